From an optimization exercise on the open Yosys and OpenROAD flow, aimed at a short achievable clock period and few clock cycles; shortcuts taken in it are not production practice.
Where RTL was checked, it was by simulation tests only, not by an equivalence proof against the original.
Runs are listed by start time; runs that overlapped did not see each other's results, and the first one shown may already differ from the original design.
The series may have gaps, and a smaller design here may also do less where the tests do not look.
No functional check of the RTL was part of run 1.
No activity file was given, so power comes from the tool's default toggle rates.

===== design.v =====
module flopr #(parameter WIDTH = 8)
            (input logic clk, reset,
              input logic [WIDTH-1:0] d,
              output logic [WIDTH-1:0] q);
  always_ff @(posedge clk, posedge reset)
    if (reset) q <= 0;
    else q <= d;
endmodule
module flopr2 #(parameter WIDTH = 8)
            (input logic clk, reset,
              input logic [WIDTH-1:0] d0, d1,
              output logic [WIDTH-1:0] q0, q1);
  always_ff @(posedge clk, posedge reset)
    if (reset)
    begin
      q0 <= 0; 
      q1 <= 0;
    end
    else 
    begin
      q0 <= d0;
      q1 <= d1;
    end
endmodule
module floprwithen #(parameter WIDTH = 8)
            (input logic clk, reset, en,
              input logic [WIDTH-1:0] d,
              output logic [WIDTH-1:0] q);
  always_ff @(posedge clk, posedge reset)
    if (reset) q <= 0;
    else if(en) q <= d;
endmodule
module mux2 #(parameter WIDTH = 8)
            (input logic [WIDTH-1:0] d0, d1,
              input logic s,
              output logic [WIDTH-1:0] y);
  assign y = s ? d1 : d0;
endmodule
module mux4 #(parameter WIDTH = 8)
            (input logic [WIDTH-1:0] d0, d1, d2, d3,
              input logic [1:0] s,
              output logic [WIDTH-1:0] y);
  assign y = s[1] ? (s[0] ? d3 : d2) : (s[0] ? d1 : d0);
endmodule
module signext(input logic [15:0] a,
                output logic [31:0] y);
  assign y = {{16{a[15]}}, a};
endmodule
module sl2(input logic [31:0] a,
            output logic [31:0] y);
  assign y = {a[29:0], 2'b00};
endmodule
module alu32(input logic [31:0] A, B,
              input logic [2:0] F,
              output logic [31:0] Y,
              output logic zero);
  always_comb
    case (F[2:0])
      3'b000: Y <= A & B;
      3'b001: Y <= A | B;
      3'b010: Y <= A + B;
      3'b011: Y <= 32'b0;
      3'b100: Y <= A & ~B;
      3'b101: Y <= A | ~B;
      3'b110: Y <= A - B;
      3'b111: Y <= (A < B);
      default: Y <= 32'b0;
    endcase
  assign zero = (Y == 0); 
endmodule
module regfile(input logic clk, 
                input logic we3, 
                input logic [4:0] ra1, ra2, wa3,
                input logic [31:0] wd3, 
                output logic [31:0] rd1, rd2);
  logic [31:0] rf[31:0];
  always_ff @(posedge clk)
    if (we3) rf[wa3] <= wd3;
  assign rd1 = (ra1 != 0) ? rf[ra1] : 0;
  assign rd2 = (ra2 != 0) ? rf[ra2] : 0;
endmodule
module aludec(input logic [5:0] funct,
              input logic [1:0] aluop,
              output logic [2:0] alucontrol);
  always_comb
    case(aluop)
      2'b00: alucontrol <= 3'b010;  
      2'b01: alucontrol <= 3'b110;  
      default: case(funct)  
        6'b100000: alucontrol <= 3'b010;  
        6'b100010: alucontrol <= 3'b110;  
        6'b100100: alucontrol <= 3'b000;  
        6'b100101: alucontrol <= 3'b001;  
        6'b101010: alucontrol <= 3'b111;  
        default: alucontrol <= 3'b010;  
        endcase
    endcase
endmodule
module maindec(input logic clk, reset,
                input logic [5:0] op,
                output logic memtoreg, memwrite,
                output logic branch, alusrca,
                output logic[1:0] alusrcb,
                output logic regdst, regwrite,
                output logic IorD,
                output logic irwrite, pcwrite,
                output logic [1:0] pcsrc, aluop);
  logic [14:0] controls;
  logic [3:0] state, nextstate;
  parameter S0 = 4'b0000;
  parameter S1 = 4'b0001;
  parameter S2 = 4'b0010;
  parameter S3 = 4'b0011;
  parameter S4 = 4'b0100;
  parameter S5 = 4'b0101;
  parameter S6 = 4'b0110;
  parameter S7 = 4'b0111;
  parameter S8 = 4'b1000;
  parameter S9 = 4'b1001;
  parameter S10 = 4'b1010;
  parameter S11 = 4'b1011;
  assign {memtoreg, memwrite, branch, alusrca, alusrcb, regdst, regwrite, IorD, irwrite, pcwrite, pcsrc, aluop} = controls;
  always_ff @(posedge clk, posedge reset)
    if(reset)
      state <= S0;
    else
      state <= nextstate;
  always_comb
    case(state)
      S0: nextstate <= S1;
      S1:
        case(op)
          6'b000000: nextstate <= S6; 
          6'b100011: nextstate <= S2;  
          6'b101011: nextstate <= S2;  
          6'b000100: nextstate <= S8;  
          6'b001000: nextstate <= S9; 
          6'b000010: nextstate <= S11;  
          default:  nextstate <= S0;  
        endcase 
      S2:
      begin
        case(op)
          6'b100011: nextstate <= S3;  
          6'b101011: nextstate <= S5;  
          default:   nextstate <= S0;
        endcase
      end
      S3: nextstate <= S4;  
      S4: nextstate <= S0;  
      S5: nextstate <= S0;  
      S6: nextstate <= S7;  
      S7: nextstate <= S0;  
      S8: nextstate <= S0;  
      S9: nextstate <= S10;  
      S10: nextstate <= S0;  
      S11: nextstate <= S0;  
      default: nextstate <= S0;
    endcase 
  always_comb
    begin
      case(state) 
	      S0: controls <= 15'b000_001_000_110_000;   
	      S1: controls <= 15'b000_011_000_000_000; 
	      S2: controls <= 15'b000_110_000_000_000;
	      S3: controls <= 15'b000_000_001_000_000;
	      S4: controls <= 15'b100_000_010_000_000;
	      S5: controls <= 15'b010_000_001_000_000;
	      S6: controls <= 15'b000_100_000_000_010;
	      S7: controls <= 15'b000_000_110_000_000;
	      S8: controls <= 15'b001_100_000_000_101;
	      S9: controls <= 15'b000_110_000_000_000;
	      S10: controls <= 15'b000_000_010_000_000;
	      S11: controls <= 15'b000_110_000_011_000;
	      default: controls <= 15'b000_001_000_110_000;
      endcase 
    end
endmodule
module controller(input logic clk, reset,
                  input logic [5:0] op, funct,  
                  input logic zero, 
                  output logic memtoreg, memwrite,
                  output logic alusrca,
                  output logic [1:0] alusrcb, pcsrc,
                  output logic regdst, regwrite,
                  output logic [2:0] alucontrol,
                  output logic IorD, irwrite,
                  output logic pcen);  
  logic [1:0] aluop;
  logic branch;  
  logic pcwrite;
  maindec md(clk, reset, op, memtoreg, memwrite, branch, alusrca, alusrcb, regdst, regwrite, IorD, irwrite, pcwrite, pcsrc, aluop);
  aludec ad(funct, aluop, alucontrol);
  logic pand;
  assign pand = branch && zero;
  assign pcen = pcwrite || pand;
endmodule
module datapath(input logic clk, reset,
                input logic memtoreg, 
                input logic [1:0] pcsrc,
                input logic alusrca,
                input logic [1:0] alusrcb,
                input logic regdst, regwrite,
                input logic [2:0] alucontrol,
                output logic zero,
                output logic [31:0] pc,
                input logic [31:0] readdata,
                output logic [31:0] adr, writedata,
                output logic [31:0] instr,
                input logic IorD,
                input logic irwrite,
                input logic pcen); 
  logic [31:0] pcnext;
  logic [31:0] signimm, signimmsh;
  logic [31:0] srca, srcb;
  logic [31:0] aluresult, aluout;
  logic [31:0] data;
  logic [31:0] jump;
  logic [4:0] a3;
  logic [31:0] rd1, rd2, a, b, wd3;
  floprwithen #(32) pcreg(clk, reset, pcen, pcnext, pc);
  sl2 sigjump({6'b0,instr[25:0]}, jump);
  mux4 #(32) pcmux(aluresult, aluout, {pc[31:28],jump[27:0]}, aluresult, pcsrc, pcnext);
  mux2 #(32) memmux(pc, aluout, IorD, adr);
  floprwithen #(32) ireg(clk, reset, irwrite, readdata, instr);
  flopr #(32) datareg(clk, reset, readdata, data); 
  mux2 #(5) a3mux(instr[20:16], instr[15:11], regdst, a3);
  mux2 #(32) wd3mux(aluout, data, memtoreg, wd3);
  regfile rf(clk, regwrite, instr[25:21], instr[20:16], a3, wd3, rd1, rd2);
  flopr2 #(32) aandbreg(clk, reset, rd1, rd2, a, writedata);    
  signext se(instr[15:0], signimm);
  mux2 #(32) srcamux(pc, a, alusrca, srca);
  sl2 signimml2(signimm, signimmsh);
  mux4 #(32) srcbmux(writedata, 32'b100, signimm, signimmsh, alusrcb, srcb);
  alu32 alu(srca, srcb, alucontrol, aluresult, zero);
  flopr #(32) resultreg(clk, reset, aluresult, aluout);
endmodule
module mips(input logic clk, reset,
            output logic memwrite,
            output logic [31:0] adr, writedata,  
            input logic [31:0] readdata);
  logic memtoreg, alusrca, regdst, regwrite, irwrite, pcen, IorD, zero;
  logic [1:0] alusrcb, pcsrc;
  logic [2:0] alucontrol;
  logic [31:0] instr;
  logic [31:0] pc;
  controller c(clk, reset, instr[31:26], instr[5:0], zero, memtoreg, memwrite,
    alusrca, alusrcb, pcsrc, regdst, regwrite, alucontrol, IorD, irwrite, pcen);
  datapath dp(clk, reset, memtoreg, pcsrc, alusrca, alusrcb, regdst, regwrite,
    alucontrol, zero, pc, readdata, adr, writedata, instr, IorD, irwrite, pcen);
endmodule

===== run.sh =====
#!/bin/bash
# synth_recipe.tcl (not shown) runs the flow's synth.tcl, then flattens the netlist and writes it again
# the make line also repeats each setting of config.mk as NAME=value (left out here)
make -C /OpenROAD-flow-scripts/flow DESIGN_CONFIG=/design/flow/config.mk WORK_HOME=/design/flow/orfs CLKGATE_MAP_FILE= SYNTH_SCRIPT=/design/flow/synth_recipe.tcl finish

===== config.mk =====
export PLATFORM = sky130hd
export DESIGN_NAME = mips
export DESIGN_NICKNAME = mips
export VERILOG_FILES = /design/flow/design.v
export SDC_FILE = /design/flow/constraint.sdc
export NUM_CORES = 4
export LEC_CHECK = 0
export CAP_MARGIN = 20
export CORE_MARGIN = 2
export CORE_UTILIZATION = 40
export SLEW_MARGIN = 20

===== constraint.sdc =====
create_clock -name core_clock -period 11.0 [get_ports {clk}]
set_input_delay 2.2000 -clock core_clock [delete_from_list [all_inputs] [get_ports {clk}]]
set_output_delay 2.2000 -clock core_clock [all_outputs]
set_load 0.01 [all_outputs]

==> impl_metrics.json, run 1 <==
{
  "whs_ps": 529,
  "avgViaCountPerCell": 6.44,
  "fillers": 13076,
  "syn_area_per_cell_um2": 16.9,
  "totalWireLength_um": 196000,
  "final_util_pct": 45.4,
  "syn-cell-area_um2": 61000,
  "cts_tree": "yes",
  "clk_latency_ps": 780,
  "overflow": 0,
  "drive_above_1_share_pct": 30.1,
  "synthCells": 3602,
  "cp.arrival_ps": 8470,
  "grt_util_all_layers_pct": 25.0,
  "start_util_pct": 40.2,
  "critPathRequiredTime_ps": 11640,
  "final_area_um2": 68800,
  "final_nets": 3768,
  "antenna_found_initial": 6,
  "synth_ff_type": "edfxtp_1",
  "cap_violations": 0,
  "synthArstFlopShare_pct": 16.1,
  "drc": 0,
  "synth_cell_type_count": 96,
  "hold_violations": 0,
  "status": "timing/DRC/antenna clean",
  "crit_path_end_kind": "register",
  "rsz0062_at_grt": "no",
  "routed-via-count": 37391,
  "cts_resized": 0,
  "worst_slew_pin_slew_ps": 1030,
  "synth_top_family_by_area": "multiplexers",
  "tns_ps": 0,
  "cts.sinks": 1220,
  "synth.area.mux_share_pct": 27.6,
  "yosys_register_bits": 1220,
  "die_x_um": 394,
  "hold_buffers": 0,
  "dieArea_um2": 156000,
  "numCtsBuffers": 131,
  "dpl_cell_area_um2": 64500,
  "synth_simple_gate_area_share_pct": 4.36,
  "yosysSeqAreaShare_pct": 58.5,
  "finalSetupViolations": 0,
  "clock.fmax_mhz": 128,
  "dp.final_hpwl_um": 114000,
  "post_cts_buffers": 0,
  "core_area_um2": 152000,
  "maxSlewViolCount": 0,
  "hp-class": "register to register",
  "io_pins": 99,
  "grt_max_degree": 103,
  "h-tree-depth": 4,
  "num_rows": 143,
  "port_buffers": 98,
  "first_pass_iters": 7,
  "start_kind": "register",
  "syn_nets": 3706,
  "area_growth_syn_to_layout_pct": 12.9,
  "grt_first_pass_wirelength_um": 277000,
  "synth_xor_area_share_pct": 0.345,
  "crit_type": "register to register",
  "yosys_warnings": 7,
  "synth_edf_count": 1024,
  "synth_fa_ha_area_share_pct": 1.53,
  "drt_iter0_drc": 4706,
  "cts-root-buf": "clkbuf_16",
  "finClkSkew_ps": 40.7,
  "clk_pin_slew_ps": 60,
  "period_share_pct": 71.2,
  "critPathMaxFanout": 25,
  "wl_per_cell_um": 33.7,
  "cts_max_path_buffers": 3,
  "die_height_um": 394,
  "final_antenna_net_count": 0,
  "synth_compound_area_share_pct": 5.32,
  "slew_headroom_pct": 30.8,
  "min_period_ps": 7840,
  "gp_congestion": 0.971,
  "grt_pass1_vias": 36908
}
-- critical path: stages (launching register included) --
cell      delay, ps
dfrtp_1         850
inv_1           360
a21oi_1         600
mux2_2          410
a22oi_1         240
inv_1            90
ha_1            460
nor2_1          120
a221oi_1        580
a21oi_1         330
or2_2           430
and3_1          200
o41ai_1         790
and4_1          410
and4_1          320
nand4_2         230
o211ai_4        430
buf_4           440
mux2_2          370
-- layer usage --
layer,routed length [um],track usage [%]
met4,7120,8.35
met1,78900,35.2
met3,18000,4.94
met5,21,0
met2,91700,39.2
-- Yosys cell counts, drive strengths merged, types with 33 or more instances --
cell type  count  area (um^2)
a21oi        126          634
buf           78          367
clkbuf       181          679
dfrtp        196         4900
edfxtp      1024        30700
ha            68          851
inv          104          390
mux2         120         1370
mux2i        107         1070
mux4         640        14400
nand2        129          484
nand3         33          165
nor2         204          771
nor3          38          195
o21ai        130          658
-- area by class of cell --
class                           count  area [um^2]  area share, %
Multi-Input combinational cell   2018        24200           35.2
Antenna cell                        1         2.50        0.00363
Inverter                          105          402          0.583
Clock inverter                     65          606          0.880
Sequential cell                  1220        35700           51.8
Tap cell                         2030         2540           3.69
Clock buffer                      176         3710           5.38
Timing Repair Buffer              188         1680           2.44
-- final timing paths --
path	endpoint	slack, ps	depth (start not counted)	startpoint
setup / recovery	dp.pcreg.q[24]$_DFFE_PP0P_	3160	18	c.md.state[3]$_DFF_PP0_
hold / removal	dp.pcreg.q[26]$_DFFE_PP0P_	530	1	dp.pcreg.q[26]$_DFFE_PP0P_
setup reg to reg	dp.pcreg.q[24]$_DFFE_PP0P_	3160	18	c.md.state[3]$_DFF_PP0_
hold reg to reg	dp.pcreg.q[26]$_DFFE_PP0P_	530	1	dp.pcreg.q[26]$_DFFE_PP0P_
max in group asynchronous	dp.pcreg.q[8]$_DFFE_PP0P_	7000	4	reset
min in group asynchronous	dp.aandbreg.q0[23]$_DFF_PP0_	1870	2	reset
-- logic make-up (layout without fill, tap and decap cells) --
group	after synthesis	count (layout)
mux	867	867
other cells	0	1
flops	1220	1220
compound gates	496	496
buf+inv	364	534
xor+xnor	24	24
simple gates	557	557
fa+ha+maj	74	74
-- flip-flops by register name (all words and copies together) (netlist names) --
register / flops
dp.pcreg.q: 32
dp.rf.rf: 1024
dp.resultreg.q: 32
dp.aandbreg.q1: 32
c.md.state: 4
dp.datareg.q: 32
dp.ireg.q: 32
dp.aandbreg.q0: 32
-- per-stage QoR --
| stage | std cells | setup slack (ps) |
|---|---|---|
| 2_1_floorplan | 3602 | 3460 |
| 4_1_cts | 5802 | 3330 |
| 3_3_place_gp | 5561 | 3480 |
| 6_report | 5803 | 3160 |
| 3_5_place_dp | 5561 | 3380 |
| 5_1_grt | 5803 | 2860 |
-- layout by cell type (no fill, tap or decap), drive strengths merged, types with 10 or more instances in the layout --
cell,n
clkinv,49
clkbuf,176
a22o,10
nand4,17
or3,23
inv,110
buf,90
nand3,33
a21o,19
ha,68
nor2b,15
mux2,120
a31oi,26
a211oi,12
mux4,640
clkdlybuf4s50,98
dfrtp,196
a221oi,13
o211ai,20
xnor2,19
nor3,38
or2,11
and3,17
a21oi,126
nor2,204
edfxtp,1024
o22ai,21
nand2,129
o31ai,12
nand2b,12
nor4,20
mux2i,107
o21ai,130
Power of run 1 is not shown: the default activity estimate is doubtful for this run.
==> inputs of run 2 (changes only) <==
--- a/design.v
+++ b/design.v
@@ -239,13 +239,130 @@
             output logic memwrite,
-            output logic [31:0] adr, writedata,  
+            output logic [31:0] adr, writedata,
             input logic [31:0] readdata);
-  logic memtoreg, alusrca, regdst, regwrite, irwrite, pcen, IorD, zero;
-  logic [1:0] alusrcb, pcsrc;
-  logic [2:0] alucontrol;
-  logic [31:0] instr;
   logic [31:0] pc;
-  controller c(clk, reset, instr[31:26], instr[5:0], zero, memtoreg, memwrite,
-    alusrca, alusrcb, pcsrc, regdst, regwrite, alucontrol, IorD, irwrite, pcen);
-  datapath dp(clk, reset, memtoreg, pcsrc, alusrca, alusrcb, regdst, regwrite,
-    alucontrol, zero, pc, readdata, adr, writedata, instr, IorD, irwrite, pcen);
+  logic        d_valid;
+  logic [31:0] d_instr, d_pc4;
+  logic        e_rw, e_lw, e_sw, e_beq, e_sub, e_and, e_or, e_slt, e_useimm;
+  logic        e_fam, e_faw, e_fbm, e_fbw;
+  logic [4:0]  e_rd;
+  logic [31:0] e_a, e_b, e_imm, e_bt;
+  logic        m_rw, m_lw, m_sw, m_mem;
+  logic [4:0]  m_rd;
+  logic [31:0] m_res, m_b;
+  logic        w_rw;
+  logic [4:0]  w_rd;
+  logic [31:0] w_val;
+  assign adr       = m_mem ? m_res : pc;
+  assign writedata = m_b;
+  assign memwrite  = m_sw;
+  logic [31:0] pc4;
+  logic        f_j;
+  assign pc4 = pc + 32'd4;
+  assign f_j = (readdata[31:26] == 6'b000010);
+  logic [5:0]  op, funct;
+  logic [4:0]  rs, rt, rdf, dest;
+  logic        is_r, is_addi, is_lw, is_sw, is_beq, uses_rt;
+  logic [31:0] simm, ra, rb;
+  logic        stall;
+  assign op    = d_instr[31:26];
+  assign rs    = d_instr[25:21];
+  assign rt    = d_instr[20:16];
+  assign rdf   = d_instr[15:11];
+  assign funct = d_instr[5:0];
+  assign is_r    = (op == 6'b000000);
+  assign is_addi = (op == 6'b001000);
+  assign is_lw   = (op == 6'b100011);
+  assign is_sw   = (op == 6'b101011);
+  assign is_beq  = (op == 6'b000100);
+  assign uses_rt = is_r | is_sw | is_beq;
+  assign dest    = is_r ? rdf : rt;
+  assign simm    = {{16{d_instr[15]}}, d_instr[15:0]};
+  logic [31:0] rf [1:31];
+  always_ff @(posedge clk)
+    if (w_rw) rf[w_rd] <= w_val;
+  assign ra = (rs == 5'd0) ? 32'd0 : (w_rw && w_rd == rs) ? w_val : rf[rs];
+  assign rb = (rt == 5'd0) ? 32'd0 : (w_rw && w_rd == rt) ? w_val : rf[rt];
+  assign stall = d_valid & e_lw & ((e_rd == rs) | (uses_rt & (e_rd == rt)));
+  logic [31:0] fa, fb, srcb, sum, res;
+  logic        cout, taken;
+  assign fa   = e_fam ? m_res : e_faw ? w_val : e_a;
+  assign fb   = e_fbm ? m_res : e_fbw ? w_val : e_b;
+  assign srcb = e_useimm ? e_imm : fb;
+  assign {cout, sum} = {1'b0, fa} + {1'b0, srcb ^ {32{e_sub}}} + {32'd0, e_sub};
+  always_comb
+    if (e_and)      res = fa & srcb;
+    else if (e_or)  res = fa | srcb;
+    else if (e_slt) res = {31'd0, ~cout};
+    else            res = sum;
+  assign taken = e_beq & (fa == fb);
+  logic id_rw;
+  assign id_rw = d_valid & (is_r | is_addi | is_lw) & (dest != 5'd0);
+  always_ff @(posedge clk, posedge reset)
+    if (reset) begin
+      pc      <= 32'd0;
+      d_valid <= 1'b0;
+      e_rw    <= 1'b0;
+      e_lw    <= 1'b0;
+      e_sw    <= 1'b0;
+      e_beq   <= 1'b0;
+      m_rw    <= 1'b0;
+      m_lw    <= 1'b0;
+      m_sw    <= 1'b0;
+      m_mem   <= 1'b0;
+      w_rw    <= 1'b0;
+    end else begin
+      if (taken) begin
+        pc      <= e_bt;
+        d_valid <= 1'b0;
+      end else if (stall) begin
+      end else if (m_mem) begin
+        d_valid <= 1'b0;
+      end else begin
+        pc      <= f_j ? {pc4[31:28], readdata[25:0], 2'b00} : pc4;
+        d_valid <= ~f_j;
+      end
+      if (taken | stall) begin
+        e_rw  <= 1'b0;
+        e_lw  <= 1'b0;
+        e_sw  <= 1'b0;
+        e_beq <= 1'b0;
+      end else begin
+        e_rw  <= id_rw;
+        e_lw  <= id_rw & is_lw;
+        e_sw  <= d_valid & is_sw;
+        e_beq <= d_valid & is_beq;
+      end
+      m_rw  <= e_rw;
+      m_lw  <= e_lw;
+      m_sw  <= e_sw;
+      m_mem <= e_lw | e_sw;
+      w_rw  <= m_rw;
+    end
+  always_ff @(posedge clk) begin
+    if (!taken && !stall && !m_mem) begin
+      d_instr <= readdata;
+      d_pc4   <= pc4;
+    end
+    if (!stall) begin
+      e_rd     <= dest;
+      e_sub    <= is_r ? (funct[1] | funct[3]) : is_beq;
+      e_and    <= is_r & funct[2] & ~funct[0];
+      e_or     <= is_r & funct[2] & funct[0];
+      e_slt    <= is_r & ~funct[2] & funct[3];
+      e_useimm <= ~is_r;
+      e_a      <= ra;
+      e_b      <= rb;
+      e_imm    <= simm;
+      e_bt     <= d_pc4 + {simm[29:0], 2'b00};
+      e_fam    <= e_rw & (e_rd == rs);
+      e_faw    <= m_rw & (m_rd == rs);
+      e_fbm    <= e_rw & (e_rd == rt);
+      e_fbw    <= m_rw & (m_rd == rt);
+    end
+    m_rd  <= e_rd;
+    m_res <= res;
+    m_b   <= fb;
+    w_rd  <= m_rd;
+    w_val <= m_lw ? readdata : m_res;
+  end
 endmodule
==> run 2 against run 1 <==
Still clean; flip-flop and latch count is 110 higher; non-clock buffer count increased by 9; hold slack worse by 120 ps; final cell count up 13%; first-iteration DRC count increased by 8.8%; die area rose by 6.0%; sequential share of layout area is 1.3 points higher; clock skew up 1.7 ps.
==> impl_metrics.json, run 2 <==
{
  "antenna_found_initial": 4,
  "hp-class": "register to register",
  "h-tree-depth": 4,
  "yosysTopAreaCell": "edfxtp_1",
  "hold_violations": 0,
  "final_antenna_net_count": 0,
  "report.power.total_uw": 14100,
  "num_rows": 147,
  "min_period_ps": 5170,
  "yosysSeqAreaShare_pct": 59.8,
  "synthCells": 4235,
  "final_area_um2": 72800,
  "synth_top_area_share_pct": 54.9,
  "final_nets": 4375,
  "synthArstFlopShare_pct": 3.16,
  "cp.arrival_ps": 2970,
  "area_growth_syn_to_layout_pct": 12.5,
  "numCtsBuffers": 140,
  "port_buffers": 98,
  "p_switching_uw": 4050,
  "maxSlewViolCount": 0,
  "syn_nets": 4337,
  "cts_resized": 0,
  "tns_ps": 0,
  "syn-cell-area_um2": 64700,
  "synth_commonest_cells": "edfxtp_1, mux4_2, a21oi_1",
  "largest_reg_flops": 992,
  "finalSetupViolations": 0,
  "worst_slew_pin_slew_ps": 1240,
  "critPathRequiredTime_ps": 8800,
  "post_cts_buffers": 0,
  "grt_pass1_vias": 40246,
  "avgViaCountPerCell": 6.19,
  "clock.fmax_mhz": 193,
  "finClkSkew_ps": 42.4,
  "grt_max_degree": 112,
  "status": "timing/DRC/antenna clean",
  "slew_headroom_pct": 17.7,
  "drt_iter0_drc": 5120,
  "hold_depth": 0,
  "rsz0062_at_grt": "no",
  "die_height_um": 406,
  "crit_type": "register to output pin",
  "routed-via-count": 40474,
  "start_kind": "register",
  "timing.rr.start": "w_val[10]$_DFF_P_",
  "synthTopCellsByArea": "edfxtp_1, mux4_2, mux2i_1",
  "dpl_cell_area_um2": 68200,
  "first_pass_iters": 6,
  "clk_latency_ps": 800,
  "crit_path_end_kind": "output pin",
  "combPwrFrac_pct": 15.2,
  "dieArea_um2": 165000,
  "yosys_warnings": 1,
  "worst_slack_ps": 5830,
  "dp.final_hpwl_um": 120000,
  "setup.worst_path.end": "adr[2]",
  "io_pins": 99,
  "cap_violations": 0,
  "mostFrequentLayoutCell": "edfxtp_1",
  "final_cell_mix": "edfxtp_1, mux4_2, a21oi_1, mux2i_1, nor2_1",
  "grt_first_pass_wirelength_um": 289000,
  "pre_cts_ws_ps": 6240,
  "gp_congestion": 0.964,
  "critPathMaxFanout": 20,
  "core_area_um2": 161000,
  "syn_area_per_cell_um2": 15.3,
  "yosys_register_bits": 1330,
  "power_density_nw_per_um2": 194,
  "p_leak_uw": 0.0243,
  "die_x_um": 406,
  "drive_above_1_share_pct": 22.4,
  "reg2regPathDepth": 9,
  "grt_util_all_layers_pct": 24.6,
  "synth_ff_type": "edfxtp_1",
  "drc": 0,
  "cts-root-buf": "clkbuf_16",
  "totalWireLength_um": 204000,
  "wl_per_cell_um": 31.2,
  "crit_start": "m_mem$_DFF_PP0_",
  "period_share_pct": 47.0,
  "overflow": 0,
  "insertedDiodeCount": 0,
  "start_util_pct": 40.3,
  "cts.sinks": 1330,
  "irDropWorstVdd_mv": 0.171,
  "r2r_setup_slack_ps": 6180,
  "cts_tree": "yes",
  "pwr-share-clk_pct": 33.8,
  "synth_cell_type_count": 78,
  "r2r-end": "d_pc4[5]$_DFFE_PP_",
  "clk_pin_slew_ps": 60,
  "synth_most_common_cell": "edfxtp_1",
  "p_int_uw": 10100,
  "p_sw_share_pct": 28.7,
  "whs_ps": 404,
  "hold_buffers": 0,
  "power_frac_seq_pct": 51.0,
  "cts_max_path_buffers": 3,
  "synth_edf_count": 1182
}
-- run 2: cell types whose count changed after synthesis, moves of 37 or more --
cell,previous run,this run
buf_2,22,59
dfrtp_1,196,42
a221oi_1,12,67
xor2_1,5,64
o21ai_0,124,163
a21oi_1,125,358
xnor2_1,19,111
dfxtp_1,0,106
mux2i_1,107,256
nor2_1,202,257
edfxtp_1,1024,1182
mux4_2,640,440
nor3_1,37,82
-- run 2: layout make-up --
class                      count  area, um^2
tap                         2160        2700
multi-input combinational   2533       24700
inverter                      71         267
sequential                  1330       38700
fill                       13928       87800
clock inverter                72         807
timing repair buffer         197        1840
clock buffer                 172        3730
-- run 2: cell families after synthesis --
| group | share of synthesized area, % |
|---|---|
| multiplexers | 21.8 |
| XOR/XNOR | 2.37 |
| buffers and inverters | 2.49 |
| adder cells (fa/ha/maj) | 1.34 |
| flip-flops | 59.8 |
| AO/OA/AOI/OAI | 7.41 |
| AND/OR/NAND/NOR | 4.81 |
-- run 2: worst max-delay path, cell delays in order, from the launching register on --
cell             delay [ps]
dfrtp_1                 820
buf_4                   440
nand2_1                  80
o21ai_0                 200
clkdlybuf4s50_1         630
-- run 2: how the worst min path moves through the flow --
| stage | startpoint | endpoint |
|---|---|---|
| 2_1_floorplan | e_sw$_DFF_PP0_ | m_sw$_DFF_PP0_ |
| 3_3_place_gp | m_rw$_DFF_PP0_ | w_rw$_DFF_PP0_ |
| 3_5_place_dp | m_rw$_DFF_PP0_ | w_rw$_DFF_PP0_ |
| 4_1_cts | m_rw$_DFF_PP0_ | w_rw$_DFF_PP0_ |
| 5_1_grt | m_rw$_DFF_PP0_ | w_rw$_DFF_PP0_ |
| 6_report | m_rw$_DFF_PP0_ | w_rw$_DFF_PP0_ |
-- run 2: per-layer routing --
metal	global-route usage [%]	up-vias	part of all wire, %
li1	-	16988	-
met1	33.1	21022	40
met2	39.1	2038	47
met3	4.19	424	8.0
met4	11.1	2	4.7
met5	0.119	-	0.013
-- run 2: through the flow --
stage	std cells	util, %
5_1_grt	6535	45.3
2_1_floorplan	4235	-
3_3_place_gp	6290	42.5
4_1_cts	6535	45.3
3_5_place_dp	6291	42.5
6_report	6535	45.3
-- run 2: power groups by stage --
stage	Clock [uW]	Sequential (uW)	Combinational [uW]
final	4770	7200	2140
after detailed placement	0	7300	2110
after CTS	4830	7200	2130
after floorplan	0	6910	1380
after global routing	5020	7260	2300
after global placement	0	7270	2110
Testbench counts for the RTL of run 2, summed over its fixed seeds: cycles 73,811.
==> inputs of run 3 (changes only) <==
--- a/design.v
+++ b/design.v
@@ -241,26 +241,135 @@
             input logic [31:0] readdata);
-  logic [31:0] pc;
-  logic        d_valid;
-  logic [31:0] d_instr, d_pc4;
-  logic        e_rw, e_lw, e_sw, e_beq, e_sub, e_and, e_or, e_slt, e_useimm;
-  logic        e_fam, e_faw, e_fbm, e_fbw;
+  logic [31:0] pc;         
+  logic [31:0] adr_q;      
+  logic        p_mode;     
+  logic [13:2] pf;         
+  logic [13:2] hw;         
+  logic        p_fill;     
+  logic [31:0] p_ins, p_pc;
+  logic        d_valid, d_v1, d_fill;
+  logic [31:0] d_instr, d_ins1, d_pc, d_pc4;
+  logic        e_rw, e_lw, e_sw, e_beq, e_sub, e_and, e_or, e_slt;
   logic [4:0]  e_rd;
   logic [31:0] e_a, e_b, e_imm, e_bt;
-  logic        m_rw, m_lw, m_sw, m_mem;
-  logic [4:0]  m_rd;
-  logic [31:0] m_res, m_b;
-  logic        w_rw;
-  logic [4:0]  w_rd;
-  logic [31:0] w_val;
-  assign adr       = m_mem ? m_res : pc;
+  logic        e_rw1, e_sub1, e_and1, e_or1, e_slt1, e_lw1, e_sw1;
+  logic [4:0]  e_rd1;
+  logic [31:0] e_a1, e_b1, e_imm1;
+  logic [2:0]  e_sa, e_sb, e_sa1, e_sb1;
+  logic        e_imm0, e_useimm1;
+  logic [2:0]  e_sst, e_sst1;             
+  logic        m_rw, m_lw, m_sw, m_mem, m_rw1, m_lw1;
+  logic        m_taken;                 
+  logic [31:0] m_bt;
+  logic [CN-1:0] m_bt_oh;
+  logic [4:0]  m_rd, m_rd1;
+  logic [31:0] m_res, m_b, m_res1;
+  assign adr       = adr_q;
   assign writedata = m_b;
   assign memwrite  = m_sw;
-  logic [31:0] pc4;
-  logic        f_j;
-  assign pc4 = pc + 32'd4;
-  assign f_j = (readdata[31:26] == 6'b000010);
-  logic [5:0]  op, funct;
-  logic [4:0]  rs, rt, rdf, dest;
-  logic        is_r, is_addi, is_lw, is_sw, is_beq, uses_rt;
-  logic [31:0] simm, ra, rb;
+  localparam int CB = 6;           
+  localparam int CN = 1 << CB;
+  logic [31:0] c_data [0:CN-1];
+  logic [13-CB-2:0] c_tag  [0:CN-1];
+  logic [CN-1:0] c_valid;
+  logic [CN-1:0] c_redir;            
+  logic [13:2] c_tgt  [0:CN-1];
+  logic [CN-1:0] c_skip;             
+  logic [13-CB-2:0] c_stag [0:CN-1]; 
+  logic [13:2] c_stgt [0:CN-1];
+  logic [CN-1:0] c_pair;             
+  logic [13-CB-2:0] c_ptag [0:CN-1]; 
+  logic        c_hit, f_ok, f_redir, f_j, f_skip, f_pair;
+  logic [31:0] pc4, pc8, f_ins, f_tgt, npc;
+  logic [CN-1:0]    oh, oh1, npc_oh, e_bt_oh;
+  logic [31:0]      r_data, n_data;
+  logic [13:2]      r_tgt, r_stgt, n_stgt;
+  logic             r_hit, r_redir, r_skip, r_pair, n_hit, n_skip;
+  assign oh1 = {oh[CN-2:0], oh[CN-1]};
+  always_comb begin
+    r_tgt = '0; r_stgt = '0; n_stgt = '0;
+    r_hit = 1'b0; r_redir = 1'b0; r_skip = 1'b0; r_pair = 1'b0; n_hit = 1'b0; n_skip = 1'b0;
+    for (int i = 0; i < CN; i++) begin
+      r_tgt   = r_tgt   | ({12{oh[i]}} & c_tgt[i]);
+      r_stgt  = r_stgt  | ({12{oh[i]}} & c_stgt[i]);
+      r_hit   = r_hit   | (oh[i] & c_valid[i] & (c_tag[i] == pc[13:CB+2]));
+      r_redir = r_redir | (oh[i] & c_redir[i]);
+      r_skip  = r_skip  | (oh[i] & c_skip[i] & (c_stag[i] == pc[13:CB+2]));
+      r_pair  = r_pair  | (oh[i] & c_pair[i] & (c_ptag[i] == pc[13:CB+2]));
+      n_hit   = n_hit   | (oh1[i] & c_valid[i] & (c_tag[i] == pc[13:CB+2]));
+      n_skip  = n_skip  | (oh1[i] & c_skip[i] & (c_stag[i] == pc[13:CB+2]));
+      n_stgt  = n_stgt  | ({12{oh1[i]}} & c_stgt[i]);
+    end
+  end
+  logic [CB-1:0] cidx1;
+  assign cidx1  = pc[CB+1:2] + 1'b1;
+  assign r_data = c_data[pc[CB+1:2]];
+  assign n_data = c_data[cidx1];
+  assign c_hit = r_hit & (pc[31:14] == 18'd0);
+  assign f_ok  = ~m_mem & ~p_mode | c_hit;
+  assign f_ins = (m_mem | p_mode) ? r_data : readdata;
+  assign pc4   = pc + 32'd4;
+  assign pc8   = pc + 32'd8;
+  assign f_j   = (readdata[31:26] == 6'b000010);
+  assign f_redir = c_hit ? r_redir : f_j;
+  assign f_tgt   = c_hit ? {18'd0, r_tgt, 2'b00} : {pc4[31:28], readdata[25:0], 2'b00};
+  assign f_skip  = c_hit & r_skip;
+  assign f_pair = c_hit & n_hit & ~oh[CN-1] & r_pair;
+  function automatic logic [CN-1:0] dec(input logic [CB-1:0] a);
+    dec = '0;
+    dec[a] = 1'b1;
+  endfunction
+  localparam int PFWIN = 32;      
+  logic        pf_want, pref_next;
+  logic [13:2] pf_d;
+  assign pf_d      = pf - hw;
+  assign pf_want   = (pf_d != 12'd0) & (pf_d <= 12'(PFWIN)) & (pf != pc4[13:2]);
+  logic        fl_en, fl_j, fl_rng;
+  logic [31:0] fl_ins, fl_pc;
+  logic [13:2] fl_tgt;
+  logic        fl_redir;
+  logic        q_en, q_redir, q_pen;
+  logic [31:0] q_ins;
+  logic [13:2] q_pc, q_prev, q_tgt;
+  logic        a_en;
+  logic [31:0] a_ins, a_pc, a_bt;
+  logic [31:0] d_bt;
+  always_ff @(posedge clk) begin
+    a_ins <= p_fill ? p_ins : d_instr;
+    a_pc  <= p_fill ? p_pc : d_pc;
+    a_bt  <= p_fill ? p_pc + 32'd4 + {{14{p_ins[15]}}, p_ins[15:0], 2'b00} : d_bt;
+  end
+  assign fl_en   = a_en;
+  assign fl_ins  = a_ins;
+  assign fl_pc   = a_pc;
+  assign fl_j    = (fl_ins[31:26] == 6'b000010);
+  assign fl_tgt  = fl_j ? fl_ins[11:0] : a_bt[13:2];
+  assign fl_rng  = fl_j ? (fl_ins[25:12] == 14'd0) : (a_bt[31:14] == 18'd0);
+  assign fl_redir = (fl_j | ((fl_ins[31:26] == 6'b000100) &
+                             ((fl_ins[25:21] == fl_ins[20:16]) | (fl_ins[15:0] == 16'd0))))
+                    & fl_rng;
+  logic        lf_valid, lf_pairs, lf_alu;
+  logic        pp_en;                  
+  logic [13:2] pp_pc;
+  logic [13:2] lf_pc;
+  logic [31:0] lf_ins;
+  logic [4:0]  lf_dst, q_dst;
+  logic        q_alu, q_r, q_mem, q_sw;
+  assign lf_alu = (lf_ins[31:26] == 6'b000000) | (lf_ins[31:26] == 6'b001000);
+  assign lf_dst = (lf_ins[31:26] == 6'b000000) ? lf_ins[15:11] :
+                  ((lf_ins[31:26] == 6'b001000) | (lf_ins[31:26] == 6'b100011)) ? lf_ins[20:16] :
+                  5'd0;
+  assign q_r    = (q_ins[31:26] == 6'b000000);
+  assign q_alu  = q_r | (q_ins[31:26] == 6'b001000);
+  assign q_sw   = (q_ins[31:26] == 6'b101011);
+  assign q_mem  = q_sw | (q_ins[31:26] == 6'b100011);
+  assign q_dst  = q_r ? q_ins[15:11] : q_sw ? 5'd0 : q_ins[20:16];
+  assign lf_pairs = lf_valid & (q_pc == lf_pc + 12'd1) & (lf_pc[CB+1:2] != {CB{1'b1}}) &
+                    (q_alu | (q_mem & lf_alu)) &
+                    ((lf_dst == 5'd0) |
+                     ((lf_dst != q_ins[25:21]) & (~(q_r | q_sw) | (lf_dst != q_ins[20:16])) &
+                      (lf_dst != q_dst)));
+  logic [5:0]  op, funct, funct1;
+  logic [4:0]  rs, rt, rdf, dest, rs1, rt1, dest1;
+  logic        is_r, is_addi, is_lw, is_sw, is_beq, uses_rt, is_r1, is_lw1, is_sw1, uses_rt1;
+  logic [31:0] simm, simm1, ra, rb, ra1, rb1;
   logic        stall;
@@ -279,17 +388,85 @@
   assign simm    = {{16{d_instr[15]}}, d_instr[15:0]};
+  assign d_bt    = d_pc4 + {simm[29:0], 2'b00};
+  assign rs1    = d_ins1[25:21];
+  assign rt1    = d_ins1[20:16];
+  assign funct1 = d_ins1[5:0];
+  assign is_r1  = (d_ins1[31:26] == 6'b000000);
+  assign is_lw1 = (d_ins1[31:26] == 6'b100011);
+  assign is_sw1 = (d_ins1[31:26] == 6'b101011);
+  assign uses_rt1 = is_r1 | is_sw1;
+  assign dest1  = is_r1 ? d_ins1[15:11] : rt1;
+  assign simm1  = {{16{d_ins1[15]}}, d_ins1[15:0]};
   logic [31:0] rf [1:31];
-  always_ff @(posedge clk)
-    if (w_rw) rf[w_rd] <= w_val;
-  assign ra = (rs == 5'd0) ? 32'd0 : (w_rw && w_rd == rs) ? w_val : rf[rs];
-  assign rb = (rt == 5'd0) ? 32'd0 : (w_rw && w_rd == rt) ? w_val : rf[rt];
-  assign stall = d_valid & e_lw & ((e_rd == rs) | (uses_rt & (e_rd == rt)));
+  logic [31:0] m_val, m_val1;
+  assign m_val  = m_lw  ? readdata : m_res;
+  assign m_val1 = m_lw1 ? readdata : m_res1;
+  always_ff @(posedge clk) begin
+    if (m_rw)  rf[m_rd]  <= m_val;
+    if (m_rw1) rf[m_rd1] <= m_val1;
+  end
+  function automatic logic [31:0] rdreg(input logic [4:0] r);
+    rdreg = (r == 5'd0) ? 32'd0 :
+            (m_rw1 && m_rd1 == r) ? m_val1 :
+            (m_rw && m_rd == r) ? m_val : rf[r];
+  endfunction
+  assign ra  = rdreg(rs);
+  assign rb  = rdreg(rt);
+  assign ra1 = rdreg(rs1);
+  assign rb1 = rdreg(rt1);
+  function automatic logic [2:0] fwd(input logic [4:0] r);
+    logic m0, m1;
+    m0 = e_rw  & (e_rd  == r);
+    m1 = e_rw1 & (e_rd1 == r);
+    fwd = {~m0 & ~m1, m1, m0};
+  endfunction
+  logic [2:0] sa, sb, sa1, sb1;
+  assign sa  = fwd(rs);
+  assign sb  = fwd(rt);
+  assign sa1 = fwd(rs1);
+  assign sb1 = fwd(rt1);
+  function automatic logic needs(input logic [4:0] r);
+    needs = (d_valid & ((r == rs) | (uses_rt & (r == rt)))) |
+            (d_v1 & ((r == rs1) | (uses_rt1 & (r == rt1))));
+  endfunction
+  logic base_busy;
+  assign base_busy = (d_valid & (is_lw | is_sw) & ((e_rw & (e_rd == rs)) | (e_rw1 & (e_rd1 == rs)))) |
+                     (d_v1 & (is_lw1 | is_sw1) & ((e_rw & (e_rd == rs1)) | (e_rw1 & (e_rd1 == rs1))));
+  assign stall = (e_lw & needs(e_rd)) | (e_lw1 & needs(e_rd1)) | base_busy;
+  function automatic logic [31:0] pick(input logic [2:0] s, input logic [31:0] own);
+    pick = ({32{s[0]}} & m_res) | ({32{s[1]}} & m_res1) | ({32{s[2]}} & own);
+  endfunction
+  function automatic logic [31:0] pickb(input logic [2:0] s, input logic [31:0] own,
+                                        input logic sub);
+    pickb = ({32{s[0]}} & (m_res ^ {32{sub}})) | ({32{s[1]}} & (m_res1 ^ {32{sub}})) |
+            ({32{s[2]}} & own);
+  endfunction
+  function automatic logic [32:0] ksadd(input logic [31:0] a, input logic [31:0] b,
+                                        input logic cin);
+    logic [32:0] g, p, g2, p2;
+    g = {a & b, cin};
+    p = {a ^ b, 1'b0};
+    for (int d = 1; d < 33; d = d * 2) begin
+      g2 = g;
+      p2 = p;
+      for (int i = d; i < 33; i++) begin
+        g2[i] = g[i] | (p[i] & g[i-d]);
+        p2[i] = p[i] & p[i-d];
+      end
+      g = g2;
+      p = p2;
+    end
+    ksadd = {g[32], (a ^ b) ^ g[31:0]};
+  endfunction
   logic [31:0] fa, fb, srcb, sum, res;
+  logic [32:0] add0;
   logic        cout, taken;
-  assign fa   = e_fam ? m_res : e_faw ? w_val : e_a;
-  assign fb   = e_fbm ? m_res : e_fbw ? w_val : e_b;
-  assign srcb = e_useimm ? e_imm : fb;
-  assign {cout, sum} = {1'b0, fa} + {1'b0, srcb ^ {32{e_sub}}} + {32'd0, e_sub};
+  assign fa   = pick(e_sa, e_a);
+  assign fb   = pick(e_sb, e_b);
+  assign srcb = pickb(e_imm0 ? 3'b100 : e_sb, e_imm0 ? e_imm : (e_b ^ {32{e_sub}}), e_sub);
+  assign add0 = ksadd(fa, srcb, e_sub);
+  assign sum  = add0[31:0];
+  assign cout = add0[32];
   always_comb
-    if (e_and)      res = fa & srcb;
-    else if (e_or)  res = fa | srcb;
+    if (e_and)      res = fa & fb;
+    else if (e_or)  res = fa | fb;
     else if (e_slt) res = {31'd0, ~cout};
@@ -297,4 +474,55 @@
   assign taken = e_beq & (fa == fb);
-  logic id_rw;
-  assign id_rw = d_valid & (is_r | is_addi | is_lw) & (dest != 5'd0);
+  logic [31:0] agu0, agu1;
+  assign agu0 = ksadd(e_a, e_imm, 1'b0);
+  assign agu1 = ksadd(e_a1, e_imm1, 1'b0);
+  logic [31:0] fa1, fb1, srcb1, res1;
+  logic [32:0] add1;
+  assign fa1   = pick(e_sa1, e_a1);
+  assign fb1   = pick(e_sb1, e_b1);
+  assign srcb1 = pickb(e_useimm1 ? 3'b100 : e_sb1, e_useimm1 ? e_imm1 : (e_b1 ^ {32{e_sub1}}),
+                       e_sub1);
+  assign add1  = ksadd(fa1, srcb1, e_sub1);
+  always_comb
+    if (e_and1)      res1 = fa1 & fb1;
+    else if (e_or1)  res1 = fa1 | fb1;
+    else if (e_slt1) res1 = {31'd0, ~add1[32]};
+    else             res1 = add1[31:0];
+  logic id_rw, id_rw1;
+  assign id_rw   = d_valid & (is_r | is_addi | is_lw) & (dest != 5'd0);
+  assign id_rw1  = d_v1 & ~is_sw1 & (dest1 != 5'd0);
+  logic [31:0]   npc_c, npc_m;
+  logic [CN-1:0] npc_c_oh, npc_m_oh;
+  logic          pair_ok;
+  assign pair_ok = r_pair & n_hit & ~oh[CN-1];
+  always_comb
+    if (r_redir) begin
+      npc_c = {18'd0, r_tgt, 2'b00};   npc_c_oh = dec(r_tgt[CB+1:2]);
+    end else if (r_skip) begin
+      npc_c = {18'd0, r_stgt, 2'b00};  npc_c_oh = dec(r_stgt[CB+1:2]);
+    end else if (pair_ok & n_skip) begin
+      npc_c = {18'd0, n_stgt, 2'b00};  npc_c_oh = dec(n_stgt[CB+1:2]);
+    end else if (pair_ok) begin
+      npc_c = pc8;  npc_c_oh = {oh[CN-3:0], oh[CN-1:CN-2]};
+    end else begin
+      npc_c = pc4;  npc_c_oh = oh1;
+    end
+  always_comb
+    if (m_mem | p_mode) begin           
+      npc_m = pc;   npc_m_oh = oh;
+    end else if (f_j) begin
+      npc_m = {pc4[31:28], readdata[25:0], 2'b00};  npc_m_oh = dec(readdata[CB-1:0]);
+    end else begin
+      npc_m = pc4;  npc_m_oh = oh1;
+    end
+  always_comb
+    if (m_taken) begin
+      npc = m_bt;   npc_oh = m_bt_oh;
+    end else if (stall) begin
+      npc = pc;     npc_oh = oh;
+    end else if (c_hit) begin
+      npc = npc_c;  npc_oh = npc_c_oh;
+    end else begin
+      npc = npc_m;  npc_oh = npc_m_oh;
+    end
+  assign pref_next = ~(e_lw | e_sw | e_lw1 | e_sw1) & ~m_taken & c_hit & pf_want;
   always_ff @(posedge clk, posedge reset)
@@ -302,3 +530,10 @@
       pc      <= 32'd0;
+      oh      <= CN'(1);
+      p_mode  <= 1'b0;
+      p_fill  <= 1'b0;
+      pf      <= 12'd0;
+      hw      <= 12'd0;
       d_valid <= 1'b0;
+      d_v1    <= 1'b0;
+      d_fill  <= 1'b0;
       e_rw    <= 1'b0;
@@ -307,19 +542,38 @@
       e_beq   <= 1'b0;
+      e_rw1   <= 1'b0;
+      e_lw1   <= 1'b0;
+      e_sw1   <= 1'b0;
       m_rw    <= 1'b0;
       m_lw    <= 1'b0;
-      m_sw    <= 1'b0;
       m_mem   <= 1'b0;
-      w_rw    <= 1'b0;
+      m_rw1   <= 1'b0;
+      m_taken <= 1'b0;
+      c_valid <= '0;
+      c_skip  <= '0;
+      c_pair  <= '0;
+      lf_valid <= 1'b0;
+      pp_en   <= 1'b0;
+      a_en    <= 1'b0;
+      q_en    <= 1'b0;
+      q_pen   <= 1'b0;
     end else begin
-      if (taken) begin
-        pc      <= e_bt;
+      pc     <= npc;
+      oh     <= npc_oh;
+      p_mode <= pref_next;
+      p_fill <= p_mode;
+      if (pc[13:2] > hw || pc[13:2] + 12'(CN) < hw) hw <= pc[13:2];
+      if (~pf_want)       pf <= hw + 12'd1;
+      else if (pref_next) pf <= pf + 12'd1;
+      if (m_taken) begin
         d_valid <= 1'b0;
+        d_v1    <= 1'b0;
+        d_fill  <= 1'b0;
       end else if (stall) begin
-      end else if (m_mem) begin
-        d_valid <= 1'b0;
+        d_fill  <= 1'b0;
       end else begin
-        pc      <= f_j ? {pc4[31:28], readdata[25:0], 2'b00} : pc4;
-        d_valid <= ~f_j;
+        d_valid <= f_ok & ~f_redir;
+        d_v1    <= f_ok & ~f_redir & ~f_skip & f_pair;
+        d_fill  <= ~m_mem & ~p_mode & ~c_hit;
       end
-      if (taken | stall) begin
+      if (m_taken | stall) begin
         e_rw  <= 1'b0;
@@ -328,2 +582,5 @@
         e_beq <= 1'b0;
+        e_rw1 <= 1'b0;
+        e_lw1 <= 1'b0;
+        e_sw1 <= 1'b0;
       end else begin
@@ -333,12 +590,64 @@
         e_beq <= d_valid & is_beq;
+        e_rw1 <= id_rw1;
+        e_lw1 <= id_rw1 & is_lw1;
+        e_sw1 <= d_v1 & is_sw1;
       end
-      m_rw  <= e_rw;
-      m_lw  <= e_lw;
-      m_sw  <= e_sw;
-      m_mem <= e_lw | e_sw;
-      w_rw  <= m_rw;
+      m_rw    <= e_rw & ~m_taken;
+      m_lw    <= e_lw & ~m_taken;
+      m_mem   <= (e_lw | e_sw | e_lw1 | e_sw1) & ~m_taken;
+      m_rw1   <= e_rw1 & ~taken & ~m_taken;
+      m_taken <= taken & ~m_taken;
+      a_en    <= p_fill ? (p_pc[31:14] == 18'd0) : (d_fill & (d_pc[31:14] == 18'd0));
+      q_en    <= fl_en;
+      q_pen   <= fl_en & fl_redir & (fl_pc[13:2] != 12'd0);
+      if (q_en)
+        c_valid[q_pc[CB+1:2]] <= 1'b1;
+      if (q_pen)
+        c_skip[q_prev[CB+1:2]] <= 1'b1;
+      if (q_en)
+        lf_valid <= 1'b1;
+      pp_en <= q_en & lf_pairs;
+      if (pp_en)
+        c_pair[pp_pc[CB+1:2]] <= 1'b1;
     end
   always_ff @(posedge clk) begin
-    if (!taken && !stall && !m_mem) begin
-      d_instr <= readdata;
+    adr_q <= ((e_lw | e_sw) & ~m_taken & ~reset) ? agu0 :
+             ((e_lw1 | e_sw1) & ~m_taken & ~reset) ? agu1 :
+             reset ? 32'd0 : pref_next ? {18'd0, pf, 2'b00} : npc;
+    m_sw  <= (e_sw | e_sw1) & ~m_taken & ~reset;
+  end
+  always_ff @(posedge clk) begin
+    q_ins   <= fl_ins;
+    q_pc    <= fl_pc[13:2];
+    q_prev  <= fl_pc[13:2] - 12'd1;
+    q_tgt   <= fl_tgt;
+    q_redir <= fl_redir;
+    if (q_en) begin
+      c_data[q_pc[CB+1:2]]  <= q_ins;
+      c_tag[q_pc[CB+1:2]]   <= q_pc[13:CB+2];
+      c_redir[q_pc[CB+1:2]] <= q_redir;
+      c_tgt[q_pc[CB+1:2]]   <= q_tgt;
+    end
+    if (q_pen) begin
+      c_stag[q_prev[CB+1:2]] <= q_prev[13:CB+2];
+      c_stgt[q_prev[CB+1:2]] <= q_tgt;
+    end
+    if (q_en) begin
+      lf_pc  <= q_pc;
+      lf_ins <= q_ins;
+    end
+    pp_pc <= lf_pc;
+    if (pp_en)
+      c_ptag[pp_pc[CB+1:2]] <= pp_pc[13:CB+2];
+  end
+  always_ff @(posedge clk)
+    if (p_mode) begin
+      p_ins <= readdata;
+      p_pc  <= adr_q;
+    end
+  always_ff @(posedge clk) begin
+    if (!stall) begin
+      d_instr <= f_ins;
+      d_ins1  <= n_data;
+      d_pc    <= pc;
       d_pc4   <= pc4;
@@ -346,22 +655,37 @@
     if (!stall) begin
-      e_rd     <= dest;
-      e_sub    <= is_r ? (funct[1] | funct[3]) : is_beq;
-      e_and    <= is_r & funct[2] & ~funct[0];
-      e_or     <= is_r & funct[2] & funct[0];
-      e_slt    <= is_r & ~funct[2] & funct[3];
-      e_useimm <= ~is_r;
-      e_a      <= ra;
-      e_b      <= rb;
-      e_imm    <= simm;
-      e_bt     <= d_pc4 + {simm[29:0], 2'b00};
-      e_fam    <= e_rw & (e_rd == rs);
-      e_faw    <= m_rw & (m_rd == rs);
-      e_fbm    <= e_rw & (e_rd == rt);
-      e_fbw    <= m_rw & (m_rd == rt);
-    end
-    m_rd  <= e_rd;
-    m_res <= res;
-    m_b   <= fb;
-    w_rd  <= m_rd;
-    w_val <= m_lw ? readdata : m_res;
+      e_rd      <= dest;
+      e_sub     <= is_r ? (funct[1] | funct[3]) : is_beq;
+      e_and     <= is_r & funct[2] & ~funct[0];
+      e_or      <= is_r & funct[2] & funct[0];
+      e_slt     <= is_r & ~funct[2] & funct[3];
+      e_imm0    <= ~is_r;
+      e_a       <= ra;
+      e_b       <= rb;
+      e_imm     <= simm;
+      e_bt      <= d_bt;
+      e_bt_oh   <= dec(d_bt[CB+1:2]);
+      e_sa      <= sa;
+      e_sb      <= sb;
+      e_sst     <= sb & {3{is_sw}};
+      e_rd1     <= dest1;
+      e_sub1    <= is_r1 & (funct1[1] | funct1[3]);
+      e_and1    <= is_r1 & funct1[2] & ~funct1[0];
+      e_or1     <= is_r1 & funct1[2] & funct1[0];
+      e_slt1    <= is_r1 & ~funct1[2] & funct1[3];
+      e_useimm1 <= ~is_r1;
+      e_a1      <= ra1;
+      e_b1      <= rb1;
+      e_imm1    <= simm1;
+      e_sa1     <= sa1;
+      e_sb1     <= sb1;
+      e_sst1    <= sb1 & {3{is_sw1}};
+    end
+    m_rd   <= e_rd;
+    m_bt   <= e_bt;
+    m_bt_oh <= e_bt_oh;
+    m_res  <= res;
+    m_b    <= e_sw1 ? pick(e_sst1, e_b1) : pick(e_sst, e_b);
+    m_lw1  <= e_lw1;
+    m_rd1  <= e_rd1;
+    m_res1 <= res1;
   end
==> flow/run.sh (new file) <==
#!/bin/bash
set -euo pipefail
bash standard.sh SETUP_SLACK_MARGIN=7.2 FASTROUTE_TCL="$PWD/flow/fastroute.tcl" finish > standard_flow.log 2>&1
==> flow/fastroute.tcl (new file) <==
# Global routing capacity: met1 and met2 are derated more than the upper
# layers, so that global routing moves wiring up and detailed routing has room
# for pin access on met1.
set_global_routing_layer_adjustment met1 0.45
set_global_routing_layer_adjustment met2 0.35
set_global_routing_layer_adjustment met3-met5 0.2
set_routing_layers -clock met3-met5
set_routing_layers -signal met1-met5
==> standard.sh (new file) <==
#!/bin/bash
# synth_recipe.tcl (not shown) runs the flow's synth.tcl, then flattens the netlist and writes it again
# the make line also repeats each setting of config.mk as NAME=value (left out here)
make -C /OpenROAD-flow-scripts/flow DESIGN_CONFIG=/design/flow/config.mk WORK_HOME=/design/flow/orfs CLKGATE_MAP_FILE= SYNTH_SCRIPT=/design/flow/synth_recipe.tcl "${@:-finish}"
--- a/config.mk
+++ b/config.mk
@@ -7,5 +7,9 @@
 export LEC_CHECK = 0
+export ABC_CLOCK_PERIOD_IN_PS = 3000
 export CAP_MARGIN = 20
+export CELL_PAD_IN_SITES_DETAIL_PLACEMENT = 1
+export CELL_PAD_IN_SITES_GLOBAL_PLACEMENT = 1
 export CORE_MARGIN = 2
 export CORE_UTILIZATION = 40
+export PLACE_DENSITY = 0.55
 export SLEW_MARGIN = 20
removed: run.sh
==> run 3 against run 2 <==
Now fails the layout checks on max-capacitance violations, max-slew violations; area after synthesis grew to 5.4 times the previous value; critical path depth up 15; synthesized cell count grew to 5.7 times the previous value; critical path type is now register to register; largest cell class unchanged.
==> impl_metrics.json, run 3 <==
{
  "status": "failed layout checks",
  "violations": "max-capacitance violations, max-slew violations",
  "synthCells": 24173,
  "min_period_ps": 4960,
  "cts_tree": "yes",
  "critPathBufInv": 7,
  "report.power.total_uw": 123000,
  "synth_most_common_cell": "edfxtp_1",
  "antenna_found_initial": 292,
  "yosys_warnings": 1,
  "io_pins": 99,
  "finClkSkew_ps": 82.6,
  "mostFrequentLayoutCell": "edfxtp_1",
  "synth_top_area_share_pct": 54.4,
  "slew_headroom_pct": -8.07,
  "tns_ps": 0,
  "syn_nets": 24540,
  "start_kind": "register",
  "p_leak_uw": 0.140,
  "critPathRequiredTime_ps": 12110,
  "synth_ff_type": "edfxtp_1",
  "die_height_um": 936,
  "rsz0062_at_grt": "yes",
  "overflow": 0,
  "final_antenna_net_count": 0,
  "synth_edf_count": 6302,
  "hold_violations": 0,
  "cts.sinks": 7027,
  "critPathMaxFanout": 8,
  "drt_iter0_drc": 26264,
  "hp-class": "register to register",
  "grt_first_pass_wirelength_um": 2450000,
  "crit_type": "register to register",
  "p_int_uw": 70400,
  "synth_cell_type_count": 118,
  "clk_pin_slew_ps": 70,
  "largest_reg_flops": 2048,
  "wl_per_cell_um": 49.4,
  "clock.fmax_mhz": 201,
  "synth_commonest_cells": "edfxtp_1, mux4_2, nor2_1",
  "combPwrFrac_pct": 48.4,
  "core_area_um2": 867000,
  "syn-cell-area_um2": 348000,
  "grt_pass1_vias": 269992,
  "yosys_register_bits": 7027,
  "drc": 0,
  "dp.final_hpwl_um": 1110000,
  "crit_path_end_kind": "register",
  "yosysTopAreaCell": "edfxtp_1",
  "numCtsBuffers": 790,
  "h-tree-depth": 6,
  "cap_violations": 1,
  "yosysSeqAreaShare_pct": 59.1,
  "first_pass_iters": 10,
  "cp_slowest_cell": "dfrtp_4",
  "hold_buffers": 0,
  "cp.arrival_ps": 6070,
  "p_sw_share_pct": 42.8,
  "gp_congestion": 1.02,
  "grt_util_all_layers_pct": 49.3,
  "cts-root-buf": "clkbuf_16",
  "path_common_cell": "buf_12",
  "maxSlewViolCount": 14,
  "cp_slowest_stage_delay_ps": 660,
  "start_util_pct": 40.1,
  "worst_slew_pin_slew_ps": 1620,
  "die_x_um": 936,
  "cp_top_family": "compound AO/OA/AOI/OAI gates",
  "totalWireLength_um": 1870000,
  "power_density_nw_per_um2": 296,
  "syn_area_per_cell_um2": 14.4,
  "period_share_pct": 45.1,
  "dieArea_um2": 877000,
  "crit_chain": "buf_12, buf_16, buf_4, xor2_2, nor3_2, nand4_1, nand4_1, a2111o_1, or4b_4, o21ai_4, buf_12, buf_16, buf_8, nor2_8, buf_12, a222oi_1, o31ai_1, a221oi_1, o31ai_1",
  "grt_max_degree": 145,
  "synthArstFlopShare_pct": 4.75,
  "power_frac_seq_pct": 29.6,
  "clk_latency_ps": 1240,
  "avgViaCountPerCell": 6.95,
  "port_buffers": 98,
  "final_cell_mix": "edfxtp_1, mux4_2, nor2_1, a21oi_1, buf_4",
  "dpl_cell_area_um2": 366000,
  "area_growth_syn_to_layout_pct": 19.9,
  "routed-via-count": 262792,
  "synthTopCellsByArea": "edfxtp_1, mux4_2, dfrtp_1",
  "cts_max_path_buffers": 4,
  "drive_above_1_share_pct": 27.6,
  "irDropWorstVdd_mv": 0.227,
  "final_nets": 25522,
  "pwr-share-clk_pct": 21.9,
  "num_rows": 342,
  "finalSetupViolations": 0,
  "p_switching_uw": 52800,
  "final_area_um2": 417000
}
run 3: logic make-up (layout without fill, tap and decap cells):
family	Yosys count	after routing	synth area share (%)
flops	7027	7027	59.1
fa+ha+maj	333	333	1.21
compound gates	5457	5461	11.0
simple gates	4353	4368	5.88
buf+inv	2413	4061	2.92
mux	3047	3047	16.0
other cells	0	431	0
xor+xnor	1543	1543	3.90
run 3: power groups by stage:
stage / clock network (uW) / registers (uW) / logic [uW]
4_1_cts: 27100 / 36200 / 55200
2_1_floorplan: 0 / 34400 / 28300
6_report: 27000 / 36500 / 59700
5_1_grt: 28000 / 36400 / 61100
3_3_place_gp: 0 / 37200 / 47300
3_5_place_dp: 0 / 37200 / 47600
run 3: path summary, 6_finish.rpt:
kind | from | endpoint | slack, ps | cells past startpoint
setup / recovery | pc[10]$_DFF_PP0_ | oh[35]$_DFFE_PP0P_ | 6040 | 19
min in group asynchronous | reset | pc[5]$_DFF_PP0_ | 1690 | 4
max in group asynchronous | reset | c_pair[9]$_DFFE_PP0P_ | 7600 | 6
hold reg to reg | e_bt[11]$_DFFE_PN_ | m_bt[11]$_DFF_P_ | 320 | 0
setup reg to reg | pc[10]$_DFF_PP0_ | oh[35]$_DFFE_PP0P_ | 6040 | 19
hold / removal | e_bt[11]$_DFFE_PN_ | m_bt[11]$_DFF_P_ | 320 | 0
run 3: area by class of cell:
| type | count | area [um^2] |
|---|---|---|
| Timing Repair Buffer | 2256 | 27800 |
| Inverter | 328 | 1310 |
| Tap cell | 11524 | 14400 |
| Clock buffer | 1041 | 21600 |
| Clock inverter | 436 | 4160 |
| Antenna cell | 431 | 1080 |
| Multi-Input combinational cell | 14752 | 140000 |
| Sequential cell | 7027 | 206000 |
| Fill cell | 83649 | 450000 |
run 3: what timing repair did:
item                                     CTS  global route
gates cloned                             175            63
resized for setup                       1767           597
hold endpoints to repair                   0             0
endpoints found under the setup margin  2087           914
setup buffers                            591           280
pin swaps                                359           345
run 3: through the flow:
step / cells / setup WS (ps) / utilization [%] / hold slack [ps]
floorplan: 24173 / 2390 / - / 323
global placement: 34752 / 3860 / 42.2 / 324
detailed placement: 34765 / 3860 / 42.2 / 328
CTS: 37008 / 6320 / 47.1 / 307
global route: 37548 / 6050 / 48.0 / 320
finish: 37795 / 6040 / 48.1 / 322
run 3: layer usage:
layer / GRT usage, % / vias up / wire (um)
li1: - / 99921 / -
met1: 63.0 / 134663 / 630000
met2: 63.7 / 20231 / 709000
met3: 32.8 / 7669 / 325000
met4: 38.0 / 308 / 193000
met5: 9.30 / - / 10600
Testbench counts for the RTL of run 3, summed over its fixed seeds: cycles 40,246.
==> inputs of run 4 (changes only) <==
==> flow/fastroute.tcl (replaced) <==
# Global routing: signals on met2-met5 (met1 is left to pin access),
# clock on met3-met5.
set_global_routing_layer_adjustment met2-met5 0.2
set_routing_layers -clock met3-met5
set_routing_layers -signal met2-met5
--- a/config.mk
+++ b/config.mk
@@ -13,2 +13,3 @@
 export CORE_UTILIZATION = 40
+export MIN_ROUTING_LAYER = met2
 export PLACE_DENSITY = 0.55
==> run 4 against run 3 <==
The flow now stops in global routing; synthesized cell count unchanged; area after synthesis unchanged.
==> impl_metrics.json, run 4 <==
{
  "synthTopCellsByArea": "edfxtp_1, mux4_2, dfrtp_1",
  "io_pins": 99,
  "synthArstFlopShare_pct": 4.75,
  "numCtsBuffers": 795,
  "yosysSeqAreaShare_pct": 59.1,
  "synth_ff_type": "edfxtp_1",
  "overflow": 196,
  "h-tree-depth": 6,
  "synth_edf_count": 6302,
  "grt_first_pass_wirelength_um": 2980000,
  "pre_cts_ws_ps": 3790,
  "tool.error": "[ERROR GRT-0116] Global routing finished with congestion. Check the congestion regions in the DRC Viewer.",
  "cts-root-buf": "clkbuf_16",
  "grt_pass1_vias": 403376,
  "grt_util_all_layers_pct": 73.9,
  "synth_most_common_cell": "edfxtp_1",
  "yosys_warnings": 1,
  "stop_stage": "global routing",
  "syn_area_per_cell_um2": 14.4,
  "synthCells": 24173,
  "synth_cell_type_count": 118,
  "cts.sinks": 7027,
  "status": "aborted with a tool error",
  "gp_congestion": 1.10,
  "dp.final_hpwl_um": 1210000,
  "die_x_um": 936,
  "die_height_um": 936,
  "grt_max_degree": 115,
  "num_rows": 342,
  "synth_top_area_share_pct": 54.4,
  "port_buffers": 98,
  "yosys_register_bits": 7027,
  "yosysTopAreaCell": "edfxtp_1",
  "syn-cell-area_um2": 348000,
  "start_util_pct": 40.1,
  "synth_commonest_cells": "edfxtp_1, mux4_2, nor2_1",
  "syn_nets": 24540,
  "cts_max_path_buffers": 4
}
-- run 4: stage by stage --
step           cell area, um^2  cells  utilization, %
4_1_cts                 412000  37183            47.5
3_5_place_dp            367000  34885            42.3
3_3_place_gp            367000  34881            42.3
2_1_floorplan           348000  24173               -
-- run 4: worst min path at each step --
stage / start / endpoint / slack [ps]
detailed placement: e_bt_oh[18]$_DFFE_PN_ / m_bt_oh[18]$_DFF_P_ / 330
global placement: e_bt_oh[62]$_DFFE_PN_ / m_bt_oh[62]$_DFF_P_ / 320
CTS: e_bt[7]$_DFFE_PN_ / m_bt[7]$_DFF_P_ / 280
floorplan: e_bt[0]$_DFFE_PN_ / m_bt[0]$_DFF_P_ / 320
-- run 4: timing repair --
| action | 4_1_cts |
|---|---|
| setup endpoints to repair | 2275 |
| resized for setup | 2081 |
| pin swaps | 391 |
| buffers inserted | 611 |
| hold endpoints to repair | 0 |
| hold buffers | 0 |
| cloned | 186 |
-- run 4: per-layer routing --
layer	global-route usage (%)	overflow
met1	-	-
met3	84.2	146
met5	60.6	28
met4	51.4	18
met2	78.0	4
-- run 4: cells by family after synthesis --
logic type / after synthesis / share of synthesized area, %
AOI/OAI and AO/OA: 5457 / 11.0
xor gates and xnor gates: 1543 / 3.90
adders and majority gates: 333 / 1.21
buffers and inverters: 2413 / 2.92
DFF: 7027 / 59.1
muxes: 3047 / 16.0
and+or+nand+nor: 4353 / 5.88
==> inputs of run 5 (changes only) <==
--- a/design.v
+++ b/design.v
@@ -529,4 +529,2 @@
     if (reset) begin
-      pc      <= 32'd0;
-      oh      <= CN'(1);
       p_mode  <= 1'b0;
@@ -559,4 +557,2 @@
     end else begin
-      pc     <= npc;
-      oh     <= npc_oh;
       p_mode <= pref_next;
@@ -613,2 +609,4 @@
   always_ff @(posedge clk) begin
+    pc    <= reset ? 32'd0 : npc;
+    oh    <= reset ? CN'(1) : npc_oh;
     adr_q <= ((e_lw | e_sw) & ~m_taken & ~reset) ? agu0 :
==> flow/run.sh (replaced) <==
#!/bin/bash
set -euo pipefail
bash standard.sh SETUP_SLACK_MARGIN=7.2 SKIP_GATE_CLONING=1 FASTROUTE_TCL="$PWD/flow/fastroute.tcl" finish > standard_flow.log 2>&1
==> flow/fastroute.tcl (replaced) <==
# Global routing capacity: met1 and met2 are derated more than the upper
# layers, so that global routing moves wiring up and detailed routing has room
# for pin access on met1.
set_global_routing_layer_adjustment met1 0.45
set_global_routing_layer_adjustment met2 0.35
set_global_routing_layer_adjustment met3-met5 0.2
set_routing_layers -clock met3-met5
set_routing_layers -signal met1-met5
--- a/config.mk
+++ b/config.mk
@@ -8,3 +8,3 @@
 export ABC_CLOCK_PERIOD_IN_PS = 3000
-export CAP_MARGIN = 20
+export CAP_MARGIN = 30
 export CELL_PAD_IN_SITES_DETAIL_PLACEMENT = 1
@@ -13,4 +13,3 @@
 export CORE_UTILIZATION = 40
-export MIN_ROUTING_LAYER = met2
 export PLACE_DENSITY = 0.55
-export SLEW_MARGIN = 20
+export SLEW_MARGIN = 30
==> run 5 against run 4 <==
The run again fails in global routing; synthesized cell count rose by 1.6%; area after synthesis rose by 0.20%.
==> impl_metrics.json, run 5 <==
{
  "yosys_warnings": 1,
  "synth_commonest_cells": "edfxtp_1, nor2_1, mux4_2",
  "synth_ff_type": "edfxtp_1",
  "tool.error": "[ERROR GRT-0229] Vertical edge usage exceeds the maximum allowed. (128, 28) usage=65535 limit=2200",
  "cts.sinks": 7027,
  "grt_max_degree": 123,
  "num_rows": 342,
  "yosys_register_bits": 7027,
  "synthCells": 24571,
  "gp_congestion": 1.01,
  "synth_simple_gate_area_share_pct": 6.31,
  "cts-root-buf": "clkbuf_16",
  "h-tree-depth": 6,
  "stop_stage": "global routing",
  "port_buffers": 98,
  "die_height_um": 937,
  "synth_top_family_by_area": "multiplexers",
  "syn-cell-area_um2": 348000,
  "synthTopCellsByArea": "edfxtp_1, mux4_2, dfxtp_1",
  "synthArstFlopShare_pct": 3.39,
  "synth_edf_count": 6302,
  "syn_area_per_cell_um2": 14.2,
  "yosysTopAreaCell": "edfxtp_1",
  "start_util_pct": 40.1,
  "cts_max_path_buffers": 4,
  "synth_cell_type_count": 112,
  "synth_xor_area_share_pct": 3.85,
  "synth_compound_area_share_pct": 11.1,
  "dp.final_hpwl_um": 1140000,
  "status": "aborted with a tool error",
  "yosysSeqAreaShare_pct": 58.8,
  "numCtsBuffers": 788,
  "synth_fa_ha_area_share_pct": 1.21,
  "synth_top_area_share_pct": 54.3,
  "synth.area.mux_share_pct": 15.8,
  "syn_nets": 24938,
  "die_x_um": 937,
  "io_pins": 99,
  "synth_most_common_cell": "edfxtp_1"
}
-- run 5: changes by cell type after synthesis, moves of 81 or more --
cell / delta
nor2_1: +81
nand3_1: +98
a22oi_1: -101
dfrtp_1: -95
nand2_1: +91
dfxtp_1: +96
-- run 5: worst min-delay path by stage --
stage | cells past startpoint | to | slack, ps
2_1_floorplan | 0 | m_bt[0]$_DFF_P_ | 320
3_3_place_gp | 0 | m_bt_oh[9]$_DFF_P_ | 320
3_5_place_dp | 0 | m_bt[23]$_DFF_P_ | 330
4_1_cts | 0 | m_bt[5]$_DFF_P_ | 320
-- run 5: logic make-up after synthesis --
group | after synthesis
flops | 7027
compound gates | 5549
simple gates | 4700
mux | 3003
buf+inv | 2427
xor+xnor | 1532
fa+ha+maj | 333
-- run 5: through the flow --
| step | hold WS, ps | area (um^2) | worst slack, ps | cells |
|---|---|---|---|---|
| 2_1_floorplan | 323 | 349000 | 7040 | 24571 |
| 3_3_place_gp | 324 | 367000 | 4190 | 35147 |
| 3_5_place_dp | 328 | 368000 | 4390 | 35173 |
| 4_1_cts | 317 | 412000 | 6720 | 37544 |
-- run 5: repair_timing --
item | 4_1_cts
endpoints found under the setup margin | 1954
gates resized for setup | 2031
cloned | 0
pin swaps | 447
setup buffers | 900
hold endpoints to repair | 0
hold buffers | 0
Testbench counts for the RTL of run 5, summed over its fixed seeds: cycles 40,246.
==> inputs of run 6 (changes only) <==
==> flow/run.sh (replaced) <==
#!/bin/bash
# The standard layout (standard synthesis, floorplan, placement, CTS,
# routing) with changes to how it is made, not to what it lays out: timing
# repair does not clone gates, and global routing derates met1/met2 more
# (flow/fastroute.tcl). The clock period and constraints are unchanged.
set -euo pipefail
bash standard.sh SKIP_GATE_CLONING=1 FASTROUTE_TCL="$PWD/flow/fastroute.tcl" finish > standard_flow.log 2>&1
--- a/config.mk
+++ b/config.mk
@@ -14,2 +14,3 @@
 export PLACE_DENSITY = 0.55
+export SETUP_SLACK_MARGIN = 5
 export SLEW_MARGIN = 30
==> run 6 against run 5 <==
The layout now fails its checks (antenna violations); area after synthesis stayed put; synthesized cell count stayed put.
==> impl_metrics.json, run 6 <==
{
  "final_antenna_net_count": 2,
  "drive_above_1_share_pct": 21.5,
  "cts.sinks": 7027,
  "hold_violations": 0,
  "final_nets": 24867,
  "grt_util_all_layers_pct": 48.0,
  "start_util_pct": 40.1,
  "clock.fmax_mhz": 165,
  "grt_first_pass_wirelength_um": 2390000,
  "clk_pin_slew_ps": 60,
  "yosys_register_bits": 7027,
  "synth_commonest_cells": "edfxtp_1, nor2_1, mux4_2",
  "period_share_pct": 55.1,
  "power_density_nw_per_um2": 255,
  "die_x_um": 937,
  "grt_pass1_vias": 264101,
  "report.power.total_uw": 101000,
  "whs_ps": 326,
  "yosysTopAreaCell": "edfxtp_1",
  "p_leak_uw": 0.131,
  "start_kind": "register",
  "dieArea_um2": 878000,
  "port_buffers": 98,
  "wl_per_cell_um": 48.5,
  "crit_path_end_kind": "register",
  "routed-via-count": 255279,
  "cts-root-buf": "clkbuf_16",
  "io_pins": 99,
  "tns_ps": 0,
  "num_rows": 342,
  "critPathRequiredTime_ps": 12130,
  "violations": "antenna violations",
  "cts_max_path_buffers": 4,
  "status": "failed layout checks",
  "r2r_setup_slack_ps": 4930,
  "avgViaCountPerCell": 6.89,
  "crit_start": "pc[10]$_SDFF_PP0_",
  "clk_latency_ps": 1240,
  "critPathMaxFanout": 57,
  "finClkSkew_ps": 78.8,
  "cp.arrival_ps": 7190,
  "gp_congestion": 1.00,
  "cap_violations": 0,
  "hp-class": "register to register",
  "finalSetupViolations": 0,
  "r2r-end": "adr_q[1]$_DFF_P_",
  "irDropWorstVdd_mv": 0.223,
  "area_growth_syn_to_layout_pct": 13.8,
  "cts_tree": "yes",
  "syn_area_per_cell_um2": 14.2,
  "final_cell_mix": "edfxtp_1, mux4_2, nor2_1, a21oi_1, buf_4",
  "worst_slew_pin_slew_ps": 1170,
  "synthArstFlopShare_pct": 3.39,
  "totalWireLength_um": 1800000,
  "hold_buffers": 0,
  "synth_ff_type": "edfxtp_1",
  "reg2regPathDepth": 14,
  "syn_nets": 24938,
  "die_height_um": 937,
  "h-tree-depth": 6,
  "first_pass_iters": 9,
  "synth_top_area_share_pct": 54.3,
  "overflow": 0,
  "core_area_um2": 868000,
  "yosysSeqAreaShare_pct": 58.8,
  "fillers": 84763,
  "maxSlewViolCount": 0,
  "mostFrequentLayoutCell": "edfxtp_1",
  "antenna_found_initial": 309,
  "crit_type": "register to register",
  "rsz0062_at_grt": "yes",
  "setup.worst_path.end": "adr_q[1]$_DFF_P_",
  "synth_most_common_cell": "edfxtp_1",
  "yosys_warnings": 1,
  "dp.final_hpwl_um": 1150000,
  "numCtsBuffers": 794,
  "synthTopCellsByArea": "edfxtp_1, mux4_2, dfxtp_1",
  "slew_headroom_pct": 21.9,
  "syn-cell-area_um2": 348000,
  "synthCells": 24571,
  "largest_reg_flops": 2048,
  "min_period_ps": 6070,
  "grt_max_degree": 129,
  "timing.rr.start": "pc[10]$_SDFF_PP0_",
  "drc": 0,
  "synth_edf_count": 6302,
  "drt_iter0_drc": 24223,
  "synth_cell_type_count": 112
}
[run 6: cell counts after synthesis]
No cell type changed its count.
[run 6: metrics by stage]
stage          util [%]  cell area [um^2]  setup slack [ps]  cells
3_5_place_dp       42.4            368000              4430  35200
2_1_floorplan         -            348000              5220  24571
5_1_grt            45.6            396000              4980  36838
3_3_place_gp       42.3            367000              4010  35167
6_report           45.7            396000              4930  37054
4_1_cts            45.5            395000              4900  36680
[run 6: final cells by class]
class                      count  area (um^2)  share of cell area [%]
sequential                  7027       205000                    51.8
multi-input combinational  15117       137000                    34.6
clock buffer                1039        21600                    5.44
tap                        11524        14400                    3.64
timing repair buffer        1263        11400                    2.87
clock inverter               440         4560                    1.15
inverter                     297         1140                   0.288
antenna                      347          868                   0.219
[run 6: kinds of logic (layout without fill, tap and decap cells)]
family                   after synthesis  in the layout  synth area share [%]
flip-flops                          7027           7027                  58.8
AO/OA/AOI/OAI                       5549           5549                  11.1
AND/OR/NAND/NOR                     4700           4700                  6.31
multiplexers                        3003           3003                  15.8
buffers and inverters               2427           3039                  2.88
XOR/XNOR                            1532           1532                  3.85
adder cells (fa/ha/maj)              333            333                  1.21
other                                  0            347                     0
[run 6: worst max-delay path: stages (launching register included)]
cell and delay, ps:
dfxtp_4 580, buf_16 270, buf_12 430, xnor2_1 140, and2_1 180, and4_1 170, a21oi_1 450, nand4_1 180
or4_1 800, o21ai_4 790, buf_6 550, nor2_1 330, o221ai_1 360, a31oi_1 180, a221oi_1 300
[run 6: worst min path at each step]
stage,startpoint,to,slack (ps),cells past startpoint
6_report,e_bt[24]$_DFFE_PN_,m_bt[24]$_DFF_P_,330,0
2_1_floorplan,e_bt[0]$_DFFE_PN_,m_bt[0]$_DFF_P_,320,0
3_5_place_dp,e_bt[6]$_DFFE_PN_,m_bt[6]$_DFF_P_,330,0
3_3_place_gp,e_bt[30]$_DFFE_PN_,m_bt[30]$_DFF_P_,320,0
5_1_grt,e_bt[24]$_DFFE_PN_,m_bt[24]$_DFF_P_,340,0
4_1_cts,e_bt[24]$_DFFE_PN_,m_bt[24]$_DFF_P_,320,0
[run 6: routing by layer]
layer / track usage, % / vias up / share of wire (%)
met5: 5.46 / - / 0.35
met4: 37.0 / 257 / 9.7
met3: 30.2 / 6437 / 16
met2: 63.1 / 17974 / 39
met1: 62.4 / 131690 / 35
li1: - / 98921 / -
[run 6: what timing repair did]
item | 4_1_cts | 5_1_grt
endpoints found under the setup margin | 103 | 62
setup buffers | 1 | 0
gates resized for setup | 17 | 20
[run 6: power by group]
| group | total [uW] | switching (uW) | internal (uW) |
|---|---|---|---|
| combinational | 37800 | 25300 | 12400 |
| clock | 27400 | 11900 | 15500 |
| sequential | 35800 | 3020 | 32800 |
| total | 101000 | 40200 | 60700 |
==> inputs of run 7 (changes only) <==
==> flow/run.sh (replaced) <==
#!/bin/bash
set -euo pipefail
bash standard.sh SETUP_SLACK_MARGIN=7.2 SKIP_GATE_CLONING=1 FASTROUTE_TCL="$PWD/flow/fastroute.tcl" finish > standard_flow.log 2>&1
--- a/config.mk
+++ b/config.mk
@@ -8,3 +8,3 @@
 export ABC_CLOCK_PERIOD_IN_PS = 3000
-export CAP_MARGIN = 30
+export CAP_MARGIN = 25
 export CELL_PAD_IN_SITES_DETAIL_PLACEMENT = 1
@@ -14,3 +14,2 @@
 export PLACE_DENSITY = 0.55
-export SETUP_SLACK_MARGIN = 5
-export SLEW_MARGIN = 30
+export SLEW_MARGIN = 25
==> run 7 against run 6 <==
Fails layout checks on max-capacitance violations; synthesized cell count stayed put; sequential power is essentially flat; first-iteration DRC count up 5.2%; area after synthesis stayed put; register-to-register slack gained 1500 ps; clock-buffer cell count is 34 lower; design area up 5.3%; critical path depth grew 5; non-clock buffer count increased by 1047; maximum frequency rose by 33%.
==> impl_metrics.json, run 7 <==
{
  "status": "failed layout checks",
  "violations": "max-capacitance violations",
  "rsz0062_at_grt": "yes",
  "final_nets": 25910,
  "hp-class": "register to register",
  "worst_slack_ps": 6450,
  "r2r_setup_slack_ps": 6450,
  "synth_commonest_cells": "edfxtp_1, nor2_1, mux4_2",
  "antenna_found_initial": 288,
  "cap_violations": 1,
  "p_leak_uw": 0.140,
  "yosysTopAreaCell": "edfxtp_1",
  "reg2regPathDepth": 19,
  "avgViaCountPerCell": 6.93,
  "grt_pass1_vias": 273295,
  "numCtsBuffers": 790,
  "clk_pin_slew_ps": 70,
  "gp_congestion": 1.01,
  "final_cell_mix": "edfxtp_1, mux4_2, nor2_1, a21oi_1, buf_4",
  "slew_headroom_pct": -2.22,
  "worst_slew_pin_slew_ps": 1520,
  "syn_nets": 24938,
  "synth_most_common_cell": "edfxtp_1",
  "clk_latency_ps": 1230,
  "largest_reg_flops": 2048,
  "hold_violations": 0,
  "overflow": 0,
  "synth_cell_type_count": 112,
  "irDropWorstVdd_mv": 0.207,
  "port_buffers": 98,
  "h-tree-depth": 6,
  "start_kind": "register",
  "critPathMaxFanout": 11,
  "drive_above_1_share_pct": 27.8,
  "cts_max_path_buffers": 4,
  "syn-cell-area_um2": 348000,
  "routed-via-count": 263907,
  "r2r-end": "oh[35]$_SDFFE_PP0P_",
  "finalSetupViolations": 0,
  "cp.arrival_ps": 5690,
  "synthCells": 24571,
  "final_antenna_net_count": 0,
  "drc": 0,
  "yosys_warnings": 1,
  "timing.rr.start": "pc[8]$_SDFF_PP0_",
  "tns_ps": 0,
  "synth_edf_count": 6302,
  "yosysSeqAreaShare_pct": 58.8,
  "finClkSkew_ps": 71.5,
  "die_x_um": 937,
  "hold_start": "e_bt[18]$_DFFE_PN_",
  "cts.sinks": 7027,
  "cts-root-buf": "clkbuf_16",
  "synthArstFlopShare_pct": 3.39,
  "synthTopCellsByArea": "edfxtp_1, mux4_2, dfxtp_1",
  "grt_max_degree": 123,
  "final_util_pct": 48.1,
  "grt_first_pass_wirelength_um": 2490000,
  "core_area_um2": 868000,
  "pre_cts_ws_ps": 4370,
  "mostFrequentLayoutCell": "edfxtp_1",
  "clock.fmax_mhz": 220,
  "wl_per_cell_um": 49.7,
  "synth_ff_type": "edfxtp_1",
  "power_density_nw_per_um2": 254,
  "first_pass_iters": 12,
  "dp.final_hpwl_um": 1140000,
  "yosys_register_bits": 7027,
  "hold_end": "m_bt[18]$_DFF_P_",
  "critPathRequiredTime_ps": 12140,
  "crit_type": "register to register",
  "grt_util_all_layers_pct": 50.3,
  "dieArea_um2": 878000,
  "io_pins": 99,
  "totalWireLength_um": 1890000,
  "min_period_ps": 4550,
  "crit_path_end_kind": "register",
  "maxSlewViolCount": 6,
  "area_growth_syn_to_layout_pct": 19.8,
  "drt_iter0_drc": 25491,
  "synth_top_area_share_pct": 54.3,
  "start_util_pct": 40.1,
  "cts_tree": "yes",
  "hold_depth": 0,
  "num_rows": 342,
  "period_share_pct": 41.3,
  "syn_area_per_cell_um2": 14.2,
  "die_height_um": 937
}
## run 7: cell counts after synthesis
Identical to the previous run, type by type.
## run 7: repair_timing
| item | CTS | global route |
|---|---|---|
| pin swaps | 484 | 305 |
| resized for setup | 2020 | 515 |
| hold buffers | 0 | 0 |
| endpoints found under the setup margin | 2034 | 972 |
| setup buffers | 876 | 235 |
## run 7: cell families (layout without fill, tap and decap cells)
family	count (synthesis)	in the layout	synth area share, %
other	0	339	0
buffers and inverters	2427	4082	2.88
xor gates and xnor gates	1532	1532	3.85
DFF	7027	7027	58.8
AOI/OAI and AO/OA	5549	5549	11.1
muxes	3003	3003	15.8
and+or+nand+nor	4700	4700	6.31
adders and majority gates	333	333	1.21
## run 7: cell type report
cell class	instances	area (um^2)
multi-input combinational	15117	142000
clock buffer	1005	21300
timing repair buffer	2310	26900
fill	83599	451000
sequential	7027	206000
clock inverter	470	4890
antenna	339	848
tap	11524	14400
inverter	297	1190
## run 7: routing by layer
metal	track usage [%]	share of wire [%]
met3	34.6	18
met1	63.9	34
met4	39.0	10
met5	8.30	0.58
met2	64.2	38
## run 7: report_power, final
group          total, uW  switching [uW]  internal [uW]
registers          35700            2960          32800
logic              42800           27700          15100
clock network      27300           11900          15400
## run 7: how the worst max path moves through the flow
| stage | startpoint | to | slack, ps |
|---|---|---|---|
| after floorplan | q_en$_DFF_PP0_ | c_data[15][0]$_DFFE_PP_ | 7040 |
| after global placement | pc[11]$_SDFF_PP0_ | adr_q[17]$_DFF_P_ | 4190 |
| after detailed placement | pc[11]$_SDFF_PP0_ | adr_q[1]$_DFF_P_ | 4370 |
| after CTS | pc[8]$_SDFF_PP0_ | adr_q[7]$_DFF_P_ | 6590 |
| after global routing | pc[8]$_SDFF_PP0_ | oh[20]$_SDFFE_PP0P_ | 6450 |
| final | pc[8]$_SDFF_PP0_ | oh[35]$_SDFFE_PP0P_ | 6450 |
## run 7: per-stage QoR
stage | std cells | total power (uW) | hold slack [ps] | instance area [um^2]
after floorplan | 24571 | 54900 | 323 | 349000
after global placement | 35147 | 71500 | 324 | 367000
after detailed placement | 35154 | 71900 | 328 | 367000
after CTS | 37505 | 103000 | 327 | 411000
after global routing | 37906 | 108000 | 330 | 417000
final | 38089 | 106000 | 319 | 417000
## run 7: critical path, stage by stage, from the launching register on
cell and delay (ps):
dfxtp_4 350, buf_12 170, buf_12 160, buf_16 150, buf_16 170, buf_4 170, xor2_1 170, nor4_1 660
a22oi_1 310, and3_1 290, nand4_4 170, buf_6 120, buf_4 140, o21ai_1 80, buf_6 160, nand3b_1 260
buf_4 240, o221a_2 260, a211oi_1 270, o21a_1 150
==> inputs of run 8 (changes only) <==
==> design.v (replaced) <==
module flopr #(parameter WIDTH = 8)
            (input logic clk, reset,
              input logic [WIDTH-1:0] d,
              output logic [WIDTH-1:0] q);
  always_ff @(posedge clk, posedge reset)
    if (reset) q <= 0;
    else q <= d;
endmodule
module flopr2 #(parameter WIDTH = 8)
            (input logic clk, reset,
              input logic [WIDTH-1:0] d0, d1,
              output logic [WIDTH-1:0] q0, q1);
  always_ff @(posedge clk, posedge reset)
    if (reset)
    begin
      q0 <= 0; 
      q1 <= 0;
    end
    else 
    begin
      q0 <= d0;
      q1 <= d1;
    end
endmodule
module floprwithen #(parameter WIDTH = 8)
            (input logic clk, reset, en,
              input logic [WIDTH-1:0] d,
              output logic [WIDTH-1:0] q);
  always_ff @(posedge clk, posedge reset)
    if (reset) q <= 0;
    else if(en) q <= d;
endmodule
module mux2 #(parameter WIDTH = 8)
            (input logic [WIDTH-1:0] d0, d1,
              input logic s,
              output logic [WIDTH-1:0] y);
  assign y = s ? d1 : d0;
endmodule
module mux4 #(parameter WIDTH = 8)
            (input logic [WIDTH-1:0] d0, d1, d2, d3,
              input logic [1:0] s,
              output logic [WIDTH-1:0] y);
  assign y = s[1] ? (s[0] ? d3 : d2) : (s[0] ? d1 : d0);
endmodule
module signext(input logic [15:0] a,
                output logic [31:0] y);
  assign y = {{16{a[15]}}, a};
endmodule
module sl2(input logic [31:0] a,
            output logic [31:0] y);
  assign y = {a[29:0], 2'b00};
endmodule
module alu32(input logic [31:0] A, B,
              input logic [2:0] F,
              output logic [31:0] Y,
              output logic zero);
  always_comb
    case (F[2:0])
      3'b000: Y <= A & B;
      3'b001: Y <= A | B;
      3'b010: Y <= A + B;
      3'b011: Y <= 32'b0;
      3'b100: Y <= A & ~B;
      3'b101: Y <= A | ~B;
      3'b110: Y <= A - B;
      3'b111: Y <= (A < B);
      default: Y <= 32'b0;
    endcase
  assign zero = (Y == 0); 
endmodule
module regfile(input logic clk, 
                input logic we3, 
                input logic [4:0] ra1, ra2, wa3,
                input logic [31:0] wd3, 
                output logic [31:0] rd1, rd2);
  logic [31:0] rf[31:0];
  always_ff @(posedge clk)
    if (we3) rf[wa3] <= wd3;
  assign rd1 = (ra1 != 0) ? rf[ra1] : 0;
  assign rd2 = (ra2 != 0) ? rf[ra2] : 0;
endmodule
module aludec(input logic [5:0] funct,
              input logic [1:0] aluop,
              output logic [2:0] alucontrol);
  always_comb
    case(aluop)
      2'b00: alucontrol <= 3'b010;  
      2'b01: alucontrol <= 3'b110;  
      default: case(funct)  
        6'b100000: alucontrol <= 3'b010;  
        6'b100010: alucontrol <= 3'b110;  
        6'b100100: alucontrol <= 3'b000;  
        6'b100101: alucontrol <= 3'b001;  
        6'b101010: alucontrol <= 3'b111;  
        default: alucontrol <= 3'b010;  
        endcase
    endcase
endmodule
module maindec(input logic clk, reset,
                input logic [5:0] op,
                output logic memtoreg, memwrite,
                output logic branch, alusrca,
                output logic[1:0] alusrcb,
                output logic regdst, regwrite,
                output logic IorD,
                output logic irwrite, pcwrite,
                output logic [1:0] pcsrc, aluop);
  logic [14:0] controls;
  logic [3:0] state, nextstate;
  parameter S0 = 4'b0000;
  parameter S1 = 4'b0001;
  parameter S2 = 4'b0010;
  parameter S3 = 4'b0011;
  parameter S4 = 4'b0100;
  parameter S5 = 4'b0101;
  parameter S6 = 4'b0110;
  parameter S7 = 4'b0111;
  parameter S8 = 4'b1000;
  parameter S9 = 4'b1001;
  parameter S10 = 4'b1010;
  parameter S11 = 4'b1011;
  assign {memtoreg, memwrite, branch, alusrca, alusrcb, regdst, regwrite, IorD, irwrite, pcwrite, pcsrc, aluop} = controls;
  always_ff @(posedge clk, posedge reset)
    if(reset)
      state <= S0;
    else
      state <= nextstate;
  always_comb
    case(state)
      S0: nextstate <= S1;
      S1:
        case(op)
          6'b000000: nextstate <= S6; 
          6'b100011: nextstate <= S2;  
          6'b101011: nextstate <= S2;  
          6'b000100: nextstate <= S8;  
          6'b001000: nextstate <= S9; 
          6'b000010: nextstate <= S11;  
          default:  nextstate <= S0;  
        endcase 
      S2:
      begin
        case(op)
          6'b100011: nextstate <= S3;  
          6'b101011: nextstate <= S5;  
          default:   nextstate <= S0;
        endcase
      end
      S3: nextstate <= S4;  
      S4: nextstate <= S0;  
      S5: nextstate <= S0;  
      S6: nextstate <= S7;  
      S7: nextstate <= S0;  
      S8: nextstate <= S0;  
      S9: nextstate <= S10;  
      S10: nextstate <= S0;  
      S11: nextstate <= S0;  
      default: nextstate <= S0;
    endcase 
  always_comb
    begin
      case(state) 
	      S0: controls <= 15'b000_001_000_110_000;   
	      S1: controls <= 15'b000_011_000_000_000; 
	      S2: controls <= 15'b000_110_000_000_000;
	      S3: controls <= 15'b000_000_001_000_000;
	      S4: controls <= 15'b100_000_010_000_000;
	      S5: controls <= 15'b010_000_001_000_000;
	      S6: controls <= 15'b000_100_000_000_010;
	      S7: controls <= 15'b000_000_110_000_000;
	      S8: controls <= 15'b001_100_000_000_101;
	      S9: controls <= 15'b000_110_000_000_000;
	      S10: controls <= 15'b000_000_010_000_000;
	      S11: controls <= 15'b000_110_000_011_000;
	      default: controls <= 15'b000_001_000_110_000;
      endcase 
    end
endmodule
module controller(input logic clk, reset,
                  input logic [5:0] op, funct,  
                  input logic zero, 
                  output logic memtoreg, memwrite,
                  output logic alusrca,
                  output logic [1:0] alusrcb, pcsrc,
                  output logic regdst, regwrite,
                  output logic [2:0] alucontrol,
                  output logic IorD, irwrite,
                  output logic pcen);  
  logic [1:0] aluop;
  logic branch;  
  logic pcwrite;
  maindec md(clk, reset, op, memtoreg, memwrite, branch, alusrca, alusrcb, regdst, regwrite, IorD, irwrite, pcwrite, pcsrc, aluop);
  aludec ad(funct, aluop, alucontrol);
  logic pand;
  assign pand = branch && zero;
  assign pcen = pcwrite || pand;
endmodule
module datapath(input logic clk, reset,
                input logic memtoreg, 
                input logic [1:0] pcsrc,
                input logic alusrca,
                input logic [1:0] alusrcb,
                input logic regdst, regwrite,
                input logic [2:0] alucontrol,
                output logic zero,
                output logic [31:0] pc,
                input logic [31:0] readdata,
                output logic [31:0] adr, writedata,
                output logic [31:0] instr,
                input logic IorD,
                input logic irwrite,
                input logic pcen); 
  logic [31:0] pcnext;
  logic [31:0] signimm, signimmsh;
  logic [31:0] srca, srcb;
  logic [31:0] aluresult, aluout;
  logic [31:0] data;
  logic [31:0] jump;
  logic [4:0] a3;
  logic [31:0] rd1, rd2, a, b, wd3;
  floprwithen #(32) pcreg(clk, reset, pcen, pcnext, pc);
  sl2 sigjump({6'b0,instr[25:0]}, jump);
  mux4 #(32) pcmux(aluresult, aluout, {pc[31:28],jump[27:0]}, aluresult, pcsrc, pcnext);
  mux2 #(32) memmux(pc, aluout, IorD, adr);
  floprwithen #(32) ireg(clk, reset, irwrite, readdata, instr);
  flopr #(32) datareg(clk, reset, readdata, data); 
  mux2 #(5) a3mux(instr[20:16], instr[15:11], regdst, a3);
  mux2 #(32) wd3mux(aluout, data, memtoreg, wd3);
  regfile rf(clk, regwrite, instr[25:21], instr[20:16], a3, wd3, rd1, rd2);
  flopr2 #(32) aandbreg(clk, reset, rd1, rd2, a, writedata);    
  signext se(instr[15:0], signimm);
  mux2 #(32) srcamux(pc, a, alusrca, srca);
  sl2 signimml2(signimm, signimmsh);
  mux4 #(32) srcbmux(writedata, 32'b100, signimm, signimmsh, alusrcb, srcb);
  alu32 alu(srca, srcb, alucontrol, aluresult, zero);
  flopr #(32) resultreg(clk, reset, aluresult, aluout);
endmodule
module mips(input logic clk, reset,
            output logic memwrite,
            output logic [31:0] adr, writedata,
            input logic [31:0] readdata);
  logic [31:0] pc;
  logic        d_valid;
  logic [31:0] d_instr, d_pc4;
  logic        e_rw, e_lw, e_sw, e_beq, e_sub, e_and, e_or, e_slt, e_useimm;
  logic        e_fam, e_faw, e_fbm, e_fbw;
  logic [4:0]  e_rd;
  logic [31:0] e_a, e_b, e_imm, e_bt;
  logic        m_rw, m_lw, m_sw, m_mem;
  logic [4:0]  m_rd;
  logic [31:0] m_res, m_b;
  logic        w_rw;
  logic [4:0]  w_rd;
  logic [31:0] w_val;
  assign adr       = m_mem ? m_res : pc;
  assign writedata = m_b;
  assign memwrite  = m_sw;
  logic [31:0] c_data [0:63];
  logic [5:0]  c_tag  [0:63];
  logic [63:0] c_valid;
  logic [5:0]  cidx;
  logic        c_hit, f_ok, inrange;
  logic [31:0] pc4, f_ins;
  logic        f_j;
  assign cidx    = pc[7:2];
  assign inrange = (pc[31:14] == 18'd0);
  assign c_hit   = c_valid[cidx] & (c_tag[cidx] == pc[13:8]) & inrange;
  assign f_ok    = ~m_mem | c_hit;
  assign f_ins   = m_mem ? c_data[cidx] : readdata;
  assign pc4 = pc + 32'd4;
  assign f_j = (f_ins[31:26] == 6'b000010);
  always_ff @(posedge clk, posedge reset)
    if (reset) c_valid <= 64'd0;
    else if (~m_mem & inrange) c_valid[cidx] <= 1'b1;
  always_ff @(posedge clk)
    if (~m_mem & inrange) begin
      c_data[cidx] <= readdata;
      c_tag[cidx]  <= pc[13:8];
    end
  logic [5:0]  op, funct;
  logic [4:0]  rs, rt, rdf, dest;
  logic        is_r, is_addi, is_lw, is_sw, is_beq, uses_rt;
  logic [31:0] simm, ra, rb;
  logic        stall;
  assign op    = d_instr[31:26];
  assign rs    = d_instr[25:21];
  assign rt    = d_instr[20:16];
  assign rdf   = d_instr[15:11];
  assign funct = d_instr[5:0];
  assign is_r    = (op == 6'b000000);
  assign is_addi = (op == 6'b001000);
  assign is_lw   = (op == 6'b100011);
  assign is_sw   = (op == 6'b101011);
  assign is_beq  = (op == 6'b000100);
  assign uses_rt = is_r | is_sw | is_beq;
  assign dest    = is_r ? rdf : rt;
  assign simm    = {{16{d_instr[15]}}, d_instr[15:0]};
  logic [31:0] rf [1:31];
  always_ff @(posedge clk)
    if (w_rw) rf[w_rd] <= w_val;
  assign ra = (rs == 5'd0) ? 32'd0 : (w_rw && w_rd == rs) ? w_val : rf[rs];
  assign rb = (rt == 5'd0) ? 32'd0 : (w_rw && w_rd == rt) ? w_val : rf[rt];
  assign stall = d_valid & e_lw & ((e_rd == rs) | (uses_rt & (e_rd == rt)));
  logic [31:0] fa, fb, srcb, sum, res;
  logic        cout, taken;
  assign fa   = e_fam ? m_res : e_faw ? w_val : e_a;
  assign fb   = e_fbm ? m_res : e_fbw ? w_val : e_b;
  assign srcb = e_useimm ? e_imm : fb;
  assign {cout, sum} = {1'b0, fa} + {1'b0, srcb ^ {32{e_sub}}} + {32'd0, e_sub};
  always_comb
    if (e_and)      res = fa & srcb;
    else if (e_or)  res = fa | srcb;
    else if (e_slt) res = {31'd0, ~cout};
    else            res = sum;
  assign taken = e_beq & (fa == fb);
  logic id_rw;
  assign id_rw = d_valid & (is_r | is_addi | is_lw) & (dest != 5'd0);
  always_ff @(posedge clk, posedge reset)
    if (reset) begin
      pc      <= 32'd0;
      d_valid <= 1'b0;
      e_rw    <= 1'b0;
      e_lw    <= 1'b0;
      e_sw    <= 1'b0;
      e_beq   <= 1'b0;
      m_rw    <= 1'b0;
      m_lw    <= 1'b0;
      m_sw    <= 1'b0;
      m_mem   <= 1'b0;
      w_rw    <= 1'b0;
    end else begin
      if (taken) begin
        pc      <= e_bt;
        d_valid <= 1'b0;
      end else if (stall) begin
      end else if (~f_ok) begin
        d_valid <= 1'b0;
      end else begin
        pc      <= f_j ? {pc4[31:28], f_ins[25:0], 2'b00} : pc4;
        d_valid <= ~f_j;
      end
      if (taken | stall) begin
        e_rw  <= 1'b0;
        e_lw  <= 1'b0;
        e_sw  <= 1'b0;
        e_beq <= 1'b0;
      end else begin
        e_rw  <= id_rw;
        e_lw  <= id_rw & is_lw;
        e_sw  <= d_valid & is_sw;
        e_beq <= d_valid & is_beq;
      end
      m_rw  <= e_rw;
      m_lw  <= e_lw;
      m_sw  <= e_sw;
      m_mem <= e_lw | e_sw;
      w_rw  <= m_rw;
    end
  always_ff @(posedge clk) begin
    if (!taken && !stall && f_ok) begin
      d_instr <= f_ins;
      d_pc4   <= pc4;
    end
    if (!stall) begin
      e_rd     <= dest;
      e_sub    <= is_r ? (funct[1] | funct[3]) : is_beq;
      e_and    <= is_r & funct[2] & ~funct[0];
      e_or     <= is_r & funct[2] & funct[0];
      e_slt    <= is_r & ~funct[2] & funct[3];
      e_useimm <= ~is_r;
      e_a      <= ra;
      e_b      <= rb;
      e_imm    <= simm;
      e_bt     <= d_pc4 + {simm[29:0], 2'b00};
      e_fam    <= e_rw & (e_rd == rs);
      e_faw    <= m_rw & (m_rd == rs);
      e_fbm    <= e_rw & (e_rd == rt);
      e_fbw    <= m_rw & (m_rd == rt);
    end
    m_rd  <= e_rd;
    m_res <= res;
    m_b   <= fb;
    w_rd  <= m_rd;
    w_val <= m_lw ? readdata : m_res;
  end
endmodule
==> config.mk (replaced) <==
export PLATFORM = sky130hd
export DESIGN_NAME = mips
export DESIGN_NICKNAME = mips
export VERILOG_FILES = /design/flow/design.v
export SDC_FILE = /design/flow/constraint.sdc
export NUM_CORES = 4
export LEC_CHECK = 0
export CAP_MARGIN = 20
export CELL_PAD_IN_SITES_DETAIL_PLACEMENT = 1
export CORE_MARGIN = 2
export CORE_UTILIZATION = 40
export SLEW_MARGIN = 20
==> run 8 against run 7 <==
Critical endpoint is now pc[12]$_DFFE_PP0P_; largest power group is now sequential cells; now clean on timing, DRC and antenna; sequential share of layout area grew 11 points; non-clock buffer count is 1409 lower; clock-buffer cell count down 498; via count is 62% lower; maximum frequency down 5.3%; design area down 55%; critical path type unchanged; die area down 55%; largest cell class unchanged; core utilization is 0.36 points higher; clock power down 49%; power is 56% lower; sequential power decreased by 49%.
==> impl_metrics.json, run 8 <==
{
  "status": "timing/DRC/antenna clean",
  "yosys_warnings": 1,
  "wl_met3_um": 90600,
  "start_kind": "register",
  "die_x_um": 629,
  "critPathRequiredTime_ps": 11930,
  "grt_max_degree": 98,
  "hold_start": "m_rd[1]$_DFF_P_",
  "synth_top_family_by_area": "multiplexers",
  "crit_path_end_kind": "register",
  "synth_fa_ha_area_share_pct": 0.585,
  "clk_latency_ps": 1060,
  "final_antenna_net_count": 0,
  "io_pins": 99,
  "period_share_pct": 43.6,
  "tns_ps": 0,
  "yosys_register_bits": 3826,
  "dp.final_hpwl_um": 318000,
  "combPwrFrac_pct": 31.8,
  "p_int_uw": 30300,
  "finClkSkew_ps": 103,
  "synth_most_common_cell": "edfxtp_1",
  "syn-cell-area_um2": 156000,
  "wl_met1_um": 200000,
  "cts_tree": "yes",
  "yosysTopAreaCell": "edfxtp_1",
  "dr_wl_met2_um": 262000,
  "synth_edf_count": 3614,
  "die_height_um": 629,
  "mostFrequentLayoutCell": "edfxtp_1",
  "dr.max_layer_used": "met5",
  "clock.fmax_mhz": 208,
  "drc": 0,
  "cp_slowest_cell": "dfrtp_4",
  "timing.rr.start": "pc[4]$_DFFE_PP0P_",
  "final_cell_mix": "edfxtp_1, a22oi_1, mux4_2, clkbuf_16, buf_4",
  "crit_chain": "buf_16, buf_16, buf_4, and3b_4, buf_4, buf_16, a22oi_2, nand2_1, a2111oi_2, a311oi_2, nor4_4, o21ai_2, nor4_4, buf_12, buf_12, buf_8, mux2i_1, nor2_1, a221o_1",
  "irDropWorstVdd_mv": 0.167,
  "totalWireLength_um": 617000,
  "synth_xor_area_share_pct": 1.02,
  "synthTopCellsByArea": "edfxtp_1, mux4_2, a22oi_1",
  "start_util_pct": 40.2,
  "hold_end": "w_rd[1]$_DFF_P_",
  "r2r-end": "pc[12]$_DFFE_PP0P_",
  "num_rows": 229,
  "h-tree-depth": 5,
  "synth_ff_type": "edfxtp_1",
  "final_nets": 9923,
  "cp_slowest_stage_delay_ps": 490,
  "grt_first_pass_wirelength_um": 845000,
  "syn_area_per_cell_um2": 17.1,
  "cp.arrival_ps": 5730,
  "largest_reg_flops": 2048,
  "crit_start": "pc[4]$_DFFE_PP0P_",
  "yosysSeqAreaShare_pct": 72.4,
  "syn_nets": 9256,
  "core_area_um2": 389000,
  "hp-class": "register to register",
  "report.power.total_uw": 47000,
  "synthArstFlopShare_pct": 2.77,
  "cts-root-buf": "clkbuf_16",
  "synth_top_area_share_pct": 69.4,
  "overflow": 0,
  "cap_violations": 0,
  "antenna_found_initial": 56,
  "worst_slew_pin_slew_ps": 1460,
  "min_period_ps": 4800,
  "hold_violations": 0,
  "drt_iter0_drc": 10280,
  "dieArea_um2": 396000,
  "cts.sinks": 3826,
  "p_leak_uw": 0.0608,
  "cts_max_path_buffers": 4,
  "area_growth_syn_to_layout_pct": 20.6,
  "rsz0062_at_grt": "yes",
  "p_sw_share_pct": 35.4,
  "power_density_nw_per_um2": 249,
  "slew_headroom_pct": 2.34,
  "synth.area.mux_share_pct": 10.4,
  "clk_pin_slew_ps": 60,
  "first_pass_iters": 6,
  "critPathMaxFanout": 39,
  "synthCells": 9150,
  "path_common_cell": "buf_16",
  "hold_depth": 0,
  "critPathBufInv": 8,
  "crit_type": "register to register",
  "avgViaCountPerCell": 6.57,
  "routed-via-count": 101326,
  "power_frac_seq_pct": 38.9,
  "p_switching_uw": 16600,
  "grt_pass1_vias": 110173,
  "synth_cell_type_count": 87,
  "whs_ps": 396,
  "synth_compound_area_share_pct": 10.2,
  "numCtsBuffers": 397,
  "r2r_setup_slack_ps": 6200,
  "synth_simple_gate_area_share_pct": 3.40,
  "synth_commonest_cells": "edfxtp_1, a22oi_1, mux4_2",
  "maxSlewViolCount": 0,
  "port_buffers": 98,
  "finalSetupViolations": 0,
  "wl_per_cell_um": 40.0,
  "drive_above_1_share_pct": 27.1,
  "reg2regPathDepth": 19,
  "cp_top_family": "buffers and inverters",
  "pwr-share-clk_pct": 29.3,
  "grt_util_all_layers_pct": 36.1,
  "gp_congestion": 0.959
}
## run 8: cell count changes in the layout (fill, tap and decap cells not counted), moves of 642 or more
| cell | previous run | this run |
|---|---|---|
| edfxtp_1 | 6302 | 3614 |
| nor2_1 | 1810 | 279 |
| mux4_2 | 1966 | 485 |
| a21oi_1 | 1497 | 313 |
| buf_4 | 1350 | 403 |
| xor2_1 | 751 | 71 |
| xnor2_1 | 741 | 99 |
## run 8: worst max-delay path by stage
stage / end / slack (ps) / cells past startpoint
2_1_floorplan: c_data[0][0]$_DFFE_PP_ / 6330 / 11
3_3_place_gp: pc[7]$_DFFE_PP0P_ / 4510 / 15
3_5_place_dp: pc[6]$_DFFE_PP0P_ / 4410 / 15
4_1_cts: adr[7] / 6340 / 5
5_1_grt: pc[12]$_DFFE_PP0P_ / 6260 / 19
6_report: pc[12]$_DFFE_PP0P_ / 6200 / 19
## run 8: routing by layer
| metal | vias up | global-route usage (%) |
|---|---|---|
| met5 | - | 0.362 |
| met3 | 2937 | 16.9 |
| met2 | 7624 | 52.7 |
| met1 | 51520 | 46.9 |
| li1 | 39201 | - |
| met4 | 44 | 28.9 |
## run 8: logic make-up after synthesis
group | count (synthesis)
AOI/OAI and AO/OA | 2246
xor gates and xnor gates | 182
adders and majority gates | 72
buffers and inverters | 724
DFF | 3826
muxes | 999
and+or+nand+nor | 1101
## run 8: power groups by stage
stage	clock network [uW]	logic (uW)	registers, uW
after floorplan	0	6140	18100
after global placement	0	10600	18500
after detailed placement	0	10800	18500
after CTS	13800	13300	18200
after global routing	14300	15400	18300
final	13800	15000	18300
## run 8: stage by stage
stage | setup slack, ps | area, um^2 | utilization (%) | instances
6_report | 6200 | 189000 | 48.4 | 15420
5_1_grt | 6260 | 189000 | 48.4 | 15400
4_1_cts | 6340 | 185000 | 47.5 | 15184
3_5_place_dp | 4410 | 165000 | 42.3 | 14118
3_3_place_gp | 4510 | 165000 | 42.3 | 14117
2_1_floorplan | 6330 | 157000 | - | 9150
## run 8: final cells by class
type / instances / area (um^2)
fill: 36077 / 201000
sequential: 3826 / 113000
multi-input combinational: 4600 / 44000
timing repair buffer: 901 / 11200
clock buffer: 507 / 10600
tap: 5197 / 6500
clock inverter: 236 / 2390
inverter: 91 / 415
antenna: 62 / 155
## run 8: repair_timing
item	in CTS	in global routing
pin swaps	112	213
setup endpoints to repair	2833	1765
setup buffers	323	173
cloned	0	0
resized for setup	995	417
hold buffers	0	0
## run 8: worst reg2reg max path, cell delays in order (launching register included)
cell	delay [ps]
dfrtp_4	490
buf_16	190
buf_16	190
buf_4	140
and3b_4	220
buf_4	200
buf_16	210
a22oi_2	330
nand2_1	160
a2111oi_2	450
a311oi_2	130
nor4_4	350
o21ai_2	130
nor4_4	410
buf_12	180
buf_12	140
buf_8	150
mux2i_1	270
nor2_1	80
a221o_1	260
Testbench counts for the RTL of run 8, summed over its fixed seeds: cycles 63,797.
==> inputs of run 9 (changes only) <==
--- a/design.v
+++ b/design.v
@@ -257,24 +257,6 @@
   assign memwrite  = m_sw;
-  logic [31:0] c_data [0:63];
-  logic [5:0]  c_tag  [0:63];
-  logic [63:0] c_valid;
-  logic [5:0]  cidx;
-  logic        c_hit, f_ok, inrange;
-  logic [31:0] pc4, f_ins;
+  logic [31:0] pc4;
   logic        f_j;
-  assign cidx    = pc[7:2];
-  assign inrange = (pc[31:14] == 18'd0);
-  assign c_hit   = c_valid[cidx] & (c_tag[cidx] == pc[13:8]) & inrange;
-  assign f_ok    = ~m_mem | c_hit;
-  assign f_ins   = m_mem ? c_data[cidx] : readdata;
   assign pc4 = pc + 32'd4;
-  assign f_j = (f_ins[31:26] == 6'b000010);
-  always_ff @(posedge clk, posedge reset)
-    if (reset) c_valid <= 64'd0;
-    else if (~m_mem & inrange) c_valid[cidx] <= 1'b1;
-  always_ff @(posedge clk)
-    if (~m_mem & inrange) begin
-      c_data[cidx] <= readdata;
-      c_tag[cidx]  <= pc[13:8];
-    end
+  assign f_j = (readdata[31:26] == 6'b000010);
   logic [5:0]  op, funct;
@@ -335,6 +317,6 @@
       end else if (stall) begin
-      end else if (~f_ok) begin
+      end else if (m_mem) begin
         d_valid <= 1'b0;
       end else begin
-        pc      <= f_j ? {pc4[31:28], f_ins[25:0], 2'b00} : pc4;
+        pc      <= f_j ? {pc4[31:28], readdata[25:0], 2'b00} : pc4;
         d_valid <= ~f_j;
@@ -359,4 +341,4 @@
   always_ff @(posedge clk) begin
-    if (!taken && !stall && f_ok) begin
-      d_instr <= f_ins;
+    if (!taken && !stall && !m_mem) begin
+      d_instr <= readdata;
       d_pc4   <= pc4;
==> run 9 against run 8 <==
Still clean on timing, DRC and antenna; sequential power is 61% lower; highest routed layer unchanged; largest power group unchanged; non-clock buffer count decreased by 607; clock power decreased by 66%; area after synthesis is 59% lower.
==> impl_metrics.json, run 9 <==
{
  "status": "timing/DRC/antenna clean",
  "clock.fmax_mhz": 236,
  "yosys_register_bits": 1330,
  "grt_max_degree": 106,
  "yosysSeqAreaShare_pct": 59.8,
  "cts-root-buf": "clkbuf_16",
  "report.power.total_uw": 14300,
  "antenna_found_initial": 16,
  "cts.sinks": 1330,
  "finalSetupViolations": 0,
  "die_height_um": 406,
  "numCtsBuffers": 145,
  "port_buffers": 98,
  "crit_chain": "buf_12, buf_12, buf_12, mux2_2, buf_6",
  "mostFrequentLayoutCell": "edfxtp_1",
  "grt_util_all_layers_pct": 32.2,
  "grt_first_pass_wirelength_um": 321000,
  "cts_max_path_buffers": 3,
  "synthArstFlopShare_pct": 3.16,
  "hp-class": "register to register",
  "dp.final_hpwl_um": 130000,
  "finClkSkew_ps": 32.5,
  "avgViaCountPerCell": 6.32,
  "start_util_pct": 40.3,
  "yosysTopAreaCell": "edfxtp_1",
  "yosys_warnings": 1,
  "dieArea_um2": 165000,
  "slew_headroom_pct": 27.7,
  "critPathRequiredTime_ps": 8800,
  "fillers": 15600,
  "core_area_um2": 161000,
  "final_antenna_net_count": 0,
  "overflow": 0,
  "final_cell_mix": "edfxtp_1, mux4_2, a21oi_1, mux2i_1, nor2_1",
  "num_rows": 147,
  "grt_pass1_vias": 45693,
  "cp_slowest_cell": "dfrtp_2",
  "fin_cells": 6653,
  "synthCells": 4235,
  "critPathMaxFanout": 6,
  "clk_pin_slew_ps": 60,
  "routed-via-count": 42062,
  "gp_congestion": 0.955,
  "placed_cells_incl_taps": 6306,
  "whs_ps": 407,
  "period_share_pct": 38.5,
  "drc": 0,
  "drt_iter0_drc": 3533,
  "maxSlewViolCount": 0,
  "synth_most_common_cell": "edfxtp_1",
  "io_pins": 99,
  "path_common_cell": "buf_12",
  "cap_violations": 0,
  "pre_cts_ws_ps": 5920,
  "synthTopCellsByArea": "edfxtp_1, mux4_2, mux2i_1",
  "clk_latency_ps": 810,
  "synth_commonest_cells": "edfxtp_1, mux4_2, a21oi_1",
  "cts_tree": "yes",
  "cp_slowest_stage_delay_ps": 430,
  "final_nets": 4477,
  "totalWireLength_um": 225000,
  "worst_slew_pin_slew_ps": 1080,
  "syn_nets": 4337,
  "die_x_um": 406,
  "start_kind": "register",
  "power_density_nw_per_um2": 191,
  "area_growth_syn_to_layout_pct": 15.7,
  "synth_edf_count": 1182,
  "irDropWorstVdd_mv": 0.111,
  "worst_slack_ps": 6760,
  "largest_reg_flops": 992,
  "first_pass_iters": 5,
  "tns_ps": 0,
  "hold_violations": 0,
  "wl_per_cell_um": 33.8,
  "p_leak_uw": 0.0251,
  "synth_top_area_share_pct": 54.9,
  "hold_buffers": 0,
  "h-tree-depth": 4,
  "cp.arrival_ps": 2040,
  "syn-cell-area_um2": 64700,
  "crit_path_end_kind": "output pin",
  "min_period_ps": 4240,
  "rsz0062_at_grt": "yes",
  "synth_ff_type": "edfxtp_1",
  "drive_above_1_share_pct": 27.6,
  "crit_type": "register to output pin",
  "syn_area_per_cell_um2": 15.3,
  "synth_cell_type_count": 78
}
==> run 9: cell count changes in the layout (fill, tap and decap cells not counted), sizes merged, moves of 58 or more <==
cell / before / now
a221oi: 215 / 67
a22o: 94 / 0
a22oi: 816 / 2
a31oi: 73 / 12
buf: 868 / 220
clkbuf: 514 / 195
clkinv: 170 / 47
dfrtp: 106 / 42
edfxtp: 3614 / 1182
mux2i: 323 / 256
nand2: 208 / 122
nand4: 136 / 13
nor2: 394 / 257
o21bai: 63 / 5
==> run 9: through the flow <==
step / utilization, % / instance area [um^2]
after floorplan: - / 64700
after global placement: 42.5 / 68300
after detailed placement: 42.5 / 68300
after CTS: 45.9 / 73600
after global routing: 46.6 / 74800
final: 46.6 / 74800
==> run 9: layout make-up <==
type | instances | area [um^2] | area share, %
Multi-Input combinational cell | 2533 | 25500 | 34.1
Timing Repair Buffer | 294 | 3100 | 4.14
Antenna cell | 5 | 12.5 | 0.0167
Tap cell | 2160 | 2700 | 3.61
Sequential cell | 1330 | 38700 | 51.7
Clock buffer | 192 | 3970 | 5.30
Clock inverter | 68 | 536 | 0.716
Inverter | 71 | 267 | 0.356
==> run 9: layer usage <==
metal,global-route usage (%),vias up,share of wire (%)
met5,0,-,0.063
met4,20.2,20,8.0
met3,13.0,935,12
met2,48.5,2365,43
met1,45.9,21530,36
li1,-,17212,-
==> run 9: worst paths after layout <==
path / startpoint / end / depth (start not counted) / slack, ps
worst max-delay path: m_mem$_DFF_PP0_ / adr[13] / 5 / 6760
worst min register to register: m_rd[0]$_DFF_P_ / w_rd[0]$_DFF_P_ / 0 / 410
worst min-delay path: m_rd[0]$_DFF_P_ / w_rd[0]$_DFF_P_ / 0 / 410
worst max register to register: e_fbw$_DFFE_PN_ / m_res[29]$_DFF_P_ / 18 / 7190
max in group asynchronous: reset / m_mem$_DFF_PP0_ / 3 / 8560
min in group asynchronous: reset / pc[7]$_DFFE_PP0P_ / 3 / 1920
==> run 9: logic make-up after synthesis <==
group,count (synthesis),synth area share (%)
AOI/OAI and AO/OA,788,7.41
xor gates and xnor gates,175,2.37
adders and majority gates,68,1.34
buffers and inverters,372,2.49
DFF,1330,59.8
muxes,840,21.8
and+or+nand+nor,662,4.81
==> run 9: power breakdown <==
group	total, uW	switching, uW	leakage, uW	internal, uW
clock network	4730	2080	0.00219	2650
registers	7110	703	0.0123	6400
logic	2490	1460	0.0106	1030
==> run 9: critical path: cells and delay by family, from the launching register on <==
family / cells / cell delay (ps)
DFF: 1 / 430
muxes: 1 / 280
buffers and inverters: 4 / 540
==> run 9: repair_timing <==
action	4_1_cts	5_1_grt
gates resized for setup	329	153
endpoints found under the hold margin	0	0
buffers inserted	31	51
endpoints found under the setup margin	254	146
pin swaps	10	51
Testbench counts for the RTL of run 9, summed over its fixed seeds: cycles 73,811.

[what the ideal ports hide]
In the flow no input, the clock included, has a driving cell. The finished layouts below were timed again as built, in two steps.
Step 1 sets driving cells, clkbuf_16 on the clock port and buf_2 on the other inputs (assumed; they add their load-dependent delay and slew).
Step 2, shift: input delay + t, output delay - t, t = (earliest + latest rising clock arrival at the registers) / 2. This alone moves slack from input paths to output paths.
Three values: ideal ports, drivers, drivers and shift; two values: the first two.
run | t (ns) | setup WS [ns] | worst hold slack (ns) | pins driven straight from the clock port
run 1 | 0.839 | 3.164 / 3.164 / 3.164 | 0.529 / 0.529 / 0.529 | 1
run 2 | 0.863 | 5.827 / 5.740 / 6.178 | 0.404 / 0.404 / 0.404 | 1
run 3 | 1.351 | 6.036 / 6.036 / 5.298 | 0.322 / 0.322 / 0.322 | 1
run 6 | 1.372 | 4.935 / 4.935 / 4.935 | 0.326 / 0.326 / 0.326 | 1
run 7 | 1.343 | 6.452 / 6.452 / 5.359 | 0.319 / 0.319 / 0.319 | 1
run 8 | 1.112 | 6.199 / 6.199 / 6.189 | 0.396 / 0.396 / 0.396 | 1
run 9 | 0.877 | 6.760 / 6.674 / 6.540 | 0.407 / 0.407 / 0.407 | 1
For run 7, which loses most, drivers alone change the setup slack by 0.000 ns; drivers and shift together by -1.093 ns.
